Source: an optimization exercise on an open RTL-to-GDS flow (aim: small area). Production flows keep margins and buffers that such runs may drop. Function was checked by simulation only, so behaviour that the tests miss may differ from the original. The runs stand in the order in which they began. Some may have run side by side, so a run need not build on the results above it, and the first need not be the original design. Not every run is shown, and edits may drop behaviour that the tests do not exercise.

===== flow/constraint.sdc =====
create_clock -name core_clock -period 12.0 [get_ports {clk}]
set_input_delay 2.4000 -clock core_clock [delete_from_list [all_inputs] [get_ports {clk}]]
set_output_delay 2.4000 -clock core_clock [all_outputs]
set_load 0.01 [all_outputs]

===== flow/run.sh =====
#!/bin/bash
# synth_recipe.tcl (not shown) runs the flow's synth.tcl, then flattens the netlist and writes it again
# the make line also repeats each setting of config.mk as NAME=value (left out here)
make -C /OpenROAD-flow-scripts/flow DESIGN_CONFIG=/design/flow/config.mk WORK_HOME=/design/flow/orfs CLKGATE_MAP_FILE= SYNTH_SCRIPT=/design/flow/synth_recipe.tcl finish

===== flow/config.mk =====
export PLATFORM = sky130hd
export DESIGN_NAME = FullyConnectedLayer
export DESIGN_NICKNAME = FullyConnectedLayer
export VERILOG_FILES = /design/flow/design.v
export SDC_FILE = /design/flow/constraint.sdc
export NUM_CORES = 4
export LEC_CHECK = 0
export CAP_MARGIN = 20
export CORE_MARGIN = 2
export CORE_UTILIZATION = 40
export SLEW_MARGIN = 20

===== flow/design.v =====
module FullyConnectedLayer #(
    parameter N = 8,              
    parameter M = 4               
) (
    input clk,                    
    input rst_n,                  
    input [N*8-1:0] input_data,      
    input [M*N*8-1:0] weights,       
    input [M*8-1:0] biases,          
    output reg [M*8-1:0] output_data   
);
    integer i, j;
    reg [15:0] temp_sum;  
    always @(posedge clk or negedge rst_n) begin
        if (!rst_n) begin
            for (i = 0; i < M; i = i + 1)
                output_data[i*8 +: 8] <= 8'b0;
        end else begin
            for (i = 0; i < M; i = i + 1) begin
                temp_sum = 0;
                for (j = 0; j < N; j = j + 1) begin
                    temp_sum = temp_sum + (input_data[j*8 +: 8] * weights[(i*N+j)*8 +: 8]);
                end
                output_data[i*8 +: 8] <= temp_sum[15:8] + biases[i*8 +: 8];
            end
        end
    end
endmodule

==> results of run 1 <==
-- repair_timing --
| action | 4_1_cts | 5_1_grt |
|---|---|---|
| hold buffers | 0 | 0 |
| buffers inserted | 0 | 0 |
| gates resized for setup | 0 | 1 |
| endpoints found under the setup margin | 0 | 1 |
-- layer usage --
metal  part of all wire [%]  up-vias  GRT usage, %
met1                     35    26200          28.2
met5                  0.045        -             0
li1                       -    22000             -
met4                    5.8       18          13.0
met2                     55     1162          47.2
met3                    3.9      400          2.53
-- per-stage QoR --
step           hold WS [ps]  instance area (um^2)  setup slack [ps]  cells  utilization (%)
5_1_grt                2200                 78400              73.2  10300             44.5
3_5_place_dp           2580                 78100               139  10200             44.4
4_1_cts                2190                 78300               469  10200             44.4
3_3_place_gp           2560                 78100               172  10200             44.4
6_report               2150                 78400               543  10300             44.5
2_1_floorplan          2100                 70800              1520   7529                -
-- cell type report --
type	instances	area, um^2	share of cell area (%)
Timing Repair Buffer	545	5070	6.47
Tap cell	2340	2930	3.73
Clock buffer	8	146	0.187
Sequential cell	32	801	1.02
Antenna cell	52	130	0.166
Multi-Input combinational cell	5072	60900	77.7
Inverter	2232	8380	10.7
-- placed cells by master, fill, tap and decap left out, types with 22 or more instances in the layout --
cell type / count
inv_1: 2232
fa_1: 1836
and2_1: 1297
ha_1: 880
nand2_1: 761
clkdlybuf4s50_1: 369
buf_4: 152
xnor2_1: 130
diode_2: 52
a21oi_1: 32
dfrtp_1: 32
xor2_1: 24
nor2_1: 22
-- worst max-delay path, delay by kind of cell --
family / cells / cell delay [ps]
adder cells (fa/ha/maj): 12 / 5530
AO/OA/AOI/OAI: 7 / 1620
buffers and inverters: 7 / 1210
AND/OR/NAND/NOR: 4 / 630
XOR/XNOR: 2 / 290
-- worst min-delay path by stage --
| stage | from | endpoint | cells after the start | slack, ps |
|---|---|---|---|---|
| 6_report | rst_n | output_data[1]$_DFF_PN0_ | 2 | 2150 |
| 3_3_place_gp | rst_n | output_data[0]$_DFF_PN0_ | 2 | 2560 |
| 5_1_grt | rst_n | output_data[1]$_DFF_PN0_ | 2 | 2200 |
| 2_1_floorplan | rst_n | output_data[0]$_DFF_PN0_ | 0 | 2100 |
| 3_5_place_dp | rst_n | output_data[0]$_DFF_PN0_ | 2 | 2580 |
| 4_1_cts | rst_n | output_data[1]$_DFF_PN0_ | 2 | 2190 |
-- cells by family (layout without fill, tap and decap cells) --
logic type                 count (synthesis)  in the layout  share of synthesized area [%]
adders and majority gates               2716           2716                           67.4
buffers and inverters                   2425           2785                           12.9
and+or+nand+nor                         2111           2111                           15.9
xor gates and xnor gates                 154            154                           1.90
AOI/OAI and AO/OA                         91             91                          0.825
DFF                                       32             32                           1.13
other                                      0             52                              0
==> results.cfg, run 1 <==
[synthesis]
yosysUniqueCellTypes = 40
synth_most_common_cell = inv_1
synth_edf_count = 0
synthTopCellsByArea = fa_1 52%, ha_1 16%, inv_1 12%
syn_area_per_cell_um2 = 9.41
yosysSeqAreaShare_pct = 1.13
yosysTopAreaCellShare_pct = 51.9
syn_area_mm2 = 0.0708
netlist_top_cells_count = 2,232 x inv_1, 1,836 x fa_1, 1,297 x and2_1
synthCells = 7529
yosys_warnings = 1
async_reset_ff_share_pct = 100
ys_ff_latch = 32
yosys_most_used_dff = dfrtp_1
yosysTopAreaCell = fa_1

[clock_tree]
cts.sinks = 32
path_clk_slew_ps = 80
cts-root-buf = clkbuf_16
tritoncts = built
clockBufferDepth = 2
cts_buffers = 5
htreeDepth = 2

[setup_path]
cpPeakStageDelay_ps = 580
crit_top_cell = fa_1
startpoint = input_data[54]
end_kind = flip-flop
worstSetupPathType = input port to flip-flop
crit_end = output_data[7]$_DFF_PN0_
cp_max_fo = 31
critPathSlowestCell = fa_1
worstPathRequired_ps = 12250
arrival_ps = 11710
start_kind = input port

[outcome]
outcome = no timing/DRC/antenna violations

[hold_path]
worstHoldPathType = input port to async pin

[finish]
nFillCells = 17400
drive_gt1_share_pct = 2.41
reg_top3 = output_data x32
largest_reg_flops = 32
synthToLayoutAreaGrowth_pct = 10.7
largest-register = output_data
fin_nets = 11000

[floorplan]
row_count = 154
die_area_mm2 = 0.180
pin_count = 386
die-width_um = 425
die_h_um = 425
core-area_mm2 = 0.176
start_util_pct = 40.2

[route]
postRouteWirelength_um = 218000
drt_first_pass_iters = 5
drc = 0
antenna_left = 0
wl_per_cell_um = 21.2
vias_per_cell = 4.84
initialDrtViolationCount = 2368
vias = 49800

[sta]
rsz0062_at_grt = no
final-setup-viol-count = 0
relSlewSlack_pct = 52.9
tns_ps = 0
timing.final.crit_period_ps = 11460
worst_pin_slew_ps = 706
hold_viol = 0
fmax_mhz = 87.3
finalCritPeriodShare_pct = 95.5
drv_slew = 0

[global_route]
grt_pass1_wl_um = 337000
grt_max_degree = 33
grt.total_usage_pct = 25.2
overflow = 0
grt_antenna_before_repair = 88
grt_pass1_vias = 56700

[placement]
dp_hpwl_um = 197000
place.gp.congestion = 0.920
port_buffers = 385

[flow_run]
maxCapViolations = 0
Power of run 1 is not shown: default switching activity piles up to over one toggle a cycle in this logic, so the estimate is an artifact.
--- run 2: outline of the changes from run 1 ---
flow/design.v: 28 -> 8836 lines; modules unchanged: 0
  FullyConnectedLayer: edited, 28 -> 8814 lines, shown in part
  FA: new, 4 lines
  PPSEL: new, 3 lines
  AOI22: new, 3 lines
  AOI21B: new, 3 lines
  PPSEL2: new, 3 lines
  TRIPLE: new, 3 lines
  ADD8: new, 3 lines
==> module FullyConnectedLayer, changes in run 2, first 104 of 8823 lines <==
@@ -9,20 +9,8806 @@
     input [M*8-1:0] biases,          
     output reg [M*8-1:0] output_data   
 );
-    integer i, j;
-    reg [15:0] temp_sum;  
-    always @(posedge clk or negedge rst_n) begin
-        if (!rst_n) begin
-            for (i = 0; i < M; i = i + 1)
-                output_data[i*8 +: 8] <= 8'b0;
-        end else begin
-            for (i = 0; i < M; i = i + 1) begin
-                temp_sum = 0;
-                for (j = 0; j < N; j = j + 1) begin
-                    temp_sum = temp_sum + (input_data[j*8 +: 8] * weights[(i*N+j)*8 +: 8]);
-                end
-                output_data[i*8 +: 8] <= temp_sum[15:8] + biases[i*8 +: 8];
-            end
-        end
-    end
+  wire d1;
+  wire d2;
+  wire d3;
+  wire p4;
+  wire p5;
+  wire h6;
+  wire p7;
+  wire h8;
+  wire p9;
+  wire h10;
+  wire p11;
+  wire h12;
+  wire p13;
+  wire h14;
+  wire p15;
+  wire h16;
+  wire p17;
+  wire h18;
+  wire p19;
+  wire p20;
+  wire d21;
+  wire d22;
+  wire d23;
+  wire p24;
+  wire p25;
+  wire h26;
+  wire p27;
+  wire h28;
+  wire p29;
+  wire h30;
+  wire p31;
+  wire h32;
+  wire p33;
+  wire h34;
+  wire p35;
+  wire h36;
+  wire p37;
+  wire h38;
+  wire p39;
+  wire p40;
+  wire d41;
+  wire d42;
+  wire d43;
+  wire p44;
+  wire p45;
+  wire h46;
+  wire p47;
+  wire h48;
+  wire p49;
+  wire h50;
+  wire p51;
+  wire h52;
+  wire p53;
+  wire h54;
+  wire p55;
+  wire h56;
+  wire p57;
+  wire h58;
+  wire p59;
+  wire p60;
+  wire d61;
+  wire d62;
+  wire d63;
+  wire p64;
+  wire p65;
+  wire h66;
+  wire p67;
+  wire h68;
+  wire p69;
+  wire h70;
+  wire p71;
+  wire h72;
+  wire p73;
+  wire h74;
+  wire p75;
+  wire h76;
+  wire p77;
+  wire h78;
+  wire p79;
+  wire p80;
+  wire d81;
+  wire d82;
+  wire d83;
+  wire p84;
==> module FA as of run 2 <==
module FA (input a, input b, input c, output s, output co);
  assign s = a ^ b ^ c;
  assign co = (a & b) | (a & c) | (b & c);
endmodule
==> module PPSEL as of run 2 <==
module PPSEL (input d1, input d2, input d3, input a, input b, input c, output y);
  assign y = ~((d1 & a) | (d2 & b) | (d3 & c));
endmodule
==> module AOI22 as of run 2 <==
module AOI22 (input a1, input a2, input b1, input b2, output y);
  assign y = ~((a1 & a2) | (b1 & b2));
endmodule
==> module AOI21B as of run 2 <==
module AOI21B (input a1, input a2, input bn, output y);
  assign y = ~((a1 & a2) | ~bn);
endmodule
==> module PPSEL2 as of run 2 <==
module PPSEL2 (input d2, input d3, input b, input c, output y);
  assign y = ~((d2 & b) | (d3 & c));
endmodule
==> module TRIPLE as of run 2 <==
module TRIPLE (input [7:0] x, output [9:0] t);
  assign t = {2'b00, x} + {1'b0, x, 1'b0};
endmodule
==> module ADD8 as of run 2 <==
module ADD8 (input [7:0] a, input [7:0] b, output [7:0] s);
  assign s = ~(a + b + 8'd1);
endmodule
removed: flow/run.sh
==> flow/flow/run.sh (new file) <==
#!/bin/bash
# Own layout flow: the standard flow (standard.sh), with two changes:
#  1. after the standard synthesis, combinational cells that synthesis mapped at a
#     higher drive strength are put back to the smallest drive strength of the
#     same function (the later timing repair sizes up whatever needs it);
#  2. the port buffers that placement adds use the smallest buffer cell.
set -euo pipefail
R=orfs/results/sky130hd/FullyConnectedLayer/base
PORTBUF="BUFFER_PORTS_ARGS=-buffer_cell sky130_fd_sc_hd__buf_1"
bash standard.sh "$PORTBUF" synth > flow_synth.log 2>&1
python3 flow/downsize.py $R/1_2_yosys.v > flow_downsize.log 2>&1
rm -f $R/1_synth.odb $R/1_synth.sdc
bash standard.sh "$PORTBUF" finish > flow_finish.log 2>&1
==> flow/flow/downsize.py (new file) <==
"""Rewrite a mapped sky130hd netlist in place: each combinational cell whose type has a
smaller drive strength of the same function (same pins) is changed to the smallest one.
Flip-flops, buffers, inverters, clock cells and tie cells are left alone."""
import re
import sys

path = sys.argv[1]
src = open(path).read()
SMALLEST = {
    'a21boi': '0', 'a21oi': '1', 'a21o': '1', 'a22oi': '1', 'a22o': '1', 'a211oi': '1',
    'a211o': '1', 'a31oi': '1', 'a31o': '1', 'a311oi': '1', 'a311o': '1', 'a41oi': '1',
    'and2': '0', 'and3': '1', 'and4': '1', 'nand2': '1', 'nand3': '1', 'nand4': '1',
    'nand2b': '1', 'nand3b': '1', 'nor2': '1', 'nor3': '1', 'nor4': '1', 'nor2b': '1',
    'nor3b': '1', 'nor4b': '1', 'o21ai': '0', 'o21a': '1', 'o21bai': '1', 'o211ai': '1',
    'o211a': '1', 'o22ai': '1', 'o22a': '1', 'o31ai': '1', 'o31a': '1', 'o311a': '1',
    'o311ai': '0', 'or2': '0', 'or3': '1', 'or4': '1', 'xor2': '1', 'xnor2': '1',
    'xnor3': '1', 'xor3': '1', 'mux2i': '1', 'mux2': '1', 'maj3': '1', 'fa': '1', 'ha': '1',
    'a2111oi': '0', 'a221oi': '1', 'a222oi': '1',
}
count = {}


def repl(m):
    base, size = m.group(1), m.group(2)
    if base in SMALLEST and size != SMALLEST[base]:
        count[m.group(0)] = count.get(m.group(0), 0) + 1
        return 'sky130_fd_sc_hd__%s_%s ' % (base, SMALLEST[base])
    return m.group(0)


out = re.sub(r'\bsky130_fd_sc_hd__([a-z0-9]+)_(\d+) ', repl, src)
open(path, 'w').write(out)
for k, v in sorted(count.items()):
    print(v, k)
==> flow/standard.sh (new file) <==
#!/bin/bash
# synth_recipe.tcl (not shown) runs the flow's synth.tcl, then flattens the netlist and writes it again
# the make line also repeats each setting of config.mk as NAME=value (left out here)
make -C /OpenROAD-flow-scripts/flow DESIGN_CONFIG=/design/flow/config.mk WORK_HOME=/design/flow/orfs CLKGATE_MAP_FILE= SYNTH_SCRIPT=/design/flow/synth_recipe.tcl "${@:-finish}"
--- a/flow/config.mk
+++ b/flow/config.mk
@@ -7,5 +7,6 @@
 export LEC_CHECK = 0
 export CAP_MARGIN = 20
 export CORE_MARGIN = 2
-export CORE_UTILIZATION = 40
+export CORE_UTILIZATION = 45
 export SLEW_MARGIN = 20
+export SYNTH_HIERARCHICAL = 1
==> results.cfg, run 2 <==
[outcome]
outcome = no timing/DRC/antenna violations

[clock_tree]
postCtsHoldBufs = 0
clockBufferDepth = 2
cts_setup_buffers = 0
ctsResizeCount = 0
htreeDepth = 2
tritoncts = built
path_clk_slew_ps = 70
cts.sinks = 32
cts-root-buf = clkbuf_16
cts_buffers = 5

[route]
met2_length_um = 101000
route.met3.wl_um = 39800
initialDrtViolationCount = 7532
vias_per_cell = 7.26
highest_layer = met5
drt_first_pass_iters = 9
drc = 0
wl_per_cell_um = 39.9
vias = 46300
postRouteWirelength_um = 254000
antenna_left = 0
drt-met1-wl_um = 93400

[setup_path]
arrival_ps = 11070
start_kind = input port
end_kind = flip-flop
cp_max_fo = 19
worstSetupPathType = input port to flip-flop
worstPathRequired_ps = 12210

[finish]
synthToLayoutAreaGrowth_pct = 10.7
mostFrequentLayoutCells = 1,159 x fa_1, 1,024 x a22oi_1, 896 x a21boi_0
reg_top3 = output_data x32
largest_reg_flops = 32
final_common_cell = fa_1
nFillCells = 9816
drive_gt1_share_pct = 5.75
fin_nets = 6597
largest-register = output_data

[synthesis]
syn_area_per_cell_um2 = 10.6
yosys_warnings = 7
synthCells = 4417
syn_area_mm2 = 0.0469

[sta]
fmax_mhz = 92.1
drv_slew = 0
worst_pin_slew_ps = 1350
relSlewSlack_pct = 9.92
hold_viol = 0
rsz0062_at_grt = no
timing.final.crit_period_ps = 10860
finalCritPeriodShare_pct = 90.5
tns_ps = 0
final-setup-viol-count = 0

[global_route]
grt_max_degree = 36
grt.total_usage_pct = 47.1
grt_pass1_wl_um = 350000
grt_antenna_before_repair = 28
grt_pass1_vias = 46100
overflow = 0

[placement]
place.gp.congestion = 1.08
dp_hpwl_um = 206000
port_buffers = 385

[floorplan]
pin_count = 386
die_area_mm2 = 0.107
die_h_um = 327
row_count = 118
start_util_pct = 45.3
core-area_mm2 = 0.103
die-width_um = 327

[flow_run]
maxCapViolations = 0

[hold_path]
worstHoldPathType = input port to async pin
run 2: stage by stage:
stage / instance area [um^2] / instances / hold WS, ps / worst slack, ps / util [%]
3_3_place_gp: 51700 / 6352 / 2540 / 1120 / 50.0
6_report: 51800 / 6379 / 2150 / 1140 / 50.2
2_1_floorplan: 46900 / 4436 / 2100 / 2260 / -
4_1_cts: 51800 / 6357 / 2180 / 1420 / 50.1
5_1_grt: 51800 / 6361 / 2210 / 1080 / 50.1
3_5_place_dp: 51700 / 6352 / 2550 / 1090 / 50.0
run 2: final cells by class:
type	count	area (um^2)	share of cell area [%]
Antenna cell	22	55.1	0.106
Clock buffer	5	125	0.241
Inverter	88	330	0.637
Multi-Input combinational cell	4284	45900	88.5
Sequential cell	32	801	1.54
Tap cell	1380	1730	3.33
Timing Repair Buffer	568	2930	5.64
run 2: per-layer routing:
layer,global-route usage (%),vias to the layer above
met5,1.02,-
met1,61.4,23400
met2,64.4,4291
met4,27.9,16
met3,20.4,870
li1,-,17700
run 2: worst max-delay path, stage by stage:
cell and delay [ps]:
clkbuf_2 370, ha_1 550, nor3b_1 240, a31oi_1 60
o21ai_0 90, a311o_1 1030, a21boi_0 480, fa_1 740
fa_1 470, fa_1 460, fa_1 450, fa_1 390
fa_1 410, fa_1 470, fa_1 400, fa_1 390
fa_1 400, xor2_1 170, xnor2_1 140, xnor2_1 230
xnor3_1 450, xnor2_1 140, xnor2_1 130
run 2: final timing paths:
kind | start | cells past startpoint | endpoint
setup / recovery | input_data[4] | 23 | output_data[15]$_DFF_PN0_
hold / removal | rst_n | 2 | output_data[30]$_DFF_PN0_
max in group asynchronous | rst_n | 2 | output_data[1]$_DFF_PN0_
min in group core_clock | biases[23] | 7 | output_data[23]$_DFF_PN0_
Power of run 2 is left out for the same reason.
--- run 3: outline of the changes from run 2 ---
flow/design.v: 8836 -> 8972 lines; modules unchanged: 7
  FullyConnectedLayer: edited, 8814 -> 8950 lines, shown in part
==> module FullyConnectedLayer, changes in run 3, first 118 of 11971 lines <==
@@ -960,8 +960,8 @@
   wire c949;
   wire s950;
   wire c951;
-  wire s952;
-  wire c953;
+  wire c952;
+  wire s953;
   wire s954;
   wire c955;
   wire s956;
@@ -1024,8 +1024,8 @@
   wire c1013;
   wire s1014;
   wire c1015;
-  wire s1016;
-  wire c1017;
+  wire c1016;
+  wire s1017;
   wire s1018;
   wire c1019;
   wire s1020;
@@ -1212,8 +1212,8 @@
   wire c1201;
   wire s1202;
   wire c1203;
-  wire s1204;
-  wire c1205;
+  wire c1204;
+  wire s1205;
   wire s1206;
   wire c1207;
   wire s1208;
@@ -1228,20 +1228,20 @@
   wire c1217;
   wire s1218;
   wire c1219;
-  wire x1220;
-  wire x1221;
-  wire x1222;
-  wire x1223;
-  wire x1224;
-  wire x1225;
-  wire x1226;
-  wire x1227;
-  wire x1228;
-  wire x1229;
-  wire x1230;
-  wire x1231;
-  wire x1232;
-  wire x1233;
+  wire s1220;
+  wire c1221;
+  wire s1222;
+  wire c1223;
+  wire s1224;
+  wire c1225;
+  wire s1226;
+  wire c1227;
+  wire s1228;
+  wire c1229;
+  wire s1230;
+  wire c1231;
+  wire c1232;
+  wire s1233;
   wire x1234;
   wire x1235;
   wire x1236;
@@ -1249,667 +1249,667 @@
   wire x1238;
   wire x1239;
   wire x1240;
-  wire d1241;
-  wire d1242;
-  wire d1243;
-  wire p1244;
-  wire p1245;
-  wire h1246;
-  wire p1247;
-  wire h1248;
-  wire p1249;
-  wire h1250;
-  wire p1251;
-  wire h1252;
-  wire p1253;
-  wire h1254;
-  wire p1255;
-  wire h1256;
-  wire p1257;
-  wire h1258;
+  wire x1241;
+  wire x1242;
+  wire x1243;
+  wire x1244;
+  wire x1245;
+  wire x1246;
+  wire x1247;
+  wire x1248;
+  wire x1249;
+  wire x1250;
+  wire x1251;
+  wire x1252;
+  wire x1253;
+  wire x1254;
+  wire x1255;
+  wire d1256;
+  wire d1257;
+  wire d1258;
   wire p1259;
   wire p1260;
-  wire d1261;
-  wire d1262;
-  wire d1263;
+  wire h1261;
+  wire p1262;
+  wire h1263;
   wire p1264;
-  wire p1265;
==> results.cfg, run 3 <==
[clock_tree]
cts_setup_buffers = 0
htreeDepth = 2
cts.sinks = 32
path_clk_slew_ps = 70
clockBufferDepth = 2
ctsResizeCount = 0
postCtsHoldBufs = 0
cts-root-buf = clkbuf_16
cts_buffers = 5
tritoncts = built

[finish]
reg_top3 = output_data x32
largest-register = output_data
synthToLayoutAreaGrowth_pct = 12.1
multi_input_area_mm2 = 0.0449
regArea_um2 = 801
postLayoutCellArea_mm2 = 0.0516
fin_nets = 6508
drive_gt1_share_pct = 7.11
mostFrequentLayoutCells = 1,168 x fa_1, 1,024 x a22oi_1, 896 x a21boi_0
largest_reg_flops = 32
nFillCells = 9564
final_common_cell = fa_1

[synthesis]
syn_area_mm2 = 0.0460
yosys_warnings = 7
syn_area_per_cell_um2 = 10.7
synthCells = 4292

[sta]
hold_viol = 0
timing.final.crit_period_ps = 11420
setup_ws_ps = 583
worst_pin_slew_ps = 1250
relSlewSlack_pct = 16.6
finalCritPeriodShare_pct = 95.1
final-setup-viol-count = 0
tns_ps = 0
fmax_mhz = 87.6
drv_slew = 0
rsz0062_at_grt = no

[setup_path]
worstSetupPathType = input port to flip-flop
crit_top_cell = fa_1
cp_max_fo = 11
critPathSlowestCell = a21boi_0
cpPeakStageDelay_ps = 640
end_kind = flip-flop
arrival_ps = 11670
startpoint = input_data[44]
worstPathRequired_ps = 12250
start_kind = input port

[placement]
dp_slack_ps = 444
place.gp.congestion = 1.11
place_area_mm2 = 0.0514
port_buffers = 385
dp_hpwl_um = 204000

[route]
vias = 45500
postRouteWirelength_um = 252000
antenna_left = 0
initialDrtViolationCount = 7529
vias_per_cell = 7.23
wl_per_cell_um = 40.0
drt_first_pass_iters = 10
drc = 0

[flow_run]
maxCapViolations = 0

[floorplan]
pin_count = 386
row_count = 117
die-width_um = 324
core-area_mm2 = 0.102
die_area_mm2 = 0.105
die_h_um = 324
start_util_pct = 45.3

[global_route]
overflow = 0
grt.total_usage_pct = 48.0
grt_pass1_vias = 44900
grt_max_degree = 37
grt_antenna_before_repair = 21
grt_pass1_wl_um = 345000

[hold_path]
worstHoldPathType = input port to async pin

[outcome]
outcome = no timing/DRC/antenna violations
==> run 3: worst max path at each step <==
stage / to / slack, ps / depth (start not counted)
after detailed placement: output_data[31]$_DFF_PN0_ / 440 / 29
after global placement: output_data[31]$_DFF_PN0_ / 520 / 29
final: output_data[31]$_DFF_PN0_ / 580 / 29
after CTS: output_data[31]$_DFF_PN0_ / 800 / 29
after global routing: output_data[31]$_DFF_PN0_ / 360 / 28
after floorplan: output_data[15]$_DFF_PN0_ / 1250 / 28
==> run 3: layout make-up <==
cell class                 count  area share, %
multi-input combinational   4124           87.1
timing repair buffer         631           6.90
tap                         1368           3.32
sequential                    32           1.55
inverter                     104          0.757
clock buffer                   5          0.243
antenna                       21          0.102
==> run 3: layer usage <==
layer	GRT usage [%]	share of wire, %	vias to the layer above
met5	0.463	0.064	-
li1	-	-	17300
met4	31.4	8.5	11
met2	67.8	41	4173
met1	60.3	35	23000
met3	19.7	15	966
==> run 3: worst max-delay path: cells and delay by family <==
kind	cells	cell delay [ps]
buf+inv	5	770
fa+ha+maj	15	6100
xor+xnor	4	880
simple gates	1	90
compound gates	4	1400
==> run 3: metrics by stage <==
step,hold WS [ps],utilization (%),cells
after global routing,2200,50.7,6270
after detailed placement,2560,50.6,6259
after CTS,2170,50.7,6264
after global placement,2560,50.6,6259
final,2140,50.8,6285
after floorplan,2100,-,4292
Power of run 3 is left out for the same reason.
==> run 4, diff against run 3 <==
==> flow/design.v: back to that of run 2 <==
--- a/flow/config.mk
+++ b/flow/config.mk
@@ -7,6 +7,6 @@
 export LEC_CHECK = 0
 export CAP_MARGIN = 20
 export CORE_MARGIN = 2
-export CORE_UTILIZATION = 45
+export CORE_UTILIZATION = 60
 export SLEW_MARGIN = 20
 export SYNTH_HIERARCHICAL = 1
==> results.cfg, run 4 <==
[floorplan]
pin_count = 386
core-area_mm2 = 0.0773
die_area_mm2 = 0.0803
die_h_um = 283
row_count = 102
start_util_pct = 60.6
die-width_um = 283

[sta]
worst_pin_slew_ps = 1320
final-setup-viol-count = 0
timing.final.crit_period_ps = 10970
rsz0062_at_grt = no
whs_ps = 2230
hold_viol = 0
fmax_mhz = 91.2
tns_ps = 0
finalCritPeriodShare_pct = 91.4
drv_slew = 0
relSlewSlack_pct = 12.0

[finish]
largest_reg_flops = 32
mostFrequentLayoutCells = 1,159 x fa_1, 1,024 x a22oi_1, 896 x a21boi_0
drive_gt1_share_pct = 5.62
postLayoutCellArea_mm2 = 0.0514
final_common_cell = fa_1
fin_nets = 6587
regArea_um2 = 801
largest-register = output_data
multi_input_area_mm2 = 0.0459
reg_top3 = output_data x32
nFillCells = 6135
synthToLayoutAreaGrowth_pct = 9.64

[setup_path]
worstPathRequired_ps = 12220
worstSetupPathType = input port to flip-flop
start_kind = input port
cpPeakStageDelay_ps = 940
critPathSlowestCell = a311o_1
arrival_ps = 11190
startpoint = input_data[3]
crit_top_cell = fa_1
end_kind = flip-flop
cp_max_fo = 19
path_cells = clkbuf_2 -> ha_1 -> a21oi_1 -> a21oi_1 -> nor4_1 -> a311o_1 -> buf_4 -> a21boi_0 -> fa_1 -> fa_1 -> fa_1 -> fa_1 -> fa_1 -> fa_1 -> fa_1 -> fa_1 -> fa_1 -> fa_1 -> xor2_1 -> xnor2_1 -> xnor2_1 -> xnor3_1 -> xnor2_1 -> xnor2_1

[flow_run]
maxCapViolations = 0

[clock_tree]
cts.sinks = 32
clockBufferDepth = 2
ctsResizeCount = 0
htreeDepth = 2
path_clk_slew_ps = 60
cts_setup_buffers = 0
cts_buffers = 5
cts-root-buf = clkbuf_16
tritoncts = built
postCtsHoldBufs = 0

[global_route]
grt.total_usage_pct = 60.4
grt_max_degree = 39
grt_antenna_before_repair = 25
overflow = 0
grt_pass1_vias = 48500
grt_pass1_wl_um = 341000

[route]
initialDrtViolationCount = 9116
antenna_left = 0
wl_per_cell_um = 40.7
drt_first_pass_iters = 11
drc = 0
vias = 48700
postRouteWirelength_um = 246000
vias_per_cell = 8.07

[hold_path]
worstHoldPathType = input port to async pin

[synthesis]
synthCells = 4417
yosys_warnings = 7
syn_area_per_cell_um2 = 10.6
syn_area_mm2 = 0.0469

[placement]
port_buffers = 385
dp_hpwl_um = 192000
place_area_mm2 = 0.0512
place.gp.congestion = 1.10

[outcome]
outcome = no timing/DRC/antenna violations
run 4: final cells by class:
cell class | instances | area share (%)
timing repair buffer | 558 | 5.52
tap | 1040 | 2.53
sequential | 32 | 1.56
clock buffer | 5 | 0.244
inverter | 88 | 0.643
multi-input combinational | 4284 | 89.4
antenna | 29 | 0.141
run 4: worst max path at each step:
| stage | end | slack [ps] |
|---|---|---|
| floorplan | output_data[15]$_DFF_PN0_ | 2260 |
| global placement | output_data[7]$_DFF_PN0_ | 1100 |
| detailed placement | output_data[15]$_DFF_PN0_ | 1010 |
| CTS | output_data[15]$_DFF_PN0_ | 1380 |
| global route | output_data[15]$_DFF_PN0_ | 950 |
| finish | output_data[15]$_DFF_PN0_ | 1030 |
run 4: per-layer routing:
metal | global-route usage, % | vias up | wire, um
li1 | - | 17700 | -
met1 | 70.2 | 23500 | 77100
met2 | 79.5 | 5656 | 92900
met3 | 34.7 | 1766 | 46000
met4 | 50.6 | 28 | 29000
met5 | 3.57 | - | 539
run 4: per-stage QoR:
| stage | worst slack [ps] | instances | util [%] |
|---|---|---|---|
| 2_1_floorplan | 2260 | 4436 | - |
| 3_3_place_gp | 1100 | 6002 | 66.1 |
| 3_5_place_dp | 1010 | 6002 | 66.1 |
| 4_1_cts | 1380 | 6007 | 66.3 |
| 5_1_grt | 950 | 6012 | 66.3 |
| 6_report | 1030 | 6036 | 66.4 |
run 4: critical path, delay by kind of cell:
family	cells	cell delay, ps
AO/OA/AOI/OAI	4	1520
buffers and inverters	2	880
XOR/XNOR	6	1210
adder cells (fa/ha/maj)	11	4960
AND/OR/NAND/NOR	1	210
Power of run 4 is left out for the same reason.
--- run 5: outline of the changes from run 4 ---
flow/design.v: 8836 -> 8978 lines; modules unchanged: 7
  FullyConnectedLayer: edited, 8814 -> 8950 lines, shown in part
  AO22: new, 3 lines
  AOI21: new, 3 lines
==> module FullyConnectedLayer, changes in run 5, first 118 of 13060 lines <==
@@ -960,8 +960,8 @@
   wire c949;
   wire s950;
   wire c951;
-  wire s952;
-  wire c953;
+  wire c952;
+  wire s953;
   wire s954;
   wire c955;
   wire s956;
@@ -1024,8 +1024,8 @@
   wire c1013;
   wire s1014;
   wire c1015;
-  wire s1016;
-  wire c1017;
+  wire c1016;
+  wire s1017;
   wire s1018;
   wire c1019;
   wire s1020;
@@ -1212,8 +1212,8 @@
   wire c1201;
   wire s1202;
   wire c1203;
-  wire s1204;
-  wire c1205;
+  wire c1204;
+  wire s1205;
   wire s1206;
   wire c1207;
   wire s1208;
@@ -1228,20 +1228,20 @@
   wire c1217;
   wire s1218;
   wire c1219;
-  wire x1220;
-  wire x1221;
-  wire x1222;
-  wire x1223;
-  wire x1224;
-  wire x1225;
-  wire x1226;
-  wire x1227;
-  wire x1228;
-  wire x1229;
-  wire x1230;
-  wire x1231;
-  wire x1232;
-  wire x1233;
+  wire s1220;
+  wire c1221;
+  wire s1222;
+  wire c1223;
+  wire s1224;
+  wire c1225;
+  wire s1226;
+  wire c1227;
+  wire s1228;
+  wire c1229;
+  wire s1230;
+  wire c1231;
+  wire c1232;
+  wire s1233;
   wire x1234;
   wire x1235;
   wire x1236;
@@ -1249,667 +1249,667 @@
   wire x1238;
   wire x1239;
   wire x1240;
-  wire d1241;
-  wire d1242;
-  wire d1243;
-  wire p1244;
-  wire p1245;
-  wire h1246;
-  wire p1247;
-  wire h1248;
-  wire p1249;
-  wire h1250;
-  wire p1251;
-  wire h1252;
-  wire p1253;
-  wire h1254;
-  wire p1255;
-  wire h1256;
-  wire p1257;
-  wire h1258;
+  wire x1241;
+  wire x1242;
+  wire x1243;
+  wire x1244;
+  wire x1245;
+  wire x1246;
+  wire x1247;
+  wire x1248;
+  wire x1249;
+  wire x1250;
+  wire x1251;
+  wire x1252;
+  wire x1253;
+  wire x1254;
+  wire x1255;
+  wire d1256;
+  wire d1257;
+  wire d1258;
   wire p1259;
   wire p1260;
-  wire d1261;
-  wire d1262;
-  wire d1263;
+  wire h1261;
+  wire p1262;
+  wire h1263;
   wire p1264;
-  wire p1265;
==> module AO22 as of run 5 <==
module AO22 (input a1, input a2, input b1, input b2, output y);
  assign y = (a1 & a2) | (b1 & b2);
endmodule
==> module AOI21 as of run 5 <==
module AOI21 (input a1, input a2, input b, output y);
  assign y = ~((a1 & a2) | b);
endmodule
--- a/flow/config.mk
+++ b/flow/config.mk
@@ -7,6 +7,6 @@
 export LEC_CHECK = 0
 export CAP_MARGIN = 20
 export CORE_MARGIN = 2
-export CORE_UTILIZATION = 60
+export CORE_UTILIZATION = 45
 export SLEW_MARGIN = 20
 export SYNTH_HIERARCHICAL = 1
==> results.cfg, run 5 <==
[global_route]
use_met2_pct = 69.2
top_usage_layer = met2
gr-usage-met3_pct = 20.0
overflow = 0
grt.total_usage_pct = 49.1
grt_pass1_vias = 45200
grt_antenna_before_repair = 29
grt_pass1_wl_um = 348000
grt_max_degree = 37
use_met1_pct = 63.2

[route]
drt_first_pass_iters = 10
postRouteWirelength_um = 253000
vias_per_cell = 7.43
vias = 46200
drc = 0
antenna_left = 0
initialDrtViolationCount = 7870
wl_per_cell_um = 40.7

[sta]
rsz0062_at_grt = no
final-setup-viol-count = 0
relSlewSlack_pct = 19.6
worst_pin_slew_ps = 1210
tns_ps = 0
finalCritPeriodShare_pct = 94.9
drv_slew = 0
fmax_mhz = 87.9
timing.final.crit_period_ps = 11380
hold_viol = 0
setup_ws_ps = 618

[setup_path]
cp_num_buf_inv = 4
crit_end = output_data[7]$_DFF_PN0_
crit_family = adder cells
end_kind = flip-flop
startpoint = input_data[3]
worstPathRequired_ps = 12240
cp_num_cells = 28
critPathSlowestCell = o311a_1
worstSetupPathType = input port to flip-flop
arrival_ps = 11620
crit_top_cell = fa_1
start_kind = input port
cp_max_fo = 8
cpPeakStageDelay_ps = 990

[clock_tree]
tritoncts = built
ctsResizeCount = 0
clockBufferDepth = 2
cts_buffers = 5
postCtsHoldBufs = 0
htreeDepth = 2
cts.sinks = 32
path_clk_slew_ps = 80
cts-root-buf = clkbuf_16
cts_setup_buffers = 0

[placement]
dp_hpwl_um = 204000
dp_slack_ps = 528
place.gp.congestion = 1.05
port_buffers = 385

[hold_path]
worstHoldPathType = input port to async pin

[finish]
synthToLayoutAreaGrowth_pct = 12.5
largest-register = output_data
reg_top3 = output_data x32
fin_nets = 6518
mostFrequentLayoutCells = 1,168 x fa_1, 936 x a21oi_1, 896 x a22o_1
nFillCells = 9208
drive_gt1_share_pct = 7.30
final_common_cell = fa_1
largest_reg_flops = 32

[synthesis]
synthCells = 4292
syn_area_per_cell_um2 = 10.5
syn_area_mm2 = 0.0449
yosys_warnings = 7

[floorplan]
start_util_pct = 45.5
core-area_mm2 = 0.0987
row_count = 115
die_h_um = 320
die-width_um = 320
die_area_mm2 = 0.102
pin_count = 386

[outcome]
outcome = no timing/DRC/antenna violations

[flow_run]
maxCapViolations = 0
-- run 5: changes by cell type in the layout (fill, tap and decap cells not counted), moves of 13 or more --
cell	delta
conb_1	-20
o21ai_0	-16
a22o_1	+896
a22oi_1	-896
buf_4	+61
buf_12	+22
a21oi_1	+884
inv_1	+16
ha_1	-13
a21boi_0	-896
-- run 5: final cells by class --
cell class,instances,area (um^2),area share [%]
Sequential cell,32,801,1.58
Clock buffer,5,125,0.248
Tap cell,1287,1610,3.19
Inverter,104,390,0.772
Antenna cell,18,45.0,0.0891
Timing Repair Buffer,641,3740,7.39
Multi-Input combinational cell,4124,43800,86.7
-- run 5: per-layer routing --
layer / share of wire [%] / up-vias
met1: 36 / 23300
met3: 15 / 994
met4: 7.5 / 30
met5: 0.089 / -
met2: 41 / 4446
li1: - / 17400
-- run 5: worst min-delay path by stage --
| stage | from | endpoint | slack, ps |
|---|---|---|---|
| final | rst_n | output_data[20]$_DFF_PN0_ | 2180 |
| after detailed placement | rst_n | output_data[21]$_DFF_PN0_ | 2570 |
| after floorplan | rst_n | output_data[0]$_DFF_PN0_ | 2100 |
| after global routing | rst_n | output_data[20]$_DFF_PN0_ | 2220 |
| after CTS | rst_n | output_data[20]$_DFF_PN0_ | 2170 |
| after global placement | rst_n | output_data[21]$_DFF_PN0_ | 2560 |
-- run 5: stage by stage --
step	hold WS (ps)	area, um^2	instances	utilization (%)
after floorplan	2100	44900	4292	-
after global placement	2560	50400	6188	51.0
after detailed placement	2570	50400	6188	51.0
after CTS	2170	50500	6193	51.2
after global routing	2220	50500	6196	51.2
final	2180	50500	6211	51.2
Power of run 5 is left out for the same reason.
--- run 6: outline of the changes from run 5 ---
flow/design.v: 8978 -> 8844 lines; modules unchanged: 8
  FullyConnectedLayer: edited, 8950 -> 8814 lines, shown in part
  TRIPLE: edited, 3 -> 5 lines
==> module FullyConnectedLayer, changes in run 6, first 118 of 11971 lines <==
@@ -960,8 +960,8 @@
   wire c949;
   wire s950;
   wire c951;
-  wire c952;
-  wire s953;
+  wire s952;
+  wire c953;
   wire s954;
   wire c955;
   wire s956;
@@ -1024,8 +1024,8 @@
   wire c1013;
   wire s1014;
   wire c1015;
-  wire c1016;
-  wire s1017;
+  wire s1016;
+  wire c1017;
   wire s1018;
   wire c1019;
   wire s1020;
@@ -1212,8 +1212,8 @@
   wire c1201;
   wire s1202;
   wire c1203;
-  wire c1204;
-  wire s1205;
+  wire s1204;
+  wire c1205;
   wire s1206;
   wire c1207;
   wire s1208;
@@ -1228,20 +1228,20 @@
   wire c1217;
   wire s1218;
   wire c1219;
-  wire s1220;
-  wire c1221;
-  wire s1222;
-  wire c1223;
-  wire s1224;
-  wire c1225;
-  wire s1226;
-  wire c1227;
-  wire s1228;
-  wire c1229;
-  wire s1230;
-  wire c1231;
-  wire c1232;
-  wire s1233;
+  wire x1220;
+  wire x1221;
+  wire x1222;
+  wire x1223;
+  wire x1224;
+  wire x1225;
+  wire x1226;
+  wire x1227;
+  wire x1228;
+  wire x1229;
+  wire x1230;
+  wire x1231;
+  wire x1232;
+  wire x1233;
   wire x1234;
   wire x1235;
   wire x1236;
@@ -1249,667 +1249,667 @@
   wire x1238;
   wire x1239;
   wire x1240;
-  wire x1241;
-  wire x1242;
-  wire x1243;
-  wire x1244;
-  wire x1245;
-  wire x1246;
-  wire x1247;
-  wire x1248;
-  wire x1249;
-  wire x1250;
-  wire x1251;
-  wire x1252;
-  wire x1253;
-  wire x1254;
-  wire x1255;
-  wire d1256;
-  wire d1257;
-  wire d1258;
+  wire d1241;
+  wire d1242;
+  wire d1243;
+  wire p1244;
+  wire p1245;
+  wire h1246;
+  wire p1247;
+  wire h1248;
+  wire p1249;
+  wire h1250;
+  wire p1251;
+  wire h1252;
+  wire p1253;
+  wire h1254;
+  wire p1255;
+  wire h1256;
+  wire p1257;
+  wire h1258;
   wire p1259;
   wire p1260;
-  wire h1261;
-  wire p1262;
-  wire h1263;
+  wire d1261;
+  wire d1262;
+  wire d1263;
   wire p1264;
-  wire h1265;
==> module TRIPLE as of run 6 <==
module TRIPLE (input [7:0] x, output [9:0] t);
  wire [4:0] lo = {1'b0, x[3:0]} + {1'b0, x[2:0], 1'b0};
  wire [5:0] hi = {2'b0, x[7:4]} + {1'b0, x[7:3]} + {5'b0, lo[4]};
  assign t = {hi, lo[3:0]};
endmodule
==> results.cfg, run 6 <==
[sta]
tns_ps = 0
relSlewSlack_pct = 15.3
hold_viol = 0
final-setup-viol-count = 0
worst_pin_slew_ps = 1270
finalCritPeriodShare_pct = 92.2
timing.final.crit_period_ps = 11060
drv_slew = 0
rsz0062_at_grt = no
fmax_mhz = 90.4

[finish]
final_common_cell = fa_1
postLayoutCellArea_mm2 = 0.0500
largest-register = output_data
drive_gt1_share_pct = 5.65
reg_top3 = output_data x32
final_cells = 6156
mostFrequentLayoutCells = 1,175 x fa_1, 924 x a21oi_1, 896 x a22o_1
fin_nets = 6480
largest_reg_flops = 32
synthToLayoutAreaGrowth_pct = 10.5

[route]
drt_first_pass_iters = 7
antenna_left = 0
initialDrtViolationCount = 6943
vias_per_cell = 7.25
drc = 0
wl_per_cell_um = 40.4
vias = 44600
postRouteWirelength_um = 249000

[setup_path]
worstSetupPathType = input port to flip-flop
arrival_ps = 11280
cpPeakStageDelay_ps = 1310
end_kind = flip-flop
critPathSlowestCell = fa_1
worstPathRequired_ps = 12220
cp_max_fo = 16
start_kind = input port
crit_top_cell = fa_1

[placement]
dpl.cell_count = 6145
dp_hpwl_um = 199000
place.gp.congestion = 1.08
place_area_mm2 = 0.0498
port_buffers = 385

[global_route]
grt_pass1_wl_um = 341000
grt_max_degree = 36
grt_pass1_vias = 44400
grt_antenna_before_repair = 11
overflow = 0
grt.total_usage_pct = 47.9

[clock_tree]
cts.sinks = 32
cts-root-buf = clkbuf_16
htreeDepth = 2
clockBufferDepth = 2
cts_setup_buffers = 0
tritoncts = built
postCtsHoldBufs = 0
ctsResizeCount = 0
cts_buffers = 5
path_clk_slew_ps = 80

[floorplan]
die_h_um = 321
pin_count = 386
core-area_mm2 = 0.0999
die-width_um = 321
row_count = 116
die_area_mm2 = 0.103
start_util_pct = 45.3

[synthesis]
yosys_warnings = 7
syn_area_mm2 = 0.0452
synthCells = 4305
syn_area_per_cell_um2 = 10.5

[outcome]
outcome = no timing/DRC/antenna violations

[flow_run]
maxCapViolations = 0

[hold_path]
worstHoldPathType = input port to async pin
-- run 6: changes by cell type in the layout (fill, tap and decap cells not counted), sizes merged, moves of 16 or more --
| cell | previous run | this run |
|---|---|---|
| inv | 104 | 88 |
| a31oi | 16 | 0 |
| conb | 0 | 20 |
| buf | 576 | 490 |
-- run 6: worst max-delay path by stage --
stage / endpoint / cells after the start / from
2_1_floorplan: output_data[15]$_DFF_PN0_ / 25 / input_data[17]
3_3_place_gp: output_data[23]$_DFF_PN0_ / 25 / input_data[26]
3_5_place_dp: output_data[23]$_DFF_PN0_ / 25 / input_data[26]
4_1_cts: output_data[23]$_DFF_PN0_ / 25 / input_data[26]
5_1_grt: output_data[23]$_DFF_PN0_ / 25 / input_data[26]
6_report: output_data[23]$_DFF_PN0_ / 25 / input_data[26]
-- run 6: routing by layer --
layer / vias to the layer above / track usage, % / wire (um)
met4: 14 / 31.2 / 20900
li1: 17100 / - / -
met5: - / 0 / 89
met3: 781 / 19.0 / 37300
met2: 4025 / 65.7 / 99600
met1: 22700 / 62.6 / 90800
-- run 6: layout make-up --
type                    instances  area [um^2]
diodes                          6         15.0
inverters                      88          330
multi-input cells            4172        44200
well taps                    1298         1620
flip-flops and latches         32          801
repair buffers                555         2830
fillers                      9450        49900
clock buffers                   5          125
-- run 6: critical path, delay by kind of cell --
family                     cells  cell delay, ps
xor gates and xnor gates       6            1230
AOI/OAI and AO/OA              3             480
buffers and inverters          3             790
adders and majority gates     13            6360
-- run 6: stage by stage --
| step | hold WS, ps | setup slack (ps) | utilization, % |
|---|---|---|---|
| after floorplan | 2100 | 1640 | - |
| after global placement | 2540 | 845 | 49.9 |
| after detailed placement | 2560 | 784 | 49.9 |
| after CTS | 2180 | 1140 | 50.0 |
| after global routing | 2190 | 684 | 50.0 |
| final | 2140 | 937 | 50.0 |
Power of run 6 is left out for the same reason.
==> run 7, diff against run 6 <==
==> flow/design.v: back to that of run 5 <==
--- a/flow/config.mk
+++ b/flow/config.mk
@@ -5,8 +5,8 @@
 export SDC_FILE = /design/flow/constraint.sdc
 export NUM_CORES = 4
 export LEC_CHECK = 0
-export CAP_MARGIN = 20
+export CAP_MARGIN = 5
 export CORE_MARGIN = 2
 export CORE_UTILIZATION = 45
-export SLEW_MARGIN = 20
+export SLEW_MARGIN = 5
 export SYNTH_HIERARCHICAL = 1
==> results.cfg, run 7 <==
[outcome]
outcome = no timing/DRC/antenna violations

[clock_tree]
ctsResizeCount = 0
postCtsHoldBufs = 0
cts_buffers = 5
cts-root-buf = clkbuf_16
path_clk_slew_ps = 80
tritoncts = built
cts_setup_buffers = 0
cts.sinks = 32
htreeDepth = 2
clockBufferDepth = 2

[setup_path]
worstPathRequired_ps = 12240
cpPeakStageDelay_ps = 990
cp_max_fo = 8
end_kind = flip-flop
crit_top_cell = fa_1
arrival_ps = 11620
cp_num_buf_inv = 4
critPathSlowestCell = o311a_1
worstSetupPathType = input port to flip-flop
crit_family = adder cells
start_kind = input port

[global_route]
grt_antenna_before_repair = 29
grt_pass1_vias = 45200
grt_max_degree = 37
overflow = 0
grt_pass1_wl_um = 348000
grt.total_usage_pct = 49.1

[synthesis]
syn_area_per_cell_um2 = 10.5
yosys_warnings = 7
syn_area_mm2 = 0.0449
synthCells = 4292

[route]
initialDrtViolationCount = 7870
vias = 46200
antenna_left = 0
wl_per_cell_um = 40.7
drc = 0
vias_per_cell = 7.43
postRouteWirelength_um = 253000
drt_first_pass_iters = 10

[finish]
mostFrequentLayoutCells = 1,168 x fa_1, 936 x a21oi_1, 896 x a22o_1
synthToLayoutAreaGrowth_pct = 12.5
final_cells = 6211
fin_nets = 6518
largest-register = output_data
final_common_cell = fa_1
largest_reg_flops = 32
drive_gt1_share_pct = 7.30
postLayoutCellArea_mm2 = 0.0505
reg_top3 = output_data x32

[placement]
place.gp.congestion = 1.05
dp_hpwl_um = 204000
place_area_mm2 = 0.0504
port_buffers = 385
dpl.cell_count = 6188

[sta]
worst_pin_slew_ps = 1210
drv_slew = 0
relSlewSlack_pct = 19.6
hold_viol = 0
timing.final.crit_period_ps = 11380
fmax_mhz = 87.9
final-setup-viol-count = 0
tns_ps = 0
rsz0062_at_grt = no
finalCritPeriodShare_pct = 94.9
whs_ps = 2180

[floorplan]
die_area_mm2 = 0.102
row_count = 115
die_h_um = 320
core-area_mm2 = 0.0987
start_util_pct = 45.5
die-width_um = 320
pin_count = 386

[hold_path]
worstHoldPathType = input port to async pin

[flow_run]
maxCapViolations = 0
## run 7: routing by layer
| metal | share of wire [%] | track usage [%] | up-vias |
|---|---|---|---|
| li1 | - | - | 17400 |
| met1 | 36 | 63.2 | 23300 |
| met2 | 41 | 69.2 | 4446 |
| met3 | 15 | 20.0 | 994 |
| met4 | 7.5 | 29.0 | 30 |
| met5 | 0.089 | 0.898 | - |
## run 7: worst paths after layout
kind	from	end	slack (ps)	cells past startpoint
setup / recovery	input_data[3]	output_data[7]$_DFF_PN0_	620	28
hold / removal	rst_n	output_data[20]$_DFF_PN0_	2180	2
max in group asynchronous	rst_n	output_data[0]$_DFF_PN0_	9270	2
min in group core_clock	weights[207]	output_data[31]$_DFF_PN0_	2740	5
## run 7: final cells by class
class / instances / area [um^2]
fillers: 9208 / 48200
repair buffers: 641 / 3740
flip-flops and latches: 32 / 801
inverters: 104 / 390
multi-input cells: 4124 / 43800
diodes: 18 / 45.0
well taps: 1287 / 1610
clock buffers: 5 / 125
## run 7: metrics by stage
step | setup WS (ps) | util [%]
finish | 618 | 51.2
global route | 421 | 51.2
CTS | 870 | 51.2
detailed placement | 528 | 51.0
global placement | 560 | 51.0
floorplan | 1250 | -
Power of run 7 is left out for the same reason.
==> run 8, diff against run 7 <==
--- a/flow/design.v
+++ b/flow/design.v
@@ -8974,5 +8974,7 @@
   assign s = ~(a + b + 8'd1);
 endmodule
 module TRIPLE (input [7:0] x, output [9:0] t);
-  assign t = {2'b00, x} + {1'b0, x, 1'b0};
+  wire [4:0] lo = {1'b0, x[3:0]} + {1'b0, x[2:0], 1'b0};
+  wire [5:0] hi = {2'b0, x[7:4]} + {1'b0, x[7:3]} + {5'b0, lo[4]};
+  assign t = {hi, lo[3:0]};
 endmodule
--- a/flow/config.mk
+++ b/flow/config.mk
@@ -5,8 +5,8 @@
 export SDC_FILE = /design/flow/constraint.sdc
 export NUM_CORES = 4
 export LEC_CHECK = 0
-export CAP_MARGIN = 5
+export CAP_MARGIN = 20
 export CORE_MARGIN = 2
 export CORE_UTILIZATION = 45
-export SLEW_MARGIN = 5
+export SLEW_MARGIN = 20
 export SYNTH_HIERARCHICAL = 1
==> results.cfg, run 8 <==
[outcome]
outcome = no timing/DRC/antenna violations

[sta]
rsz0062_at_grt = no
worst_pin_slew_ps = 1140
hold_viol = 0
fmax_mhz = 85.8
timing.final.crit_period_ps = 11650
tns_ps = 0
finalCritPeriodShare_pct = 97.1
drv_slew = 0
relSlewSlack_pct = 24.0
final-setup-viol-count = 0

[route]
drt-met1-wl_um = 87800
wl_per_cell_um = 40.0
vias_per_cell = 7.30
drt_first_pass_iters = 9
antenna_left = 0
initialDrtViolationCount = 7169
vias = 44400
drc = 0
postRouteWirelength_um = 244000
route.met3.wl_um = 39900
highest_layer = met5
met2_length_um = 96400

[setup_path]
end_kind = flip-flop
arrival_ps = 11870
cp_max_fo = 4
worstSetupPathType = input port to flip-flop
worstPathRequired_ps = 12220
cpPeakStageDelay_ps = 550
critPathSlowestCell = fa_1
start_kind = input port
crit_top_cell = fa_1
crit_family = adder cells
cp_num_buf_inv = 5

[placement]
dp_hpwl_um = 197000
place.gp.congestion = 1.07
port_buffers = 385
place_area_mm2 = 0.0497

[clock_tree]
path_clk_slew_ps = 70
cts_setup_buffers = 0
cts_buffers = 5
clockBufferDepth = 2
cts.sinks = 32
htreeDepth = 2
tritoncts = built
cts-root-buf = clkbuf_16

[floorplan]
core-area_mm2 = 0.0980
row_count = 115
die-width_um = 318
start_util_pct = 45.3
die_h_um = 318
pin_count = 386
die_area_mm2 = 0.101

[synthesis]
syn_area_mm2 = 0.0444
yosys_warnings = 7
synthCells = 4180
syn_area_per_cell_um2 = 10.6

[finish]
final_common_cell = fa_1
reg_top3 = output_data x32
largest-register = output_data
drive_gt1_share_pct = 7.35
synthToLayoutAreaGrowth_pct = 12.4
largest_reg_flops = 32
post-route-util_pct = 50.9
mostFrequentLayoutCells = 1,184 x fa_1, 912 x a21oi_1, 896 x a22o_1
postLayoutCellArea_mm2 = 0.0499
fin_nets = 6408

[global_route]
grt_pass1_wl_um = 335000
overflow = 0
grt.total_usage_pct = 47.7
grt_pass1_vias = 44300
grt_max_degree = 35
grt_antenna_before_repair = 16

[hold_path]
worstHoldPathType = input port to async pin

[flow_run]
maxCapViolations = 0
==> run 8: area by class of cell <==
cell class                      count  area, um^2
Antenna cell                        6        15.0
Fill cell                        9316       48100
Clock buffer                        5         125
Inverter                          104         390
Sequential cell                    32         801
Timing Repair Buffer              635        3630
Tap cell                         1287        1610
Multi-Input combinational cell   4012       43300
==> run 8: path summary, 6_finish.rpt <==
check                      slack [ps]  cells past startpoint                        end      startpoint
min in group core_clock          2780                      5   output_data[7]$_DFF_PN0_     weights[63]
min                              2180                      2  output_data[16]$_DFF_PN0_           rst_n
max                               350                     32   output_data[7]$_DFF_PN0_  input_data[49]
max in group asynchronous        9330                      2   output_data[0]$_DFF_PN0_           rst_n
==> run 8: metal layers <==
| metal | GRT usage [%] | vias to the layer above |
|---|---|---|
| li1 | - | 16800 |
| met3 | 20.9 | 820 |
| met1 | 62.2 | 22500 |
| met4 | 29.6 | 26 |
| met5 | 0.426 | - |
| met2 | 64.7 | 4281 |
==> run 8: what timing repair did <==
action | CTS | global route
hold buffers | 0 | 0
setup endpoints to repair | 0 | 3
gates resized for setup | 0 | 1
==> run 8: stage by stage <==
step	hold slack (ps)	setup WS [ps]	instances
2_1_floorplan	2100	785	4180
3_3_place_gp	2540	54.3	6070
3_5_place_dp	2550	-34.1	6070
4_1_cts	2180	299	6075
5_1_grt	2230	52.2	6075
6_report	2180	347	6081
Power of run 8 is left out for the same reason.
==> run 9: too many edits to list; what changed since run 8 <==
flow/design.v: 8980 -> 8846 lines; modules unchanged: 8
  FullyConnectedLayer: edited, 8950 -> 8814 lines, shown in part
  ADD8: edited, 3 -> 5 lines
==> module FullyConnectedLayer, changes in run 9, first 118 of 11971 lines <==
@@ -960,8 +960,8 @@
   wire c949;
   wire s950;
   wire c951;
-  wire c952;
-  wire s953;
+  wire s952;
+  wire c953;
   wire s954;
   wire c955;
   wire s956;
@@ -1024,8 +1024,8 @@
   wire c1013;
   wire s1014;
   wire c1015;
-  wire c1016;
-  wire s1017;
+  wire s1016;
+  wire c1017;
   wire s1018;
   wire c1019;
   wire s1020;
@@ -1212,8 +1212,8 @@
   wire c1201;
   wire s1202;
   wire c1203;
-  wire c1204;
-  wire s1205;
+  wire s1204;
+  wire c1205;
   wire s1206;
   wire c1207;
   wire s1208;
@@ -1228,20 +1228,20 @@
   wire c1217;
   wire s1218;
   wire c1219;
-  wire s1220;
-  wire c1221;
-  wire s1222;
-  wire c1223;
-  wire s1224;
-  wire c1225;
-  wire s1226;
-  wire c1227;
-  wire s1228;
-  wire c1229;
-  wire s1230;
-  wire c1231;
-  wire c1232;
-  wire s1233;
+  wire x1220;
+  wire x1221;
+  wire x1222;
+  wire x1223;
+  wire x1224;
+  wire x1225;
+  wire x1226;
+  wire x1227;
+  wire x1228;
+  wire x1229;
+  wire x1230;
+  wire x1231;
+  wire x1232;
+  wire x1233;
   wire x1234;
   wire x1235;
   wire x1236;
@@ -1249,667 +1249,667 @@
   wire x1238;
   wire x1239;
   wire x1240;
-  wire x1241;
-  wire x1242;
-  wire x1243;
-  wire x1244;
-  wire x1245;
-  wire x1246;
-  wire x1247;
-  wire x1248;
-  wire x1249;
-  wire x1250;
-  wire x1251;
-  wire x1252;
-  wire x1253;
-  wire x1254;
-  wire x1255;
-  wire d1256;
-  wire d1257;
-  wire d1258;
+  wire d1241;
+  wire d1242;
+  wire d1243;
+  wire p1244;
+  wire p1245;
+  wire h1246;
+  wire p1247;
+  wire h1248;
+  wire p1249;
+  wire h1250;
+  wire p1251;
+  wire h1252;
+  wire p1253;
+  wire h1254;
+  wire p1255;
+  wire h1256;
+  wire p1257;
+  wire h1258;
   wire p1259;
   wire p1260;
-  wire h1261;
-  wire p1262;
-  wire h1263;
+  wire d1261;
+  wire d1262;
+  wire d1263;
   wire p1264;
-  wire h1265;
==> module ADD8 as of run 9 <==
module ADD8 (input [7:0] a, input [7:0] b, output [7:0] s);
  wire [4:0] lo = {1'b0, a[3:0]} + {1'b0, b[3:0]} + 5'd1;
  wire [3:0] hi = a[7:4] + b[7:4] + {3'b0, lo[4]};
  assign s = ~{hi, lo[3:0]};
endmodule
==> results.cfg, run 9 <==
[outcome]
outcome = no timing/DRC/antenna violations

[clock_tree]
htreeDepth = 2
clockBufferDepth = 2
cts_setup_buffers = 0
cts-root-buf = clkbuf_16
path_clk_slew_ps = 110
postCtsHoldBufs = 0
cts.sinks = 32
cts_buffers = 5
ctsResizeCount = 0
tritoncts = built

[placement]
port_buffers = 385
place.gp.congestion = 1.08
dp_hpwl_um = 211000
dpl.cell_count = 6105

[sta]
relSlewSlack_pct = 15.9
tns_ps = 0
worst_pin_slew_ps = 1260
finalCritPeriodShare_pct = 92.5
timing.final.crit_period_ps = 11100
rsz0062_at_grt = no
drv_slew = 0
fmax_mhz = 90.1
hold_viol = 0
final-setup-viol-count = 0

[synthesis]
syn_area_per_cell_um2 = 10.6
syn_area_mm2 = 0.0448
yosys_warnings = 7
synthCells = 4237

[route]
antenna_left = 0
drt_first_pass_iters = 6
postRouteWirelength_um = 266000
vias = 45400
wl_per_cell_um = 43.4
vias_per_cell = 7.41
drc = 0
initialDrtViolationCount = 7268

[setup_path]
startpoint = input_data[26]
start_kind = input port
end_kind = flip-flop
cp_max_fo = 11
worstPathRequired_ps = 12340
worstSetupPathType = input port to flip-flop
arrival_ps = 11440

[floorplan]
pin_count = 386
die_h_um = 319
row_count = 115
die_area_mm2 = 0.102
die-width_um = 319
core-area_mm2 = 0.0986
start_util_pct = 45.4

[hold_path]
worstHoldPathType = input port to async pin

[finish]
drive_gt1_share_pct = 6.46
reg_top3 = output_data x32
largest-register = output_data
final_common_cell = fa_1
fin_nets = 6451
nFillCells = 9393
synthToLayoutAreaGrowth_pct = 11.5
mostFrequentLayoutCells = 1,183 x fa_1, 920 x a21oi_1, 896 x a22o_1
final_cells = 6123
largest_reg_flops = 32

[global_route]
grt_pass1_vias = 44600
grt_pass1_wl_um = 361000
overflow = 0
grt.total_usage_pct = 51.8
grt_max_degree = 37
grt_antenna_before_repair = 22

[flow_run]
maxCapViolations = 0
[run 9: stage by stage]
step	instance area, um^2	util [%]	worst slack (ps)	hold slack (ps)
finish	49900	50.7	899	2160
floorplan	44900	-	1640	2100
global placement	49800	50.5	775	2590
CTS	49900	50.6	1100	2170
detailed placement	49800	50.5	718	2600
global route	49900	50.6	781	2200
[run 9: layout make-up]
cell class / instances / area (um^2) / area share [%]
antenna: 10 / 25.0 / 0.0501
clock buffer: 8 / 146 / 0.293
inverter: 104 / 390 / 0.782
multi-input combinational: 4092 / 43800 / 87.6
timing repair buffer: 590 / 3200 / 6.41
sequential: 32 / 801 / 1.60
tap: 1287 / 1610 / 3.22
[run 9: worst paths after layout]
check                                            end  slack (ps)  depth (start not counted)
setup / recovery           output_data[21]$_DFF_PN0_         900                         27
hold / removal             output_data[22]$_DFF_PN0_        2160                          2
max in group asynchronous   output_data[8]$_DFF_PN0_        9190                          2
min in group core_clock    output_data[23]$_DFF_PN0_        2950                          7
[run 9: metal layers]
layer / vias to the layer above / global-route usage (%) / wire length, um
li1: 16900 / - / -
met5: - / 0.993 / 208
met2: 4468 / 69.4 / 104000
met1: 23100 / 67.8 / 98100
met3: 866 / 26.4 / 45500
met4: 34 / 27.2 / 17600
[run 9: worst max-delay path, cell delays in order]
cell      delay [ps]
clkbuf_2         300
ha_1             300
a21o_1           180
a21o_1           180
fa_1             420
fa_1             450
a21oi_1          160
o21bai_1         100
xor2_2           780
a22oi_1          310
fa_1             610
fa_1             450
fa_1             560
fa_1             450
fa_1             520
fa_1             430
fa_1             450
fa_1             530
inv_1             70
fa_1             450
inv_1             70
a21o_1           110
a21oi_1          120
fa_1             440
inv_1            130
fa_1             420
inv_1             60
Power of run 9 is left out for the same reason.
==> run 10, diff against run 9 <==
--- a/flow/design.v
+++ b/flow/design.v
@@ -8840,7 +8840,8 @@
   assign s = ~{hi, lo[3:0]};
 endmodule
 module TRIPLE (input [7:0] x, output [9:0] t);
-  wire [4:0] lo = {1'b0, x[3:0]} + {1'b0, x[2:0], 1'b0};
-  wire [5:0] hi = {2'b0, x[7:4]} + {1'b0, x[7:3]} + {5'b0, lo[4]};
-  assign t = {hi, lo[3:0]};
+  wire [3:0] a = {1'b0, x[2:0]} + {1'b0, x[1:0], 1'b0};
+  wire [3:0] b = {1'b0, x[5:3]} + {1'b0, x[4:2]} + {3'b0, a[3]};
+  wire [3:0] c = {2'b0, x[7:6]} + {1'b0, x[7:5]} + {3'b0, b[3]};
+  assign t = {c, b[2:0], a[2:0]};
 endmodule
==> results.cfg, run 10 <==
[sta]
tns_ps = 0
finalCritPeriodShare_pct = 93.2
final-setup-viol-count = 0
timing.final.crit_period_ps = 11180
fmax_mhz = 89.4
drv_slew = 0
hold_viol = 0
relSlewSlack_pct = 12.6
whs_ps = 2220
worst_pin_slew_ps = 1310
rsz0062_at_grt = no

[placement]
port_buffers = 385
place.gp.congestion = 1.08
dp_hpwl_um = 199000

[route]
wl_per_cell_um = 41.0
postRouteWirelength_um = 248000
vias_per_cell = 7.29
met2_length_um = 96200
drt-met1-wl_um = 91700
route.met3.wl_um = 39200
drc = 0
highest_layer = met5
antenna_left = 0
vias = 44200
drt_first_pass_iters = 8
initialDrtViolationCount = 7307

[floorplan]
die-width_um = 319
core-area_mm2 = 0.0983
row_count = 115
pin_count = 386
start_util_pct = 45.3
die_h_um = 319
die_area_mm2 = 0.101

[setup_path]
cpPeakStageDelay_ps = 740
end_kind = flip-flop
cp_max_fo = 11
worstSetupPathType = input port to flip-flop
worstPathRequired_ps = 12320
start_kind = input port
arrival_ps = 11510
startpoint = input_data[9]
crit_top_cell = fa_1
critPathSlowestCell = inv_1

[finish]
drive_gt1_share_pct = 5.73
synthToLayoutAreaGrowth_pct = 10.8
post-route-util_pct = 50.2
reg_top3 = output_data x32
nFillCells = 9283
largest_reg_flops = 32
largest-register = output_data
fin_nets = 6385
mostFrequentLayoutCells = 1,196 x fa_1, 912 x a21oi_1, 896 x a22o_1
final_common_cell = fa_1

[flow_run]
maxCapViolations = 0

[clock_tree]
cts_buffers = 5
tritoncts = built
path_clk_slew_ps = 70
ctsResizeCount = 0
cts-root-buf = clkbuf_16
htreeDepth = 2
cts_setup_buffers = 0
cts.sinks = 32
postCtsHoldBufs = 0
clockBufferDepth = 2

[synthesis]
syn_area_per_cell_um2 = 10.6
synthCells = 4205
syn_area_mm2 = 0.0445
yosys_warnings = 7

[global_route]
grt_antenna_before_repair = 17
overflow = 0
grt_max_degree = 36
grt_pass1_vias = 44000
grt.total_usage_pct = 48.8
grt_pass1_wl_um = 342000

[outcome]
outcome = no timing/DRC/antenna violations

[hold_path]
worstHoldPathType = input port to async pin
run 10: cell count changes in the layout (fill, tap and decap cells not counted), moves of 7 or more:
cell | before | now
ha_1 | 86 | 61
inv_1 | 103 | 128
buf_4 | 194 | 175
a21o_1 | 32 | 15
xor2_2 | 16 | 0
fa_1 | 1183 | 1196
a21oi_1 | 920 | 912
o21bai_1 | 8 | 0
buf_12 | 11 | 4
run 10: final timing paths:
check | endpoint | slack (ps) | cells past startpoint
min in group core_clock | output_data[31]$_DFF_PN0_ | 2930 | 7
max in group asynchronous | output_data[31]$_DFF_PN0_ | 9250 | 2
setup / recovery | output_data[29]$_DFF_PN0_ | 820 | 28
hold / removal | output_data[10]$_DFF_PN0_ | 2220 | 2
run 10: layer usage:
layer / GRT usage (%) / vias to the layer above
met3: 20.2 / 830
met1: 65.3 / 22400
li1: - / 16700
met5: 0 / -
met2: 64.1 / 4244
met4: 32.6 / 20
run 10: per-stage QoR:
step,worst slack (ps),cell area [um^2],std cells
floorplan,1750,44600,4228
global placement,704,49200,6047
detailed placement,626,49200,6047
CTS,1010,49300,6052
global route,664,49300,6054
finish,817,49300,6059
run 10: layout make-up:
| cell class | count | area [um^2] | share of cell area [%] |
|---|---|---|---|
| multi-input combinational | 4036 | 43400 | 87.9 |
| timing repair buffer | 564 | 2920 | 5.92 |
| tap | 1287 | 1610 | 3.27 |
| sequential | 32 | 801 | 1.62 |
| inverter | 128 | 480 | 0.974 |
| clock buffer | 5 | 125 | 0.254 |
| antenna | 7 | 17.5 | 0.0355 |
run 10: critical path, delay by kind of cell:
family | cells | cell delay [ps]
buffers and inverters | 7 | 1240
AOI/OAI and AO/OA | 3 | 390
adders and majority gates | 16 | 7250
and+or+nand+nor | 2 | 210
Power of run 10 is left out for the same reason.
==> run 11, diff against run 10 <==
--- a/flow/design.v
+++ b/flow/design.v
@@ -8835,9 +8835,10 @@
   assign y = ~((d2 & b) | (d3 & c));
 endmodule
 module ADD8 (input [7:0] a, input [7:0] b, output [7:0] s);
-  wire [4:0] lo = {1'b0, a[3:0]} + {1'b0, b[3:0]} + 5'd1;
-  wire [3:0] hi = a[7:4] + b[7:4] + {3'b0, lo[4]};
-  assign s = ~{hi, lo[3:0]};
+  wire [3:0] lo = {1'b0, a[2:0]} + {1'b0, b[2:0]} + 4'd1;
+  wire [3:0] mi = {1'b0, a[5:3]} + {1'b0, b[5:3]} + {3'b0, lo[3]};
+  wire [1:0] hi = a[7:6] + b[7:6] + {1'b0, mi[3]};
+  assign s = ~{hi, mi[2:0], lo[2:0]};
 endmodule
 module TRIPLE (input [7:0] x, output [9:0] t);
   wire [3:0] a = {1'b0, x[2:0]} + {1'b0, x[1:0], 1'b0};
==> results.cfg, run 11 <==
[placement]
dpl.cell_count = 6052
dp_hpwl_um = 204000
port_buffers = 385
place.gp.congestion = 1.06

[sta]
fmax_mhz = 90.2
timing.final.crit_period_ps = 11080
drv_slew = 0
rsz0062_at_grt = no
worst_pin_slew_ps = 1330
hold_viol = 0
relSlewSlack_pct = 11.6
tns_ps = 0
finalCritPeriodShare_pct = 92.3
final-setup-viol-count = 0

[setup_path]
crit_top_cell = fa_1
critPathSlowestCell = inv_1
start_kind = input port
cp_max_fo = 11
crit_end = output_data[22]$_DFF_PN0_
arrival_ps = 11300
cpPeakStageDelay_ps = 590
worstSetupPathType = input port to flip-flop
startpoint = input_data[33]
worstPathRequired_ps = 12220
end_kind = flip-flop

[clock_tree]
cts_setup_buffers = 0
cts_buffers = 5
clockBufferDepth = 2
postCtsHoldBufs = 0
cts-root-buf = clkbuf_16
ctsResizeCount = 0
cts.sinks = 32
htreeDepth = 2
tritoncts = built
path_clk_slew_ps = 60

[finish]
drive_gt1_share_pct = 5.85
largest_reg_flops = 32
mostFrequentLayoutCells = 1,204 x fa_1, 912 x a21oi_1, 896 x a22o_1
synthToLayoutAreaGrowth_pct = 11.0
final_common_cell = fa_1
final_cells = 6069
fin_nets = 6390
largest-register = output_data
reg_top3 = output_data x32

[floorplan]
start_util_pct = 45.3
row_count = 115
die-width_um = 318
core-area_mm2 = 0.0983
die_area_mm2 = 0.101
pin_count = 386
die_h_um = 318

[global_route]
overflow = 0
grt.total_usage_pct = 49.9
grt_pass1_vias = 44800
grt_max_degree = 36
grt_antenna_before_repair = 30
grt_pass1_wl_um = 350000

[synthesis]
yosys_warnings = 7
synthCells = 4201
syn_area_per_cell_um2 = 10.6
syn_area_mm2 = 0.0445

[flow_run]
maxCapViolations = 0

[route]
vias_per_cell = 7.32
postRouteWirelength_um = 255000
drc = 0
antenna_left = 0
initialDrtViolationCount = 6721
drt_first_pass_iters = 7
vias = 44400
wl_per_cell_um = 42.0

[hold_path]
worstHoldPathType = input port to async pin

[outcome]
outcome = no timing/DRC/antenna violations
==> run 11: worst max-delay path, delay by kind of cell <==
| kind | cells | cell delay [ps] |
|---|---|---|
| AOI/OAI and AO/OA | 5 | 1060 |
| adders and majority gates | 16 | 6800 |
| buffers and inverters | 4 | 850 |
| and+or+nand+nor | 2 | 180 |
==> run 11: how the worst min path moves through the flow <==
stage,cells past startpoint,from,endpoint
finish,2,rst_n,output_data[0]$_DFF_PN0_
global route,2,rst_n,output_data[0]$_DFF_PN0_
CTS,2,rst_n,output_data[25]$_DFF_PN0_
detailed placement,2,rst_n,output_data[25]$_DFF_PN0_
global placement,2,rst_n,output_data[25]$_DFF_PN0_
floorplan,0,rst_n,output_data[0]$_DFF_PN0_
==> run 11: area by class of cell <==
type                            instances  area (um^2)
Fill cell                            9287        48900
Multi-Input combinational cell       4016        43200
Timing Repair Buffer                  577         3080
Tap cell                             1287         1610
Sequential cell                        32          801
Inverter                              140          526
Clock buffer                            5          125
Antenna cell                           12         30.0
==> run 11: stage by stage <==
stage               cell area (um^2)  worst slack (ps)  hold slack (ps)  util, %
floorplan                      44600              1700             2100        -
global placement               49200               786             2570     50.1
detailed placement             49200               686             2580     50.1
CTS                            49400              1070             2200     50.2
global route                   49400               738             2250     50.2
finish                         49400               919             2210     50.3
==> run 11: routing by layer <==
metal / track usage (%) / wire length, um / up-vias
li1: - / - / 16700
met1: 61.1 / 90400 / 22700
met2: 71.0 / 105000 / 3993
met3: 23.3 / 38700 / 1037
met4: 31.0 / 20300 / 42
met5: 0.709 / 368 / -
Power of run 11 is left out for the same reason.
==> run 12, diff against run 11 <==
--- a/flow/design.v
+++ b/flow/design.v
@@ -8835,14 +8835,14 @@
   assign y = ~((d2 & b) | (d3 & c));
 endmodule
 module ADD8 (input [7:0] a, input [7:0] b, output [7:0] s);
-  wire [3:0] lo = {1'b0, a[2:0]} + {1'b0, b[2:0]} + 4'd1;
-  wire [3:0] mi = {1'b0, a[5:3]} + {1'b0, b[5:3]} + {3'b0, lo[3]};
-  wire [1:0] hi = a[7:6] + b[7:6] + {1'b0, mi[3]};
-  assign s = ~{hi, mi[2:0], lo[2:0]};
+  wire [4:0] lo = {1'b0, a[3:0]} + {1'b0, b[3:0]} + 5'd1;
+  wire [3:0] hi = a[7:4] + b[7:4] + {3'b0, lo[4]};
+  assign s = ~{hi, lo[3:0]};
 endmodule
 module TRIPLE (input [7:0] x, output [9:0] t);
-  wire [3:0] a = {1'b0, x[2:0]} + {1'b0, x[1:0], 1'b0};
-  wire [3:0] b = {1'b0, x[5:3]} + {1'b0, x[4:2]} + {3'b0, a[3]};
-  wire [3:0] c = {2'b0, x[7:6]} + {1'b0, x[7:5]} + {3'b0, b[3]};
-  assign t = {c, b[2:0], a[2:0]};
+  wire [2:0] a = {1'b0, x[1:0]} + {1'b0, x[0], 1'b0};
+  wire [2:0] b = {1'b0, x[3:2]} + {1'b0, x[2:1]} + {2'b0, a[2]};
+  wire [2:0] c = {1'b0, x[5:4]} + {1'b0, x[4:3]} + {2'b0, b[2]};
+  wire [3:0] d = {2'b0, x[7:6]} + {1'b0, x[7:5]} + {3'b0, c[2]};
+  assign t = {d, c[1:0], b[1:0], a[1:0]};
 endmodule
==> results.cfg, run 12 <==
[finish]
largest-register = output_data
mostFrequentLayoutCells = 1,205 x fa_1, 904 x a21oi_1, 896 x a22o_1
synthToLayoutAreaGrowth_pct = 10.8
final_common_cell = fa_1
reg_top3 = output_data x32
largest_reg_flops = 32
fin_nets = 6309
final_cells = 5985
postLayoutCellArea_mm2 = 0.0490
drive_gt1_share_pct = 5.71

[clock_tree]
cts.sinks = 32
tritoncts = built
cts-root-buf = clkbuf_16
ctsResizeCount = 0
clockBufferDepth = 2
postCtsHoldBufs = 0
htreeDepth = 2
cts_setup_buffers = 0
path_clk_slew_ps = 70
cts_buffers = 5

[floorplan]
core-area_mm2 = 0.0970
start_util_pct = 45.6
die_area_mm2 = 0.101
die-width_um = 317
row_count = 114
die_h_um = 317
pin_count = 386

[synthesis]
syn_area_per_cell_um2 = 10.7
syn_area_mm2 = 0.0442
yosys_warnings = 7
synthCells = 4133

[placement]
dpl.cell_count = 5968
port_buffers = 385
place_area_mm2 = 0.0488
dp_hpwl_um = 199000
place.gp.congestion = 1.07

[outcome]
outcome = no timing/DRC/antenna violations

[setup_path]
cpPeakStageDelay_ps = 560
worstSetupPathType = input port to flip-flop
start_kind = input port
end_kind = flip-flop
cp_num_cells = 27
worstPathRequired_ps = 12240
crit_family = adder cells
crit_top_cell = fa_1
cp_max_fo = 7
critPathSlowestCell = fa_1
arrival_ps = 11820
cp_num_buf_inv = 3

[sta]
final-setup-viol-count = 0
fmax_mhz = 86.4
finalCritPeriodShare_pct = 96.5
hold_viol = 0
rsz0062_at_grt = no
worst_pin_slew_ps = 1380
relSlewSlack_pct = 8.15
tns_ps = 0
timing.final.crit_period_ps = 11580
drv_slew = 0

[global_route]
grt_antenna_before_repair = 9
grt_max_degree = 37
grt_pass1_vias = 43100
grt_pass1_wl_um = 332000
grt.total_usage_pct = 48.5
overflow = 0

[route]
vias_per_cell = 7.23
antenna_left = 0
drc = 0
drt_first_pass_iters = 9
vias = 43300
initialDrtViolationCount = 6664
wl_per_cell_um = 40.8
postRouteWirelength_um = 244000

[hold_path]
worstHoldPathType = input port to async pin

[flow_run]
maxCapViolations = 0
==> run 12: worst max-delay path by stage <==
stage | from | slack, ps | to
global route | input_data[1] | 130 | output_data[21]$_DFF_PN0_
global placement | input_data[1] | 280 | output_data[23]$_DFF_PN0_
CTS | input_data[1] | 550 | output_data[23]$_DFF_PN0_
detailed placement | input_data[1] | 160 | output_data[31]$_DFF_PN0_
floorplan | input_data[40] | 1120 | output_data[15]$_DFF_PN0_
finish | input_data[1] | 420 | output_data[23]$_DFF_PN0_
==> run 12: metal layers <==
layer | track usage (%) | part of all wire [%]
met1 | 63.3 | 37
met2 | 65.2 | 40
met3 | 22.2 | 16
met4 | 28.8 | 7.5
met5 | 2.08 | 0.13
==> run 12: through the flow <==
step | hold WS [ps] | setup WS, ps | util (%)
2_1_floorplan | 2100 | 1120 | -
4_1_cts | 2170 | 552 | 50.4
5_1_grt | 2190 | 128 | 50.4
3_3_place_gp | 2560 | 277 | 50.3
3_5_place_dp | 2570 | 157 | 50.3
6_report | 2150 | 422 | 50.5
==> run 12: final cells by class <==
cell class / count / area (um^2)
Multi-Input combinational cell: 3996 / 43100
Inverter: 96 / 360
Timing Repair Buffer: 568 / 2980
Tap cell: 1276 / 1600
Fill cell: 9199 / 48000
Antenna cell: 12 / 30.0
Sequential cell: 32 / 801
Clock buffer: 5 / 125
Power of run 12 is left out for the same reason.
==> run 13, diff against run 12 <==
--- a/flow/config.mk
+++ b/flow/config.mk
@@ -8,5 +8,6 @@
 export CAP_MARGIN = 20
 export CORE_MARGIN = 2
 export CORE_UTILIZATION = 45
+export PLACE_DENSITY = 0.7
 export SLEW_MARGIN = 20
 export SYNTH_HIERARCHICAL = 1
==> results.cfg, run 13 <==
[outcome]
outcome = no timing/DRC/antenna violations

[placement]
dp_hpwl_um = 202000
port_buffers = 385
place.gp.congestion = 1.07

[route]
drt_first_pass_iters = 8
antenna_left = 0
postRouteWirelength_um = 253000
drc = 0
vias_per_cell = 7.44
wl_per_cell_um = 42.3
initialDrtViolationCount = 7428
vias = 44500

[global_route]
grt_pass1_vias = 43700
grt_antenna_before_repair = 17
grt.total_usage_pct = 50.0
grt_max_degree = 36
overflow = 0
grt_pass1_wl_um = 342000

[finish]
synthToLayoutAreaGrowth_pct = 10.7
fin_nets = 6307
largest-register = output_data
drive_gt1_share_pct = 5.79
mostFrequentLayoutCells = 1,200 x fa_1, 904 x a21oi_1, 896 x a22o_1
nFillCells = 9088
final_common_cell = fa_1
largest_reg_flops = 32
reg_top3 = output_data x32

[clock_tree]
cts.sinks = 32
cts-root-buf = clkbuf_16
path_clk_slew_ps = 70
clockBufferDepth = 2
ctsResizeCount = 0
postCtsHoldBufs = 0
htreeDepth = 2
cts_setup_buffers = 0
cts_buffers = 5
tritoncts = built

[sta]
timing.final.crit_period_ps = 11540
final-setup-viol-count = 0
hold_viol = 0
relSlewSlack_pct = 11.4
tns_ps = 0
finalCritPeriodShare_pct = 96.2
drv_slew = 0
rsz0062_at_grt = no
worst_pin_slew_ps = 1320
whs_ps = 2010
fmax_mhz = 86.7

[floorplan]
row_count = 114
start_util_pct = 45.6
die_area_mm2 = 0.101
die_h_um = 317
core-area_mm2 = 0.0970
pin_count = 386
die-width_um = 317

[setup_path]
worstPathRequired_ps = 12300
end_kind = flip-flop
arrival_ps = 11830
cp_max_fo = 8
start_kind = input port
worstSetupPathType = input port to flip-flop

[synthesis]
syn_area_per_cell_um2 = 10.7
syn_area_mm2 = 0.0442
yosys_warnings = 7
synthCells = 4133

[hold_path]
worstHoldPathType = input port to async pin

[flow_run]
maxCapViolations = 0
-- run 13: changes by cell type in the layout (fill, tap and decap cells not counted), moves of 2 or more --
cell / previous run / this run
fa_1: 1205 / 1200
fa_2: 3 / 8
nor2b_1: 256 / 254
nor2b_2: 0 / 2
xnor2_2: 5 / 8
xnor2_4: 3 / 0
-- run 13: per-stage QoR --
stage               instance area, um^2  std cells  setup slack [ps]  util [%]
detailed placement                48700       5966               218      50.3
floorplan                         44300       4156              1120         -
CTS                               48900       5971               600      50.4
finish                            48900       5982               462      50.4
global route                      48900       5971               211      50.4
global placement                  48700       5966               289      50.3
-- run 13: area by class of cell --
cell class	instances	area, um^2	share of cell area, %
Tap cell	1276	1600	3.26
Inverter	96	360	0.737
Sequential cell	32	801	1.64
Clock buffer	5	125	0.256
Multi-Input combinational cell	3996	43000	88.0
Timing Repair Buffer	566	2950	6.03
Antenna cell	11	27.5	0.0563
-- run 13: worst max-delay path: stages --
cell and delay (ps):
clkbuf_2 110, ha_1 200, fa_1 380, fa_1 390, fa_1 450, fa_1 410
fa_1 390, inv_1 80, fa_1 400, inv_1 640, a21oi_1 200, fa_1 550
fa_1 580, fa_1 440, fa_1 600, fa_1 440, fa_1 460, fa_1 430
fa_1 530, inv_1 70, fa_1 450, inv_1 70, a21o_1 100, a21oi_1 90
fa_1 380, inv_1 90, fa_1 410, inv_1 70
-- run 13: worst paths after layout --
| kind | from | end | slack (ps) | cells past startpoint |
|---|---|---|---|---|
| hold / removal | rst_n | output_data[28]$_DFF_PN0_ | 2010 | 1 |
| max in group asynchronous | rst_n | output_data[13]$_DFF_PN0_ | 9130 | 2 |
| setup / recovery | input_data[17] | output_data[29]$_DFF_PN0_ | 460 | 28 |
| min in group core_clock | biases[31] | output_data[31]$_DFF_PN0_ | 3010 | 7 |
-- run 13: per-layer routing --
layer | vias up | wire [um] | GRT usage, %
li1 | 16500 | - | -
met1 | 22500 | 90800 | 64.8
met2 | 4561 | 96300 | 65.2
met3 | 969 | 43000 | 24.2
met4 | 10 | 23100 | 34.0
met5 | - | 62 | 0
Power of run 13 is left out for the same reason.
==> run 14, diff against run 13 <==
--- a/flow/config.mk
+++ b/flow/config.mk
@@ -7,7 +7,6 @@
 export LEC_CHECK = 0
 export CAP_MARGIN = 20
 export CORE_MARGIN = 2
-export CORE_UTILIZATION = 45
-export PLACE_DENSITY = 0.7
+export CORE_UTILIZATION = 50
 export SLEW_MARGIN = 20
 export SYNTH_HIERARCHICAL = 1
==> results.cfg, run 14 <==
[global_route]
grt_max_degree = 36
grt_pass1_vias = 43300
grt_pass1_wl_um = 322000
grt.total_usage_pct = 51.4
grt_antenna_before_repair = 6
overflow = 0

[finish]
drive_gt1_share_pct = 5.38
largest_reg_flops = 32
mostFrequentLayoutCells = 1,203 x fa_1, 904 x a21oi_1, 896 x a22o_1
reg_top3 = output_data x32
fin_nets = 6295
final_cells = 5850
regArea_um2 = 801
nFillCells = 7962
final_common_cell = fa_1
multi_input_area_mm2 = 0.0430
synthToLayoutAreaGrowth_pct = 10.1
largest-register = output_data

[floorplan]
core-area_mm2 = 0.0880
start_util_pct = 50.2
die_h_um = 301
die_area_mm2 = 0.0908
die-width_um = 301
pin_count = 386
row_count = 109

[route]
drc = 0
postRouteWirelength_um = 233000
initialDrtViolationCount = 7317
vias_per_cell = 7.44
wl_per_cell_um = 39.8
drt_first_pass_iters = 9
antenna_left = 0
vias = 43500

[setup_path]
crit_end = output_data[29]$_DFF_PN0_
cp_num_cells = 28
crit_top_cell = fa_1
start_kind = input port
cpPeakStageDelay_ps = 620
worstPathRequired_ps = 12300
critPathSlowestCell = fa_1
cp_max_fo = 7
cp_num_buf_inv = 7
arrival_ps = 11770
end_kind = flip-flop
crit_family = adder cells
worstSetupPathType = input port to flip-flop
startpoint = input_data[1]

[sta]
drv_slew = 0
timing.final.crit_period_ps = 11470
whs_ps = 2160
finalCritPeriodShare_pct = 95.6
hold_viol = 0
tns_ps = 0
final-setup-viol-count = 0
rsz0062_at_grt = no
worst_pin_slew_ps = 1300
fmax_mhz = 87.2
relSlewSlack_pct = 13.2
setup_ws_ps = 533

[clock_tree]
ctsResizeCount = 0
cts-root-buf = clkbuf_16
cts_setup_buffers = 0
postCtsHoldBufs = 0
tritoncts = built
path_clk_slew_ps = 60
cts_buffers = 5
clockBufferDepth = 2
cts.sinks = 32
htreeDepth = 2

[placement]
dpl.cell_count = 5843
dp_hpwl_um = 186000
dp_slack_ps = 171
place.gp.congestion = 1.10
port_buffers = 385

[synthesis]
yosys_warnings = 7
synthCells = 4133
syn_area_per_cell_um2 = 10.7
syn_area_mm2 = 0.0442

[flow_run]
maxCapViolations = 0

[outcome]
outcome = no timing/DRC/antenna violations

[hold_path]
worstHoldPathType = input port to async pin
[run 14: worst min-delay path by stage]
stage | start | endpoint | cells after the start
after global routing | rst_n | output_data[25]$_DFF_PN0_ | 2
after floorplan | rst_n | output_data[0]$_DFF_PN0_ | 0
after CTS | rst_n | output_data[25]$_DFF_PN0_ | 2
after global placement | rst_n | output_data[27]$_DFF_PN0_ | 2
final | rst_n | output_data[25]$_DFF_PN0_ | 2
after detailed placement | rst_n | output_data[25]$_DFF_PN0_ | 2
[run 14: final cells by class]
class,count,share of cell area [%]
flip-flops and latches,32,1.65
inverters,96,0.741
well taps,1165,3.00
multi-input cells,3996,88.4
clock buffers,5,0.257
repair buffers,554,5.92
diodes,2,0.0103
[run 14: routing by layer]
layer  global-route usage [%]  wire length (um)
met1                     67.5             82400
met2                     67.7             91000
met3                     23.4             39400
met4                     34.1             20000
met5                    0.582               205
[run 14: through the flow]
stage,cell area (um^2),util [%]
after floorplan,44300,-
after global placement,48500,55.2
after detailed placement,48500,55.2
after CTS,48700,55.3
after global routing,48700,55.3
final,48700,55.3
Power of run 14 is left out for the same reason.
==> run 15, diff against run 14 <==
--- a/flow/config.mk
+++ b/flow/config.mk
@@ -7,6 +7,6 @@
 export LEC_CHECK = 0
 export CAP_MARGIN = 20
 export CORE_MARGIN = 2
-export CORE_UTILIZATION = 50
+export CORE_UTILIZATION = 55
 export SLEW_MARGIN = 20
 export SYNTH_HIERARCHICAL = 1
==> results.cfg, run 15 <==
[sta]
finalCritPeriodShare_pct = 97.6
relSlewSlack_pct = 10.9
fmax_mhz = 85.4
tns_ps = 0
worst_pin_slew_ps = 1330
final-setup-viol-count = 0
hold_viol = 0
timing.final.crit_period_ps = 11710
drv_slew = 0
rsz0062_at_grt = no

[global_route]
top_usage_layer = met2
use_met2_pct = 70.7
grt_antenna_before_repair = 4
overflow = 0
grt_pass1_wl_um = 314000
use_met1_pct = 69.6
grt.total_usage_pct = 54.8
gr-usage-met3_pct = 27.6
grt_max_degree = 36
grt_pass1_vias = 43500

[setup_path]
cp_max_fo = 11
cpPeakStageDelay_ps = 630
crit_family = adder cells
arrival_ps = 12000
start_kind = input port
end_kind = flip-flop
worstSetupPathType = input port to flip-flop
crit_top_cell = fa_1
cp_num_buf_inv = 7
critPathSlowestCell = inv_1
worstPathRequired_ps = 12290

[synthesis]
syn_area_mm2 = 0.0442
yosys_warnings = 7
syn_area_per_cell_um2 = 10.7
synthCells = 4133

[clock_tree]
cts.sinks = 32
path_clk_slew_ps = 70
clockBufferDepth = 2
cts_buffers = 5
htreeDepth = 2
cts_setup_buffers = 0
postCtsHoldBufs = 0
tritoncts = built
ctsResizeCount = 0
cts-root-buf = clkbuf_16

[route]
wl_per_cell_um = 39.4
initialDrtViolationCount = 7888
vias = 44200
postRouteWirelength_um = 226000
drc = 0
drt_first_pass_iters = 12
vias_per_cell = 7.71
antenna_left = 0

[floorplan]
pin_count = 386
start_util_pct = 55.7
core-area_mm2 = 0.0793
die_area_mm2 = 0.0826
die-width_um = 287
die_h_um = 287
row_count = 103

[finish]
drive_gt1_share_pct = 5.26
synthToLayoutAreaGrowth_pct = 9.67
final_common_cell = fa_1
fin_nets = 6288
largest_reg_flops = 32
reg_top3 = output_data x32
largest-register = output_data
mostFrequentLayoutCells = 1,204 x fa_1, 904 x a21oi_1, 896 x a22o_1

[outcome]
outcome = no timing/DRC/antenna violations

[hold_path]
worstHoldPathType = input port to async pin

[placement]
port_buffers = 385
dp_hpwl_um = 179000
place.gp.congestion = 1.08

[flow_run]
maxCapViolations = 0
-- run 15: cell types whose count changed in the layout (fill, tap and decap cells not counted), sizes merged --
cell   previous run  this run
buf             489       482
diode             2         5
-- run 15: area by class of cell --
cell class / count / area (um^2)
multi-input combinational: 3996 / 43100
tap: 1050 / 1310
antenna: 5 / 12.5
timing repair buffer: 547 / 2790
inverter: 96 / 360
clock buffer: 5 / 125
fill: 6866 / 30800
sequential: 32 / 801
-- run 15: per-stage QoR --
stage	utilization [%]	hold slack (ps)	cells	setup slack (ps)	cell area, um^2
floorplan	-	2100	4156	1120	44300
global placement	60.9	2560	5721	245	48300
detailed placement	60.9	2560	5721	142	48300
CTS	61.1	2190	5726	493	48400
global route	61.1	2220	5729	142	48500
finish	61.1	2190	5731	291	48500
-- run 15: metal layers --
| metal | vias up | part of all wire, % |
|---|---|---|
| met5 | - | 0.024 |
| met4 | 4 | 10 |
| met3 | 999 | 18 |
| met2 | 4952 | 38 |
| met1 | 21800 | 33 |
| li1 | 16400 | - |
-- run 15: how the worst max path moves through the flow --
stage,from,to,slack (ps),depth (start not counted)
after global placement,input_data[9],output_data[5]$_DFF_PN0_,250,28
final,input_data[9],output_data[5]$_DFF_PN0_,290,28
after global routing,input_data[9],output_data[29]$_DFF_PN0_,140,28
after CTS,input_data[9],output_data[5]$_DFF_PN0_,490,28
after floorplan,input_data[40],output_data[15]$_DFF_PN0_,1120,26
after detailed placement,input_data[9],output_data[5]$_DFF_PN0_,140,28
Power of run 15 is left out for the same reason.
==> run 16, diff against run 15 <==
--- a/flow/config.mk
+++ b/flow/config.mk
@@ -7,6 +7,7 @@
 export LEC_CHECK = 0
 export CAP_MARGIN = 20
 export CORE_MARGIN = 2
-export CORE_UTILIZATION = 55
+export CORE_UTILIZATION = 50
+export PLACE_DENSITY = 0.7
 export SLEW_MARGIN = 20
 export SYNTH_HIERARCHICAL = 1
==> results.cfg, run 16 <==
[clock_tree]
tritoncts = built
ctsResizeCount = 0
clockBufferDepth = 2
path_clk_slew_ps = 60
cts-root-buf = clkbuf_16
cts_buffers = 5
htreeDepth = 2
postCtsHoldBufs = 0
cts.sinks = 32
cts_setup_buffers = 0

[finish]
drive_gt1_share_pct = 5.75
final_cells = 5870
fin_nets = 6308
largest-register = output_data
reg_top3 = output_data x32
final_common_cell = fa_1
mostFrequentLayoutCells = 1,200 x fa_1, 904 x a21oi_1, 896 x a22o_1
largest_reg_flops = 32
synthToLayoutAreaGrowth_pct = 10.3

[setup_path]
end_kind = flip-flop
critPathSlowestCell = inv_1
worstSetupPathType = input port to flip-flop
crit_top_cell = fa_1
start_kind = input port
cp_max_fo = 7
cpPeakStageDelay_ps = 670
arrival_ps = 11820
worstPathRequired_ps = 12290

[floorplan]
start_util_pct = 50.2
row_count = 109
die_area_mm2 = 0.0908
pin_count = 386
core-area_mm2 = 0.0880
die-width_um = 301
die_h_um = 301

[sta]
final-setup-viol-count = 0
drv_slew = 0
rsz0062_at_grt = no
finalCritPeriodShare_pct = 96.1
fmax_mhz = 86.7
hold_viol = 0
tns_ps = 0
worst_pin_slew_ps = 1270
relSlewSlack_pct = 14.7
timing.final.crit_period_ps = 11540

[placement]
dpl.cell_count = 5856
place.gp.congestion = 1.10
dp_hpwl_um = 186000
port_buffers = 385

[route]
antenna_left = 0
wl_per_cell_um = 39.9
drt_first_pass_iters = 10
postRouteWirelength_um = 234000
initialDrtViolationCount = 7699
vias = 44200
drc = 0
vias_per_cell = 7.52

[global_route]
grt_max_degree = 36
grt.total_usage_pct = 51.3
grt_pass1_vias = 43300
grt_pass1_wl_um = 321000
overflow = 0
grt_antenna_before_repair = 7

[hold_path]
worstHoldPathType = input port to async pin

[synthesis]
yosys_warnings = 7
syn_area_per_cell_um2 = 10.7
synthCells = 4133
syn_area_mm2 = 0.0442

[outcome]
outcome = no timing/DRC/antenna violations

[flow_run]
maxCapViolations = 0
[run 16: final timing paths]
kind	startpoint	to	slack, ps	cells after the start
worst max-delay path	input_data[17]	output_data[29]$_DFF_PN0_	460	28
worst min-delay path	rst_n	output_data[9]$_DFF_PN0_	2190	2
max in group asynchronous	rst_n	output_data[31]$_DFF_PN0_	9360	2
min in group core_clock	biases[31]	output_data[31]$_DFF_PN0_	2990	7
[run 16: routing by layer]
layer	GRT usage, %	vias to the layer above	part of all wire (%)
li1	-	16500	-
met1	64.4	22000	34
met2	67.9	4601	39
met3	26.8	1002	18
met4	34.7	9	9.0
met5	1.22	-	0.075
[run 16: final cells by class]
| cell class | instances | area, um^2 |
|---|---|---|
| Fill cell | 8001 | 39200 |
| Inverter | 96 | 360 |
| Multi-Input combinational cell | 3996 | 43100 |
| Clock buffer | 5 | 125 |
| Timing Repair Buffer | 567 | 2920 |
| Tap cell | 1165 | 1460 |
| Antenna cell | 9 | 22.5 |
| Sequential cell | 32 | 801 |
[run 16: worst max-delay path: cells and delay by family]
family / cells / cell delay (ps)
adder cells (fa/ha/maj): 18 / 7800
AO/OA/AOI/OAI: 3 / 380
buffers and inverters: 7 / 1210
[run 16: through the flow]
step / area [um^2] / hold WS [ps] / worst slack, ps / utilization [%]
floorplan: 44300 / 2100 / 1120 / -
global placement: 48600 / 2540 / 338 / 55.2
detailed placement: 48600 / 2550 / 223 / 55.2
CTS: 48700 / 2190 / 574 / 55.4
global route: 48700 / 2220 / 199 / 55.4
finish: 48700 / 2190 / 465 / 55.4
Power of run 16 is left out for the same reason.

port drivers added, routing unchanged:
How much do the figures lean on ideal ports? The routed layouts below were timed once more, with nothing changed but the port constraints. Step 1, drivers: a clkbuf_16 drives clk and a buf_2 each remaining input, both assumed. Step 2 moves the port delays by t, midway between the first and last clock arrival at a register: inputs arrive t later, outputs are due t later. That takes back most of the time a late clock gives input paths. Slacks: no drivers / after step 1 / after step 2; pairs: no drivers / after step 1.
run | t, ns | setup slack, ns | worst hold slack (ns)
run 1 | 0.416 | 0.543 / 0.479 / 0.063 | 2.154 / 2.109 / 2.525
run 2 | 0.402 | 1.144 / 1.190 / 0.789 | 2.149 / 2.105 / 2.507
run 3 | 0.436 | 0.583 / 0.627 / 0.191 | 2.144 / 2.093 / 2.529
run 4 | 0.421 | 1.030 / 1.080 / 0.659 | 2.234 / 2.183 / 2.604
run 5 | 0.443 | 0.618 / 0.674 / 0.231 | 2.178 / 2.125 / 2.568
run 6 | 0.416 | 0.937 / 0.981 / 0.565 | 2.139 / 2.086 / 2.503
run 7 | 0.443 | 0.618 / 0.674 / 0.231 | 2.178 / 2.125 / 2.568
run 8 | 0.414 | 0.347 / 0.391 / -0.024 | 2.180 / 2.135 / 2.549
run 9 | 0.455 | 0.899 / 0.956 / 0.501 | 2.161 / 2.102 / 2.557
run 10 | 0.443 | 0.817 / 0.869 / 0.427 | 2.215 / 2.164 / 2.606
run 11 | 0.429 | 0.919 / 0.973 / 0.544 | 2.213 / 2.159 / 2.588
run 12 | 0.442 | 0.422 / 0.472 / 0.030 | 2.149 / 2.101 / 2.543
run 13 | 0.415 | 0.462 / 0.508 / 0.093 | 2.009 / 1.962 / 2.377
run 14 | 0.436 | 0.533 / 0.586 / 0.150 | 2.160 / 2.108 / 2.545
run 15 | 0.422 | 0.291 / 0.321 / -0.101 | 2.195 / 2.143 / 2.565
run 16 | 0.412 | 0.465 / 0.501 / 0.089 | 2.189 / 2.144 / 2.556
With both steps, setup timing fails in run 8 and run 15, where it was met with ideal ports. The setup slack of run 1, which loses most, moves by -0.064 ns with the drivers and by -0.480 ns with both steps.
